This is an optimization exercise on Yosys and OpenROAD, whose aim is small area, not a production implementation.
RTL that was checked went through simulation tests only; none was proved equivalent to the original.
Order is by start time. A run may have started before the one above it ended, and the first run may already hold edits.
Not every run is shown, and edits may drop behaviour that the tests do not exercise.
Only the layout flow was run in runs 2 and 3; the RTL was not checked for function there.
Power and IR drop assume default switching activity.

$ cat config.mk
export PLATFORM = sky130hd
export DESIGN_NAME = alu
export DESIGN_NICKNAME = alu
export VERILOG_FILES = /design/flow/design.v
export SDC_FILE = /design/flow/constraint.sdc
export NUM_CORES = 4
export LEC_CHECK = 0
export CAP_MARGIN = 20
export CORE_MARGIN = 2
export CORE_UTILIZATION = 40
export SLEW_MARGIN = 20
$ cat constraint.sdc
create_clock -name core_clock -period 11.0 [get_ports {i_clk}]
set_input_delay 2.2000 -clock core_clock [delete_from_list [all_inputs] [get_ports {i_clk}]]
set_output_delay 2.2000 -clock core_clock [all_outputs]
set_load 0.01 [all_outputs]
$ cat design.v
module alu #(
    parameter INT_W  = 4,
    parameter FRAC_W = 6,
    parameter INST_W = 4,
    parameter DATA_W = INT_W + FRAC_W
)(
    input                     i_clk,
    input                     i_rst_n,
    input                     i_valid,
    input signed [DATA_W-1:0] i_data_a,
    input signed [DATA_W-1:0] i_data_b,
    input        [INST_W-1:0] i_inst,
    output                    o_valid,
    output       [DATA_W-1:0] o_data
);  
reg [DATA_W-1:0] o_data_w, o_data_r;
reg              o_valid_w, o_valid_r;
assign o_valid = o_valid_r;
assign o_data = o_data_r;
reg [9:0] o_data_t;  
wire signed [10:0] sum_temp;
assign sum_temp = {i_data_a[9],i_data_a} + {i_data_b[9],i_data_b};
wire signed [10:0] sub_temp;
assign sub_temp = {i_data_a[9],i_data_a} - {i_data_b[9],i_data_b};
wire signed [19:0] mult_temp;
wire signed [20:0] mult_rnd;
wire signed [14:0] mult_r;
assign mult_temp = i_data_a * i_data_b;
assign mult_rnd = $signed({mult_temp[19],mult_temp}) + $signed(21'd32);  
assign mult_r = mult_rnd[20:6];
wire signed [20:0] i_data_f;
wire signed [20:0] o_data_f;
wire signed [14:0] mult_f;
assign i_data_f = {{5{o_data_r[9]}},o_data_r,6'b0};
assign o_data_f = i_data_f + $signed({mult_temp[19],mult_temp}) + $signed(21'd32);
assign mult_f = o_data_f[20:6];
wire signed [10:0] tanh_pos;
wire signed [10:0] tanh_neg;
assign tanh_pos = ({i_data_a[9],i_data_a} + $signed(11'd33)) >>> 1;
assign tanh_neg = ({i_data_a[9],i_data_a} - $signed(11'd31)) >>> 1;
always@(*)begin
    o_data_t = 10'd0;
    case(i_inst)
        4'd0:begin  
            if (sum_temp > $signed(11'd511)) o_data_t = 10'b0111_1111_11;
            else if (sum_temp < $signed(-11'sd512)) o_data_t = 10'b1000_0000_00;
            else o_data_t = sum_temp[9:0];
        end
        4'd1:begin  
            if (sub_temp > $signed(11'd511)) o_data_t = 10'b0111_1111_11;
            else if (sub_temp < $signed(-11'sd512)) o_data_t = 10'b1000_0000_00;
            else o_data_t = sub_temp[9:0];
        end
        4'd2:begin  
            if (mult_r > $signed(15'd511)) o_data_t = 10'b0111_1111_11;
            else if (mult_r < $signed(-15'sd512)) o_data_t = 10'b1000_0000_00;
            else o_data_t = mult_r[9:0];
        end
        4'd3:begin  
            if (mult_f > $signed(15'd511)) o_data_t = 10'b0111_1111_11;
            else if (mult_f < $signed(-15'sd512)) o_data_t = 10'b1000_0000_00;
            else o_data_t = mult_f[9:0];
        end
        4'd4:begin  
            if(!i_data_a[9])begin
                if(i_data_a >= 10'b0001_1000_00) o_data_t = 10'b0001_0000_00;
                else if(i_data_a >= 10'b0000_1000_00) o_data_t = tanh_pos[9:0];
                else o_data_t = i_data_a;
            end
            else begin
                if(i_data_a >= 10'b1111_100000) o_data_t = i_data_a;
                else if(i_data_a >= 10'b1110_1000_00) o_data_t = tanh_neg[9:0];
                else o_data_t = 10'b1111_0000_00;
            end
        end
        4'd5:begin  
            o_data_t = i_data_a | (~i_data_b);
        end
        4'd6:begin  
            casez(i_data_a)
            10'b1???_????_??: o_data_t = 10'd0;
            10'b01??_????_??: o_data_t = 10'd1;
            10'b001?_????_??: o_data_t = 10'd2;
            10'b0001_????_??: o_data_t = 10'd3;
            10'b0000_1???_??: o_data_t = 10'd4;
            10'b0000_01??_??: o_data_t = 10'd5;
            10'b0000_001?_??: o_data_t = 10'd6;
            10'b0000_0001_??: o_data_t = 10'd7;
            10'b0000_0000_1?: o_data_t = 10'd8;
            10'b0000_0000_01: o_data_t = 10'd9;
            10'd0: o_data_t = 10'd10;
            endcase
        end
        4'd7:begin  
            casez(i_data_a)
            10'd0: o_data_t = 10'd0;
            10'b????_????_?1: o_data_t = 10'd0;
            10'b????_????_10: o_data_t = 10'd1;
            10'b????_???1_00: o_data_t = 10'd2;
            10'b????_??10_00: o_data_t = 10'd3;
            10'b????_?100_00: o_data_t = 10'd4;
            10'b????_1000_00: o_data_t = 10'd5;
            10'b???1_0000_00: o_data_t = 10'd6;
            10'b??10_0000_00: o_data_t = 10'd7;
            10'b?100_0000_00: o_data_t = 10'd8;
            10'b1000_0000_00: o_data_t = 10'd9;
            endcase
        end
        4'd8:begin  
            o_data_t = i_data_a[9] + i_data_a[8] +i_data_a[7] +i_data_a[6] +i_data_a[5] +i_data_a[4] +i_data_a[3] +i_data_a[2] +i_data_a[1] +i_data_a[0];
        end
        4'd9:begin  
            if(i_data_b == 10'd0) o_data_t = i_data_a;
            else if(i_data_b == 10'd1) o_data_t = {i_data_a[8:0],i_data_a[9]};
            else if(i_data_b == 10'd2) o_data_t = {i_data_a[7:0],i_data_a[9:8]};
            else if(i_data_b == 10'd3) o_data_t = {i_data_a[6:0],i_data_a[9:7]};
            else if(i_data_b == 10'd4) o_data_t = {i_data_a[5:0],i_data_a[9:6]};
            else if(i_data_b == 10'd5) o_data_t = {i_data_a[4:0],i_data_a[9:5]};
            else if(i_data_b == 10'd6) o_data_t = {i_data_a[3:0],i_data_a[9:4]};
            else if(i_data_b == 10'd7) o_data_t = {i_data_a[2:0],i_data_a[9:3]};
            else if(i_data_b == 10'd8) o_data_t = {i_data_a[1:0],i_data_a[9:2]};
            else   o_data_t = {i_data_a[0],i_data_a[9:1]};
        end
    endcase
end
always@(*) begin
    o_data_w = o_data_t;
    o_valid_w = (i_valid == 1'b1)? 1'b1:1'b0;
end
always@(posedge i_clk or negedge i_rst_n) begin
    if (!i_rst_n) begin
        o_data_r <= 'b0;
        o_valid_r <= 'b0;
    end 
    else begin
        if (i_valid) o_data_r <= o_data_w;
        o_valid_r <= o_valid_w;
    end
end
endmodule
$ cat run.sh
#!/bin/bash
# synth_recipe.tcl (not shown) runs the flow's synth.tcl, then flattens the netlist and writes it again
# the make line also repeats each setting of config.mk as NAME=value (left out here)
make -C /OpenROAD-flow-scripts/flow DESIGN_CONFIG=/design/flow/config.mk WORK_HOME=/design/flow/orfs CLKGATE_MAP_FILE= SYNTH_SCRIPT=/design/flow/synth_recipe.tcl finish
==> flow_metrics.tcl, run 1 <==
set metrics [dict create \
    initial_core_util_pct 40.80 \
    max-cap-violations 0 \
    die_area_sq_um 23470 \
    viasPerCell 6.127 \
    critPathRequiredTime_ns 11.07 \
    crit_path_start_kind "input pin" \
    status "finished clean" \
    htreeDepth 1 \
    cts_root_buf "clkbuf_16" \
    cp-end-kind "flop" \
    whs_endpoint "o_data_r[1]" \
    synth_flop_cell "dfrtp_1" \
    synth_edf_count 0 \
    drc 0 \
    rr_worst_depth 10 \
    synth.distinct_cells 92 \
    grt_pass1_wl_um 50680 \
    wl_per_cell_um 21.73 \
    grt_antenna_before_repair 0 \
    cts_sinks 11 \
    portBuffers 37 \
    hold_viol 0 \
    grt_max_degree 28 \
    firstDrtPassIters 8 \
    cts_tree "built" \
    grt_use_total_pct 27.18 \
    rows 54 \
    final_cell_mix "156 x inv_1, 114 x nand2_1, 109 x nor2_1, 99 x fa_1, 97 x ha_1" \
    syn_area_per_cell_sq_um 7.591 \
    hold_path_class "reg -> reg" \
    postSynthRegisterBits 11 \
    setup_viol 0 \
    nNetsFinal 1428 \
    tns_ns 0 \
    die_height_um 153.2 \
    core_area_sq_um 21820 \
    drv_slew 0 \
    worst_slack_ns 0.6160 \
    fin_util_pct 45.03 \
    grt_pass1_vias 8886 \
    synthesis.nets 1396 \
    drt_iter0_markers 790 \
    cp_max_fo 9 \
    diodes 0 \
    hold_depth 2 \
    cts_resized 0 \
    period_needed_ns 10.38 \
    postRouteWirelength_um 32250 \
    syn2layout_area_growth_pct 10.36 \
    insertion_delay_ns 0.24 \
    io_pins 38 \
    async_reset_ff_share_pct 100.0 \
    placed_area_sq_um 9748 \
    cp.arrival_ns 10.46 \
    r2r-end "o_data_r[8]" \
    ys_warn_count 1 \
    gp_congestion 0.9828 \
    drive_above_1_share_pct 6.478 \
    dp_hpwl_um 26550 \
    clk_pin_slew_ns 0.04 \
    final_common_cell "inv_1" \
    hold_buffers 0 \
    tightest_slew_ns 1.058 \
    rr_startpoint "o_data_r[0]" \
    fmax_ghz 0.09630 \
    vias 9092 \
    post-route-cell-area_sq_um 9827 \
    relSlewSlack_pct 28.91 \
    rsz0062_at_grt "no" \
    ant_nets 0 \
    cts_made_buffers 3 \
    r2r_slack_ns 7.31 \
    period_share_pct 94.40 \
    grt_overflow 0 \
    post_cts_buffers 0 \
    die_x_um 153.2 \
    ys_seq_area_share_pct 3.091 \
    netlist_area_sq_um 8905 \
    synthCells 1173 \
    skew_ns 0.009253 \
    crit_type "in -> reg" \
    place_ws_ns 0.4567 \
    min_from "o_data_r[1]" \
    clock_path_buffers 2 \
]
flip-flops by register name (all words and copies together) (netlist names):
signal     count
o_data_r      10
o_valid_r      1
final cells by class:
cell class                      instances  area [sq um]
Fill cell                            2203         12000
Clock buffer                            4         78.83
Tap cell                              280         350.3
Timing Repair Buffer                   81         713.2
Sequential cell                        11         275.3
Inverter                              166         623.1
Multi-Input combinational cell        942          7786
how the worst max path moves through the flow:
stage,depth (start not counted),slack (ns),endpoint,startpoint
after floorplan,30,1.42,o_data_r[3],i_data_a[0]
after global placement,28,0.55,o_data_r[3],i_data_b[3]
after detailed placement,28,0.46,o_data_r[3],i_data_b[3]
after CTS,28,0.70,o_data_r[3],i_data_b[3]
after global routing,30,0.13,o_data_r[8],i_data_a[3]
final,28,0.62,o_data_r[8],i_data_b[3]
logic make-up (layout without fill, tap and decap cells):
family	Yosys count	after routing	share of synthesized area, %
compound gates	308	308	24.35
xor+xnor	47	47	4.876
fa+ha+maj	196	196	35.89
buf+inv	220	251	9.583
flops	11	11	3.091
mux	17	17	1.911
simple gates	374	374	20.30
synth_stat cells (17+ instances only):
| cell type | count | area (sq um) |
|---|---|---|
| clkbuf_1 | 40 | 150.1 |
| nand3_1 | 23 | 115.1 |
| a211oi_1 | 21 | 157.7 |
| nor3_1 | 32 | 160.2 |
| xnor2_1 | 27 | 236.5 |
| nor2_1 | 109 | 409.1 |
| o22ai_1 | 19 | 118.9 |
| o21ai_0 | 54 | 270.3 |
| nand2_1 | 114 | 427.9 |
| a21oi_1 | 66 | 330.3 |
| ha_1 | 97 | 1214 |
| fa_1 | 99 | 1982 |
| mux2i_1 | 17 | 170.2 |
| xor2_1 | 17 | 148.9 |
| inv_1 | 156 | 585.6 |
through the flow:
step	hold WS [ns]	cells
floorplan	0.5745	1173
global placement	0.5908	1480
detailed placement	0.5880	1480
CTS	0.5954	1484
global route	0.6218	1484
finish	0.5956	1484
worst max-delay path, cell delays in order:
cell and delay [ns]:
clkdlybuf4s50_1 0.74, ha_1 0.31, inv_1 0.13, fa_1 0.53
fa_1 0.52, inv_1 0.04, ha_1 0.31, fa_1 0.55
inv_1 0.06, fa_1 0.53, inv_1 0.07, ha_1 0.39
and4_4 0.22, and2_4 0.16, a211o_4 0.38, or4_1 0.41
nand3_1 0.23, ha_1 0.38, inv_1 0.21, o2bb2ai_1 0.21
o211ai_1 0.13, o21ai_0 0.21, xor2_1 0.24, nand4_1 0.28
a21boi_1 0.40, nand2_1 0.15, o31ai_1 0.29, o2111ai_1 0.15
routing by layer:
| metal | share of wire [%] | vias up | wire [um] | track usage [%] |
|---|---|---|---|---|
| met4 | 3.8 | 0 | 1225 | 9.436 |
| met3 | 7.7 | 78 | 2481 | 2.694 |
| li1 | - | 4180 | - | - |
| met2 | 45 | 429 | 14640 | 43.43 |
| met1 | 43 | 4405 | 13900 | 38.40 |
| met5 | 0 | - | 0 | 0 |
Power of run 1 is not shown: the default activity estimate is doubtful for this run.
==> inputs of run 2 (changes only) <==
==> design.v (replaced) <==
module alu (
    input             i_clk,
    input             i_rst_n,
    input             i_valid,
    input      [9:0]  i_data_a,
    input      [9:0]  i_data_b,
    input      [3:0]  i_inst,
    output            o_valid,
    output     [9:0]  o_data
);
reg [9:0] o_data_r;
reg       o_valid_r;
assign o_valid = o_valid_r;
assign o_data  = o_data_r;
wire [9:0] a = i_data_a;
wire [9:0] b = i_data_b;
wire t_hi = ~a[9] & (a[8] | a[7] | (a[6] & a[5]));      
wire t_pm = ~a[9] & ~t_hi & (a[6] | a[5]);              
wire t_lo =  a[9] & ~(a[8] & a[7] & (a[6] | a[5]));     
wire t_nm =  a[9] & ~t_lo & ~(a[6] & a[5]);             
wire arith = i_valid ? (i_inst <= 4'd4) : 1'b1;
reg  [9:0] bm;
reg  [9:0] x;
reg        cin;
always @(*) begin
    bm = 10'd0; x = 10'd0; cin = 1'b0;
    if (!i_valid) x = o_data_r;        
    else case (i_inst)
        4'd0: begin bm = 10'd64; x = b; end
        4'd1: begin bm = 10'd64; x = ~b; cin = 1'b1; end
        4'd2: begin bm = b; end
        4'd3: begin bm = b; x = o_data_r; end
        4'd4: begin
            if (t_hi)      x = 10'd64;
            else if (t_lo) x = 10'h3c0;           
            else if (t_pm) begin bm = 10'd32; x = 10'd16; end
            else if (t_nm) begin bm = 10'd32; x = 10'h3f0; end    
            else bm = 10'd64;
        end
        default: ;
    endcase
end
wire c1;
wire s2;
wire c3;
wire c4;
wire s5;
wire c6;
wire s7;
wire c8;
wire c9;
wire s10;
wire c11;
wire s12;
wire c13;
wire s14;
wire c15;
wire c16;
wire s17;
wire c18;
wire s19;
wire c20;
wire s21;
wire c22;
wire s23;
wire c24;
wire c25;
wire s26;
wire c27;
wire s28;
wire c29;
wire s30;
wire c31;
wire s32;
wire c33;
wire s34;
wire c35;
wire s36;
wire c37;
wire c38;
wire s39;
wire s40;
wire c41;
wire s42;
wire c43;
wire s44;
wire c45;
wire s46;
wire c47;
wire s48;
wire c49;
wire s50;
wire c51;
wire s52;
wire c53;
wire c54;
wire s55;
wire s56;
wire c57;
wire s58;
wire c59;
wire s60;
wire c61;
wire s62;
wire c63;
wire s64;
wire c65;
wire s66;
wire c67;
wire s68;
wire c69;
wire s70;
wire c71;
wire c72;
wire s73;
wire s74;
wire c75;
wire s76;
wire c77;
wire s78;
wire c79;
wire s80;
wire c81;
wire s82;
wire c83;
wire s84;
wire c85;
wire s86;
wire c87;
wire s88;
wire c89;
wire s90;
wire c91;
wire c92;
wire s93;
wire s94;
wire c95;
wire s96;
wire c97;
wire s98;
wire c99;
wire s100;
wire c101;
wire s102;
wire c103;
wire s104;
wire c105;
wire s106;
wire c107;
wire s108;
wire c109;
wire s110;
wire c111;
wire s112;
wire c113;
wire s114;
wire c115;
wire s116;
wire c117;
wire s118;
wire c119;
wire s120;
wire c121;
wire s122;
wire c123;
wire s124;
wire c125;
wire s126;
wire c127;
wire s128;
wire c129;
wire s130;
wire c131;
wire s132;
wire c133;
wire s134;
wire c135;
wire s136;
wire c137;
wire s138;
wire c139;
wire s140;
wire c141;
wire s142;
wire c143;
wire s144;
wire c145;
wire s146;
wire c147;
wire s148;
wire c149;
wire s150;
wire c151;
wire s152;
wire c153;
wire s154;
wire c155;
wire s156;
wire c157;
wire s158;
wire c159;
wire s160;
wire c161;
wire s162;
wire c163;
wire s164;
wire c165;
wire s166;
wire c167;
wire s168;
wire c169;
wire s170;
wire c171;
wire s172;
wire c173;
wire s174;
wire c175;
wire s176;
wire c177;
wire s178;
wire c179;
wire s180;
wire c181;
wire s182;
wire c183;
wire c184;
wire s185;
wire s186;
wire c187;
wire s188;
wire c189;
wire s190;
wire c191;
wire s192;
wire c193;
wire c194;
wire s195;
wire s196;
wire c197;
wire s198;
wire c199;
wire s200;
wire c201;
wire c202;
wire s203;
wire s204;
wire c205;
wire s206;
wire c207;
wire c208;
wire s209;
wire s210;
wire c211;
wire s212;
wire c213;
assign c1 = (a[0] & bm[1]) & (a[1] & bm[0]);
assign s2 = (a[0] & bm[2]) ^ (a[1] & bm[1]) ^ (a[2] & bm[0]);
assign c3 = ((a[0] & bm[2]) & (a[1] & bm[1])) | ((a[0] & bm[2]) & (a[2] & bm[0])) | ((a[1] & bm[1]) & (a[2] & bm[0]));
assign c4 = c1 & s2;
assign s5 = (a[0] & bm[3]) ^ (a[1] & bm[2]) ^ (a[2] & bm[1]);
assign c6 = ((a[0] & bm[3]) & (a[1] & bm[2])) | ((a[0] & bm[3]) & (a[2] & bm[1])) | ((a[1] & bm[2]) & (a[2] & bm[1]));
assign s7 = (a[3] & bm[0]) ^ c3 ^ s5;
assign c8 = ((a[3] & bm[0]) & c3) | ((a[3] & bm[0]) & s5) | (c3 & s5);
assign c9 = c4 & s7;
assign s10 = (a[0] & bm[4]) ^ (a[1] & bm[3]) ^ (a[2] & bm[2]);
assign c11 = ((a[0] & bm[4]) & (a[1] & bm[3])) | ((a[0] & bm[4]) & (a[2] & bm[2])) | ((a[1] & bm[3]) & (a[2] & bm[2]));
assign s12 = (a[3] & bm[1]) ^ (a[4] & bm[0]) ^ c6;
assign c13 = ((a[3] & bm[1]) & (a[4] & bm[0])) | ((a[3] & bm[1]) & c6) | ((a[4] & bm[0]) & c6);
assign s14 = s10 ^ c8 ^ s12;
assign c15 = (s10 & c8) | (s10 & s12) | (c8 & s12);
assign c16 = c9 & s14;
assign s17 = 1'b1 ^ (a[0] & bm[5]) ^ (a[1] & bm[4]);
assign c18 = (1'b1 & (a[0] & bm[5])) | (1'b1 & (a[1] & bm[4])) | ((a[0] & bm[5]) & (a[1] & bm[4]));
assign s19 = (a[2] & bm[3]) ^ (a[3] & bm[2]) ^ (a[4] & bm[1]);
assign c20 = ((a[2] & bm[3]) & (a[3] & bm[2])) | ((a[2] & bm[3]) & (a[4] & bm[1])) | ((a[3] & bm[2]) & (a[4] & bm[1]));
assign s21 = (a[5] & bm[0]) ^ c11 ^ s17;
assign c22 = ((a[5] & bm[0]) & c11) | ((a[5] & bm[0]) & s17) | (c11 & s17);
assign s23 = s19 ^ c13 ^ s21;
assign c24 = (s19 & c13) | (s19 & s21) | (c13 & s21);
assign c25 = (c15 & s23) | (c15 & c16) | (s23 & c16);
assign s26 = (a[0] & bm[6]) ^ (a[1] & bm[5]) ^ (a[2] & bm[4]);
assign c27 = ((a[0] & bm[6]) & (a[1] & bm[5])) | ((a[0] & bm[6]) & (a[2] & bm[4])) | ((a[1] & bm[5]) & (a[2] & bm[4]));
assign s28 = (a[3] & bm[3]) ^ (a[4] & bm[2]) ^ (a[5] & bm[1]);
assign c29 = ((a[3] & bm[3]) & (a[4] & bm[2])) | ((a[3] & bm[3]) & (a[5] & bm[1])) | ((a[4] & bm[2]) & (a[5] & bm[1]));
assign s30 = (a[6] & bm[0]) ^ x[0] ^ cin;
assign c31 = ((a[6] & bm[0]) & x[0]) | ((a[6] & bm[0]) & cin) | (x[0] & cin);
assign s32 = c18 ^ c20 ^ s26;
assign c33 = (c18 & c20) | (c18 & s26) | (c20 & s26);
assign s34 = s28 ^ s30 ^ c22;
assign c35 = (s28 & s30) | (s28 & c22) | (s30 & c22);
assign s36 = s32 ^ c24 ^ s34;
assign c37 = (s32 & c24) | (s32 & s34) | (c24 & s34);
assign c38 = s36 & c25;
assign s39 = s36 ^ c25;
assign s40 = (a[0] & bm[7]) ^ (a[1] & bm[6]) ^ (a[2] & bm[5]);
assign c41 = ((a[0] & bm[7]) & (a[1] & bm[6])) | ((a[0] & bm[7]) & (a[2] & bm[5])) | ((a[1] & bm[6]) & (a[2] & bm[5]));
assign s42 = (a[3] & bm[4]) ^ (a[4] & bm[3]) ^ (a[5] & bm[2]);
assign c43 = ((a[3] & bm[4]) & (a[4] & bm[3])) | ((a[3] & bm[4]) & (a[5] & bm[2])) | ((a[4] & bm[3]) & (a[5] & bm[2]));
assign s44 = (a[6] & bm[1]) ^ (a[7] & bm[0]) ^ x[1];
assign c45 = ((a[6] & bm[1]) & (a[7] & bm[0])) | ((a[6] & bm[1]) & x[1]) | ((a[7] & bm[0]) & x[1]);
assign s46 = c27 ^ c29 ^ c31;
assign c47 = (c27 & c29) | (c27 & c31) | (c29 & c31);
assign s48 = s40 ^ s42 ^ s44;
assign c49 = (s40 & s42) | (s40 & s44) | (s42 & s44);
assign s50 = c33 ^ s46 ^ s48;
assign c51 = (c33 & s46) | (c33 & s48) | (s46 & s48);
assign s52 = c35 ^ s50 ^ c37;
assign c53 = (c35 & s50) | (c35 & c37) | (s50 & c37);
assign c54 = s52 & c38;
assign s55 = s52 ^ c38;
assign s56 = (a[0] & bm[8]) ^ (a[1] & bm[7]) ^ (a[2] & bm[6]);
assign c57 = ((a[0] & bm[8]) & (a[1] & bm[7])) | ((a[0] & bm[8]) & (a[2] & bm[6])) | ((a[1] & bm[7]) & (a[2] & bm[6]));
assign s58 = (a[3] & bm[5]) ^ (a[4] & bm[4]) ^ (a[5] & bm[3]);
assign c59 = ((a[3] & bm[5]) & (a[4] & bm[4])) | ((a[3] & bm[5]) & (a[5] & bm[3])) | ((a[4] & bm[4]) & (a[5] & bm[3]));
assign s60 = (a[6] & bm[2]) ^ (a[7] & bm[1]) ^ (a[8] & bm[0]);
assign c61 = ((a[6] & bm[2]) & (a[7] & bm[1])) | ((a[6] & bm[2]) & (a[8] & bm[0])) | ((a[7] & bm[1]) & (a[8] & bm[0]));
assign s62 = x[2] ^ c41 ^ c43;
assign c63 = (x[2] & c41) | (x[2] & c43) | (c41 & c43);
assign s64 = c45 ^ s56 ^ s58;
assign c65 = (c45 & s56) | (c45 & s58) | (s56 & s58);
assign s66 = s60 ^ c47 ^ c49;
assign c67 = (s60 & c47) | (s60 & c49) | (c47 & c49);
assign s68 = s62 ^ s64 ^ c51;
assign c69 = (s62 & s64) | (s62 & c51) | (s64 & c51);
assign s70 = s66 ^ s68 ^ c53;
assign c71 = (s66 & s68) | (s66 & c53) | (s68 & c53);
assign c72 = s70 & c54;
assign s73 = s70 ^ c54;
assign s74 = ~(a[0] & bm[9]) ^ (a[1] & bm[8]) ^ (a[2] & bm[7]);
assign c75 = (~(a[0] & bm[9]) & (a[1] & bm[8])) | (~(a[0] & bm[9]) & (a[2] & bm[7])) | ((a[1] & bm[8]) & (a[2] & bm[7]));
assign s76 = (a[3] & bm[6]) ^ (a[4] & bm[5]) ^ (a[5] & bm[4]);
assign c77 = ((a[3] & bm[6]) & (a[4] & bm[5])) | ((a[3] & bm[6]) & (a[5] & bm[4])) | ((a[4] & bm[5]) & (a[5] & bm[4]));
assign s78 = (a[6] & bm[3]) ^ (a[7] & bm[2]) ^ (a[8] & bm[1]);
assign c79 = ((a[6] & bm[3]) & (a[7] & bm[2])) | ((a[6] & bm[3]) & (a[8] & bm[1])) | ((a[7] & bm[2]) & (a[8] & bm[1]));
assign s80 = ~(a[9] & bm[0]) ^ x[3] ^ c57;
assign c81 = (~(a[9] & bm[0]) & x[3]) | (~(a[9] & bm[0]) & c57) | (x[3] & c57);
assign s82 = c59 ^ c61 ^ s74;
assign c83 = (c59 & c61) | (c59 & s74) | (c61 & s74);
assign s84 = s76 ^ s78 ^ c63;
assign c85 = (s76 & s78) | (s76 & c63) | (s78 & c63);
assign s86 = c65 ^ s80 ^ s82;
assign c87 = (c65 & s80) | (c65 & s82) | (s80 & s82);
assign s88 = c67 ^ s84 ^ s86;
assign c89 = (c67 & s84) | (c67 & s86) | (s84 & s86);
assign s90 = c69 ^ s88 ^ c71;
assign c91 = (c69 & s88) | (c69 & c71) | (s88 & c71);
assign c92 = s90 & c72;
assign s93 = s90 ^ c72;
assign s94 = 1'b1 ^ ~(a[1] & bm[9]) ^ (a[2] & bm[8]);
assign c95 = (1'b1 & ~(a[1] & bm[9])) | (1'b1 & (a[2] & bm[8])) | (~(a[1] & bm[9]) & (a[2] & bm[8]));
assign s96 = (a[3] & bm[7]) ^ (a[4] & bm[6]) ^ (a[5] & bm[5]);
assign c97 = ((a[3] & bm[7]) & (a[4] & bm[6])) | ((a[3] & bm[7]) & (a[5] & bm[5])) | ((a[4] & bm[6]) & (a[5] & bm[5]));
assign s98 = (a[6] & bm[4]) ^ (a[7] & bm[3]) ^ (a[8] & bm[2]);
assign c99 = ((a[6] & bm[4]) & (a[7] & bm[3])) | ((a[6] & bm[4]) & (a[8] & bm[2])) | ((a[7] & bm[3]) & (a[8] & bm[2]));
assign s100 = ~(a[9] & bm[1]) ^ x[4] ^ c75;
assign c101 = (~(a[9] & bm[1]) & x[4]) | (~(a[9] & bm[1]) & c75) | (x[4] & c75);
assign s102 = c77 ^ c79 ^ s94;
assign c103 = (c77 & c79) | (c77 & s94) | (c79 & s94);
assign s104 = s96 ^ s98 ^ c81;
assign c105 = (s96 & s98) | (s96 & c81) | (s98 & c81);
assign s106 = c83 ^ s100 ^ s102;
assign c107 = (c83 & s100) | (c83 & s102) | (s100 & s102);
assign s108 = c85 ^ s104 ^ c87;
assign c109 = (c85 & s104) | (c85 & c87) | (s104 & c87);
assign s110 = s106 ^ c89 ^ s108;
assign c111 = (s106 & c89) | (s106 & s108) | (c89 & s108);
assign s112 = s110 ^ c91 ^ c92;
assign c113 = (s110 & c91) | (s110 & c92) | (c91 & c92);
assign s114 = ~(a[2] & bm[9]) ^ (a[3] & bm[8]) ^ (a[4] & bm[7]);
assign c115 = (~(a[2] & bm[9]) & (a[3] & bm[8])) | (~(a[2] & bm[9]) & (a[4] & bm[7])) | ((a[3] & bm[8]) & (a[4] & bm[7]));
assign s116 = (a[5] & bm[6]) ^ (a[6] & bm[5]) ^ (a[7] & bm[4]);
assign c117 = ((a[5] & bm[6]) & (a[6] & bm[5])) | ((a[5] & bm[6]) & (a[7] & bm[4])) | ((a[6] & bm[5]) & (a[7] & bm[4]));
assign s118 = (a[8] & bm[3]) ^ ~(a[9] & bm[2]) ^ x[5];
assign c119 = ((a[8] & bm[3]) & ~(a[9] & bm[2])) | ((a[8] & bm[3]) & x[5]) | (~(a[9] & bm[2]) & x[5]);
assign s120 = c95 ^ c97 ^ c99;
assign c121 = (c95 & c97) | (c95 & c99) | (c97 & c99);
assign s122 = s114 ^ s116 ^ s118;
assign c123 = (s114 & s116) | (s114 & s118) | (s116 & s118);
assign s124 = c101 ^ c103 ^ s120;
assign c125 = (c101 & c103) | (c101 & s120) | (c103 & s120);
assign s126 = s122 ^ c105 ^ c107;
assign c127 = (s122 & c105) | (s122 & c107) | (c105 & c107);
assign s128 = s124 ^ c109 ^ s126;
assign c129 = (s124 & c109) | (s124 & s126) | (c109 & s126);
assign s130 = c111 ^ s128 ^ c113;
assign c131 = (c111 & s128) | (c111 & c113) | (s128 & c113);
assign s132 = ~(a[3] & bm[9]) ^ (a[4] & bm[8]) ^ (a[5] & bm[7]);
assign c133 = (~(a[3] & bm[9]) & (a[4] & bm[8])) | (~(a[3] & bm[9]) & (a[5] & bm[7])) | ((a[4] & bm[8]) & (a[5] & bm[7]));
assign s134 = (a[6] & bm[6]) ^ (a[7] & bm[5]) ^ (a[8] & bm[4]);
assign c135 = ((a[6] & bm[6]) & (a[7] & bm[5])) | ((a[6] & bm[6]) & (a[8] & bm[4])) | ((a[7] & bm[5]) & (a[8] & bm[4]));
assign s136 = ~(a[9] & bm[3]) ^ x[6] ^ c115;
assign c137 = (~(a[9] & bm[3]) & x[6]) | (~(a[9] & bm[3]) & c115) | (x[6] & c115);
assign s138 = c117 ^ c119 ^ s132;
assign c139 = (c117 & c119) | (c117 & s132) | (c119 & s132);
assign s140 = s134 ^ c121 ^ c123;
assign c141 = (s134 & c121) | (s134 & c123) | (c121 & c123);
assign s142 = s136 ^ s138 ^ c125;
assign c143 = (s136 & s138) | (s136 & c125) | (s138 & c125);
assign s144 = s140 ^ c127 ^ s142;
assign c145 = (s140 & c127) | (s140 & s142) | (c127 & s142);
assign s146 = c129 ^ s144 ^ c131;
assign c147 = (c129 & s144) | (c129 & c131) | (s144 & c131);
assign s148 = ~(a[4] & bm[9]) ^ (a[5] & bm[8]) ^ (a[6] & bm[7]);
assign c149 = (~(a[4] & bm[9]) & (a[5] & bm[8])) | (~(a[4] & bm[9]) & (a[6] & bm[7])) | ((a[5] & bm[8]) & (a[6] & bm[7]));
assign s150 = (a[7] & bm[6]) ^ (a[8] & bm[5]) ^ ~(a[9] & bm[4]);
assign c151 = ((a[7] & bm[6]) & (a[8] & bm[5])) | ((a[7] & bm[6]) & ~(a[9] & bm[4])) | ((a[8] & bm[5]) & ~(a[9] & bm[4]));
assign s152 = x[7] ^ c133 ^ c135;
assign c153 = (x[7] & c133) | (x[7] & c135) | (c133 & c135);
assign s154 = s148 ^ s150 ^ c137;
assign c155 = (s148 & s150) | (s148 & c137) | (s150 & c137);
assign s156 = c139 ^ s152 ^ c141;
assign c157 = (c139 & s152) | (c139 & c141) | (s152 & c141);
assign s158 = s154 ^ c143 ^ s156;
assign c159 = (s154 & c143) | (s154 & s156) | (c143 & s156);
assign s160 = c145 ^ s158 ^ c147;
assign c161 = (c145 & s158) | (c145 & c147) | (s158 & c147);
assign s162 = ~(a[5] & bm[9]) ^ (a[6] & bm[8]) ^ (a[7] & bm[7]);
assign c163 = (~(a[5] & bm[9]) & (a[6] & bm[8])) | (~(a[5] & bm[9]) & (a[7] & bm[7])) | ((a[6] & bm[8]) & (a[7] & bm[7]));
assign s164 = (a[8] & bm[6]) ^ ~(a[9] & bm[5]) ^ x[8];
assign c165 = ((a[8] & bm[6]) & ~(a[9] & bm[5])) | ((a[8] & bm[6]) & x[8]) | (~(a[9] & bm[5]) & x[8]);
assign s166 = c149 ^ c151 ^ s162;
assign c167 = (c149 & c151) | (c149 & s162) | (c151 & s162);
assign s168 = s164 ^ c153 ^ s166;
assign c169 = (s164 & c153) | (s164 & s166) | (c153 & s166);
assign s170 = c155 ^ s168 ^ c157;
assign c171 = (c155 & s168) | (c155 & c157) | (s168 & c157);
assign s172 = c159 ^ s170 ^ c161;
assign c173 = (c159 & s170) | (c159 & c161) | (s170 & c161);
assign s174 = 1'b1 ^ ~(a[6] & bm[9]) ^ (a[7] & bm[8]);
assign c175 = (1'b1 & ~(a[6] & bm[9])) | (1'b1 & (a[7] & bm[8])) | (~(a[6] & bm[9]) & (a[7] & bm[8]));
assign s176 = (a[8] & bm[7]) ^ ~(a[9] & bm[6]) ^ ~x[9];
assign c177 = ((a[8] & bm[7]) & ~(a[9] & bm[6])) | ((a[8] & bm[7]) & ~x[9]) | (~(a[9] & bm[6]) & ~x[9]);
assign s178 = c163 ^ c165 ^ s174;
assign c179 = (c163 & c165) | (c163 & s174) | (c165 & s174);
assign s180 = s176 ^ c167 ^ s178;
assign c181 = (s176 & c167) | (s176 & s178) | (c167 & s178);
assign s182 = c169 ^ s180 ^ c171;
assign c183 = (c169 & s180) | (c169 & c171) | (s180 & c171);
assign c184 = s182 & c173;
assign s185 = s182 ^ c173;
assign s186 = 1'b1 ^ ~(a[7] & bm[9]) ^ (a[8] & bm[8]);
assign c187 = (1'b1 & ~(a[7] & bm[9])) | (1'b1 & (a[8] & bm[8])) | (~(a[7] & bm[9]) & (a[8] & bm[8]));
assign s188 = ~(a[9] & bm[7]) ^ c175 ^ c177;
assign c189 = (~(a[9] & bm[7]) & c175) | (~(a[9] & bm[7]) & c177) | (c175 & c177);
assign s190 = s186 ^ c179 ^ s188;
assign c191 = (s186 & c179) | (s186 & s188) | (c179 & s188);
assign s192 = c181 ^ s190 ^ c183;
assign c193 = (c181 & s190) | (c181 & c183) | (s190 & c183);
assign c194 = s192 & c184;
assign s195 = s192 ^ c184;
assign s196 = 1'b1 ^ ~(a[8] & bm[9]) ^ ~(a[9] & bm[8]);
assign c197 = (1'b1 & ~(a[8] & bm[9])) | (1'b1 & ~(a[9] & bm[8])) | (~(a[8] & bm[9]) & ~(a[9] & bm[8]));
assign s198 = c187 ^ s196 ^ c189;
assign c199 = (c187 & s196) | (c187 & c189) | (s196 & c189);
assign s200 = c191 ^ s198 ^ c193;
assign c201 = (c191 & s198) | (c191 & c193) | (s198 & c193);
assign c202 = s200 & c194;
assign s203 = s200 ^ c194;
assign s204 = 1'b1 ^ (a[9] & bm[9]) ^ c197;
assign c205 = (1'b1 & (a[9] & bm[9])) | (1'b1 & c197) | ((a[9] & bm[9]) & c197);
assign s206 = s204 ^ c199 ^ c201;
assign c207 = (s204 & c199) | (s204 & c201) | (c199 & c201);
assign c208 = s206 & c202;
assign s209 = s206 ^ c202;
assign s210 = 1'b1 ^ 1'b1 ^ c205;
assign c211 = (1'b1 & 1'b1) | (1'b1 & c205) | (1'b1 & c205);
assign s212 = s210 ^ c207 ^ c208;
assign c213 = (s210 & c207) | (s210 & c208) | (c207 & c208);
wire [19:6] sum = {s212, s209, s203, s195, s185, s172, s160, s146, s130, s112, s93, s73, s55, s39};
wire ovf = ~((sum[19:15] == 5'b00000) | (sum[19:15] == 5'b11111));
wire [9:0] ares = ovf ? {sum[19], {9{~sum[19]}}} : sum[15:6];
reg [3:0] clz, ctz;
integer k;
always @(*) begin
    clz = 4'd10;
    for (k = 0; k < 10; k = k + 1) if (a[k]) clz = 4'd9 - k;
    ctz = 4'd0;
    for (k = 9; k >= 0; k = k - 1) if (a[k]) ctz = k;
end
wire [3:0] pop = a[0] + a[1] + a[2] + a[3] + a[4] + a[5] + a[6] + a[7] + a[8] + a[9];
wire [3:0] sh = (b > 10'd8) ? 4'd9 : b[3:0];
wire [19:0] dbl = {a, a} << sh;
wire [9:0] rot = dbl[19:10];
reg [9:0] res;
always @(*) begin
    if (arith) res = ares;
    else case (i_inst)
        4'd5: res = a | ~b;
        4'd6: res = {6'd0, clz};
        4'd7: res = {6'd0, ctz};
        4'd8: res = {6'd0, pop};
        4'd9: res = rot;
        default: res = 10'd0;
    endcase
end
always @(posedge i_clk or negedge i_rst_n) begin
    if (!i_rst_n) begin
        o_data_r  <= 10'd0;
        o_valid_r <= 1'b0;
    end else begin
        o_data_r  <= res;
        o_valid_r <= i_valid;
    end
end
endmodule
--- a/config.mk
+++ b/config.mk
@@ -5,6 +5,7 @@
 export SDC_FILE = /design/flow/constraint.sdc
 export NUM_CORES = 4
 export LEC_CHECK = 0
+export ABC_AREA = 1
 export CAP_MARGIN = 20
 export CORE_MARGIN = 2
 export CORE_UTILIZATION = 40
==> run 2 against run 1 <==
  * Critical endpoint is now o_data_r[5]
  * Synthesized cell count decreased by 40%
  * Global-route usage decreased by 2.3 points
  * Highest routed layer unchanged
  * Critical path type unchanged
  * Count of clock-buffer cells in the layout unchanged
==> flow_metrics.tcl, run 2 <==
set metrics [dict create \
    status "finished clean" \
    post-route-cell-area_sq_um 5758 \
    min_from "o_data_r[1]" \
    drc 0 \
    power.share.switching_pct 52.18 \
    die_area_sq_um 13370 \
    crit_top_cell "fa_1" \
    fmax_ghz 0.09553 \
    cts_made_buffers 3 \
    ys_warn_count 1 \
    internal_power_mw 0.3499 \
    die_x_um 115.6 \
    cp-end-kind "flop" \
    whs_endpoint "o_data_r[2]" \
    hold_depth 11 \
    grt_use_total_pct 24.92 \
    cts_root_buf "clkbuf_16" \
    synthesis.nets 838 \
    synth_common_cells "165 x nand2_1, 134 x inv_1, 94 x fa_1, 88 x nor2_1, 44 x nand3_1" \
    synth_top_area_cell "fa_1" \
    vias 4870 \
    relSlewSlack_pct 62.89 \
    largest_reg_flops 10 \
    final_cell_mix "165 x nand2_1, 133 x inv_1, 94 x fa_1, 84 x nor2_1, 44 x nand3_1" \
    crit_type "in -> reg" \
    drt_iter0_markers 385 \
    top_regs "o_data_r (10), o_valid_r (1)" \
    die_height_um 115.6 \
    leakagePower_nw 2.804 \
    pwr-share-comb_pct 79.9 \
    grt_max_degree 14 \
    finalPower_mw 0.7316 \
    synth_flop_cell "dfrtp_1" \
    yosysMostFrequentCell "nand2_1" \
    multi_input_area_sq_um 4081 \
    rr_worst_depth 31 \
    rr_startpoint "o_data_r[0]" \
    gp_congestion 0.9619 \
    crit_path_start_kind "input pin" \
    hold_path_class "reg -> reg" \
    grt_pass1_wl_um 25630 \
    fin_util_pct 47.54 \
    grt_pass1_vias 4939 \
    vdd_drop_max_v 0.0001162 \
    cts_tree "built" \
    insertion_delay_ns 0.24 \
    syn2layout_area_growth_pct 15.54 \
    synthCells 699 \
    grt_antenna_before_repair 0 \
    n_fill_cell 1275 \
    period_share_pct 95.16 \
    dp_hpwl_um 13490 \
    core_area_sq_um 12110 \
    viasPerCell 5.317 \
    period_needed_ns 10.47 \
    nNetsFinal 888 \
    synth.distinct_cells 42 \
    diodes 0 \
    final_common_cell "nand2_1" \
    hold_viol 0 \
    power_density_nw_per_um2 127.1 \
    pwr-share-clk_pct 9.4 \
    portBuffers 37 \
    ys_seq_area_share_pct 5.523 \
    max-cap-violations 0 \
    slowest_stage "fa_1" \
    rsz0062_at_grt "no" \
    htreeDepth 1 \
    drive_above_1_share_pct 9.492 \
    r2r_slack_ns 3.55 \
    yosysTopAreaCellShare_pct 37.76 \
    wl_per_cell_um 17.63 \
    initial_core_util_pct 41.15 \
    cp_max_fo 9 \
    slowest_delay_ns 0.57 \
    ant_nets 0 \
    synth_edf_count 0 \
    skew_ns 0.0007274 \
    placed_area_sq_um 5654 \
    netlist_area_sq_um 4984 \
    drv_slew 0 \
    r2r-end "o_data_r[5]" \
    clock_path_buffers 2 \
    p_switching_mw 0.3817 \
    postRouteWirelength_um 16150 \
    grt_overflow 0 \
    postSynthRegisterBits 11 \
    seqCellArea_sq_um 275.3 \
    clk_pin_slew_ns 0.04 \
    async_reset_ff_share_pct 100.0 \
    critPathRequiredTime_ns 11.13 \
    firstDrtPassIters 5 \
    cp.arrival_ns 10.60 \
    cts_sinks 11 \
    syn_area_per_cell_sq_um 7.130 \
    io_pins 38 \
    synth_area_leaders "fa_1 38%, nand2_1 12%, inv_1 10%, nor2_1 6.6%, dfrtp_1 5.5%" \
    rows 40 \
    power_frac_seq_pct 10.7 \
    setup_viol 0 \
    top_register "o_data_r" \
    tightest_slew_ns 0.5560 \
]
run 2: layout make-up:
type | count | share of cell area (%)
Multi-Input combinational cell | 526 | 70.88
Timing Repair Buffer | 64 | 9.996
Inverter | 143 | 9.322
Sequential cell | 11 | 4.781
Tap cell | 168 | 3.651
Clock buffer | 4 | 1.369
run 2: how the worst max path moves through the flow:
| stage | startpoint | endpoint | slack [ns] | depth (start not counted) |
|---|---|---|---|---|
| after floorplan | i_valid | o_data_r[4] | 1.27 | 35 |
| after global placement | i_inst[3] | o_data_r[8] | 0.19 | 36 |
| after detailed placement | i_inst[3] | o_data_r[8] | -0.06 | 36 |
| after CTS | i_inst[3] | o_data_r[5] | 0.23 | 36 |
| after global routing | i_data_a[5] | o_data_r[8] | 0.01 | 39 |
| final | i_inst[1] | o_data_r[5] | 0.53 | 36 |
run 2: logic make-up (layout without fill, tap and decap cells):
logic type,after synthesis,in the layout,synth area share (%)
xor+xnor,3,3,0.6780
flops,11,11,5.523
fa+ha+maj,112,112,42.28
compound gates,70,70,8.034
mux,1,1,0.2009
buf+inv,162,211,12.88
simple gates,340,340,30.40
run 2: power groups by stage:
stage	logic [mW]	clock network [mW]	registers, mW
2_1_floorplan	0.344	0	0.0765
3_3_place_gp	0.557	0	0.0778
3_5_place_dp	0.567	0	0.0775
4_1_cts	0.578	0.0682	0.0777
5_1_grt	0.656	0.0703	0.0793
6_report	0.584	0.0691	0.0781
run 2: worst max-delay path, delay by kind of cell:
| family | cells | cell delay (ns) |
|---|---|---|
| xor+xnor | 2 | 0.34 |
| fa+ha+maj | 16 | 5.47 |
| compound gates | 3 | 0.37 |
| buf+inv | 6 | 0.92 |
| simple gates | 9 | 1.26 |
run 2: timing repair:
item	4_1_cts	5_1_grt
setup buffers	0	1
endpoints found under the hold margin	0	0
endpoints found under the setup margin	0	9
hold buffers	0	0
gates resized for setup	0	7
run 2: per-stage QoR:
step	TNS (ns)	std cells	hold WS (ns)	setup WS, ns
after floorplan	0	699	1.527	1.274
after global placement	0	911	1.822	0.1908
after detailed placement	-0.2562	911	1.825	-0.05673
after CTS	0	915	1.890	0.2270
after global routing	0	916	2.029	0.01278
final	0	916	1.918	0.5325
run 2: layer usage:
layer / part of all wire, % / vias to the layer above / GRT usage, %
met5: 0 / - / 0
met4: 2.3 / 0 / 6.111
met3: 8.1 / 31 / 3.504
met2: 46 / 207 / 39.73
met1: 44 / 2402 / 36.11
li1: - / 2230 / -
==> inputs of run 3 (changes only) <==
--- a/design.v
+++ b/design.v
@@ -326,14 +326,14 @@
 assign c71 = (s66 & s68) | (s66 & c53) | (s68 & c53);
 assign c72 = s70 & c54;
 assign s73 = s70 ^ c54;
-assign s74 = ~(a[0] & bm[9]) ^ (a[1] & bm[8]) ^ (a[2] & bm[7]);
-assign c75 = (~(a[0] & bm[9]) & (a[1] & bm[8])) | (~(a[0] & bm[9]) & (a[2] & bm[7])) | ((a[1] & bm[8]) & (a[2] & bm[7]));
+assign s74 = (~(a[0] & bm[9])) ^ (a[1] & bm[8]) ^ (a[2] & bm[7]);
+assign c75 = ((~(a[0] & bm[9])) & (a[1] & bm[8])) | ((~(a[0] & bm[9])) & (a[2] & bm[7])) | ((a[1] & bm[8]) & (a[2] & bm[7]));
 assign s76 = (a[3] & bm[6]) ^ (a[4] & bm[5]) ^ (a[5] & bm[4]);
 assign c77 = ((a[3] & bm[6]) & (a[4] & bm[5])) | ((a[3] & bm[6]) & (a[5] & bm[4])) | ((a[4] & bm[5]) & (a[5] & bm[4]));
 assign s78 = (a[6] & bm[3]) ^ (a[7] & bm[2]) ^ (a[8] & bm[1]);
 assign c79 = ((a[6] & bm[3]) & (a[7] & bm[2])) | ((a[6] & bm[3]) & (a[8] & bm[1])) | ((a[7] & bm[2]) & (a[8] & bm[1]));
-assign s80 = ~(a[9] & bm[0]) ^ x[3] ^ c57;
-assign c81 = (~(a[9] & bm[0]) & x[3]) | (~(a[9] & bm[0]) & c57) | (x[3] & c57);
+assign s80 = (~(a[9] & bm[0])) ^ x[3] ^ c57;
+assign c81 = ((~(a[9] & bm[0])) & x[3]) | ((~(a[9] & bm[0])) & c57) | (x[3] & c57);
 assign s82 = c59 ^ c61 ^ s74;
 assign c83 = (c59 & c61) | (c59 & s74) | (c61 & s74);
 assign s84 = s76 ^ s78 ^ c63;
@@ -346,14 +346,14 @@
 assign c91 = (c69 & s88) | (c69 & c71) | (s88 & c71);
 assign c92 = s90 & c72;
 assign s93 = s90 ^ c72;
-assign s94 = 1'b1 ^ ~(a[1] & bm[9]) ^ (a[2] & bm[8]);
-assign c95 = (1'b1 & ~(a[1] & bm[9])) | (1'b1 & (a[2] & bm[8])) | (~(a[1] & bm[9]) & (a[2] & bm[8]));
+assign s94 = 1'b1 ^ (~(a[1] & bm[9])) ^ (a[2] & bm[8]);
+assign c95 = (1'b1 & (~(a[1] & bm[9]))) | (1'b1 & (a[2] & bm[8])) | ((~(a[1] & bm[9])) & (a[2] & bm[8]));
 assign s96 = (a[3] & bm[7]) ^ (a[4] & bm[6]) ^ (a[5] & bm[5]);
 assign c97 = ((a[3] & bm[7]) & (a[4] & bm[6])) | ((a[3] & bm[7]) & (a[5] & bm[5])) | ((a[4] & bm[6]) & (a[5] & bm[5]));
 assign s98 = (a[6] & bm[4]) ^ (a[7] & bm[3]) ^ (a[8] & bm[2]);
 assign c99 = ((a[6] & bm[4]) & (a[7] & bm[3])) | ((a[6] & bm[4]) & (a[8] & bm[2])) | ((a[7] & bm[3]) & (a[8] & bm[2]));
-assign s100 = ~(a[9] & bm[1]) ^ x[4] ^ c75;
-assign c101 = (~(a[9] & bm[1]) & x[4]) | (~(a[9] & bm[1]) & c75) | (x[4] & c75);
+assign s100 = (~(a[9] & bm[1])) ^ x[4] ^ c75;
+assign c101 = ((~(a[9] & bm[1])) & x[4]) | ((~(a[9] & bm[1])) & c75) | (x[4] & c75);
 assign s102 = c77 ^ c79 ^ s94;
 assign c103 = (c77 & c79) | (c77 & s94) | (c79 & s94);
 assign s104 = s96 ^ s98 ^ c81;
@@ -366,12 +366,12 @@
 assign c111 = (s106 & c89) | (s106 & s108) | (c89 & s108);
 assign s112 = s110 ^ c91 ^ c92;
 assign c113 = (s110 & c91) | (s110 & c92) | (c91 & c92);
-assign s114 = ~(a[2] & bm[9]) ^ (a[3] & bm[8]) ^ (a[4] & bm[7]);
-assign c115 = (~(a[2] & bm[9]) & (a[3] & bm[8])) | (~(a[2] & bm[9]) & (a[4] & bm[7])) | ((a[3] & bm[8]) & (a[4] & bm[7]));
+assign s114 = (~(a[2] & bm[9])) ^ (a[3] & bm[8]) ^ (a[4] & bm[7]);
+assign c115 = ((~(a[2] & bm[9])) & (a[3] & bm[8])) | ((~(a[2] & bm[9])) & (a[4] & bm[7])) | ((a[3] & bm[8]) & (a[4] & bm[7]));
 assign s116 = (a[5] & bm[6]) ^ (a[6] & bm[5]) ^ (a[7] & bm[4]);
 assign c117 = ((a[5] & bm[6]) & (a[6] & bm[5])) | ((a[5] & bm[6]) & (a[7] & bm[4])) | ((a[6] & bm[5]) & (a[7] & bm[4]));
-assign s118 = (a[8] & bm[3]) ^ ~(a[9] & bm[2]) ^ x[5];
-assign c119 = ((a[8] & bm[3]) & ~(a[9] & bm[2])) | ((a[8] & bm[3]) & x[5]) | (~(a[9] & bm[2]) & x[5]);
+assign s118 = (a[8] & bm[3]) ^ (~(a[9] & bm[2])) ^ x[5];
+assign c119 = ((a[8] & bm[3]) & (~(a[9] & bm[2]))) | ((a[8] & bm[3]) & x[5]) | ((~(a[9] & bm[2])) & x[5]);
 assign s120 = c95 ^ c97 ^ c99;
 assign c121 = (c95 & c97) | (c95 & c99) | (c97 & c99);
 assign s122 = s114 ^ s116 ^ s118;
@@ -384,12 +384,12 @@
 assign c129 = (s124 & c109) | (s124 & s126) | (c109 & s126);
 assign s130 = c111 ^ s128 ^ c113;
 assign c131 = (c111 & s128) | (c111 & c113) | (s128 & c113);
-assign s132 = ~(a[3] & bm[9]) ^ (a[4] & bm[8]) ^ (a[5] & bm[7]);
-assign c133 = (~(a[3] & bm[9]) & (a[4] & bm[8])) | (~(a[3] & bm[9]) & (a[5] & bm[7])) | ((a[4] & bm[8]) & (a[5] & bm[7]));
+assign s132 = (~(a[3] & bm[9])) ^ (a[4] & bm[8]) ^ (a[5] & bm[7]);
+assign c133 = ((~(a[3] & bm[9])) & (a[4] & bm[8])) | ((~(a[3] & bm[9])) & (a[5] & bm[7])) | ((a[4] & bm[8]) & (a[5] & bm[7]));
 assign s134 = (a[6] & bm[6]) ^ (a[7] & bm[5]) ^ (a[8] & bm[4]);
 assign c135 = ((a[6] & bm[6]) & (a[7] & bm[5])) | ((a[6] & bm[6]) & (a[8] & bm[4])) | ((a[7] & bm[5]) & (a[8] & bm[4]));
-assign s136 = ~(a[9] & bm[3]) ^ x[6] ^ c115;
-assign c137 = (~(a[9] & bm[3]) & x[6]) | (~(a[9] & bm[3]) & c115) | (x[6] & c115);
+assign s136 = (~(a[9] & bm[3])) ^ x[6] ^ c115;
+assign c137 = ((~(a[9] & bm[3])) & x[6]) | ((~(a[9] & bm[3])) & c115) | (x[6] & c115);
 assign s138 = c117 ^ c119 ^ s132;
 assign c139 = (c117 & c119) | (c117 & s132) | (c119 & s132);
 assign s140 = s134 ^ c121 ^ c123;
@@ -400,10 +400,10 @@
 assign c145 = (s140 & c127) | (s140 & s142) | (c127 & s142);
 assign s146 = c129 ^ s144 ^ c131;
 assign c147 = (c129 & s144) | (c129 & c131) | (s144 & c131);
-assign s148 = ~(a[4] & bm[9]) ^ (a[5] & bm[8]) ^ (a[6] & bm[7]);
-assign c149 = (~(a[4] & bm[9]) & (a[5] & bm[8])) | (~(a[4] & bm[9]) & (a[6] & bm[7])) | ((a[5] & bm[8]) & (a[6] & bm[7]));
-assign s150 = (a[7] & bm[6]) ^ (a[8] & bm[5]) ^ ~(a[9] & bm[4]);
-assign c151 = ((a[7] & bm[6]) & (a[8] & bm[5])) | ((a[7] & bm[6]) & ~(a[9] & bm[4])) | ((a[8] & bm[5]) & ~(a[9] & bm[4]));
+assign s148 = (~(a[4] & bm[9])) ^ (a[5] & bm[8]) ^ (a[6] & bm[7]);
+assign c149 = ((~(a[4] & bm[9])) & (a[5] & bm[8])) | ((~(a[4] & bm[9])) & (a[6] & bm[7])) | ((a[5] & bm[8]) & (a[6] & bm[7]));
+assign s150 = (a[7] & bm[6]) ^ (a[8] & bm[5]) ^ (~(a[9] & bm[4]));
+assign c151 = ((a[7] & bm[6]) & (a[8] & bm[5])) | ((a[7] & bm[6]) & (~(a[9] & bm[4]))) | ((a[8] & bm[5]) & (~(a[9] & bm[4])));
 assign s152 = x[7] ^ c133 ^ c135;
 assign c153 = (x[7] & c133) | (x[7] & c135) | (c133 & c135);
 assign s154 = s148 ^ s150 ^ c137;
@@ -414,10 +414,10 @@
 assign c159 = (s154 & c143) | (s154 & s156) | (c143 & s156);
 assign s160 = c145 ^ s158 ^ c147;
 assign c161 = (c145 & s158) | (c145 & c147) | (s158 & c147);
-assign s162 = ~(a[5] & bm[9]) ^ (a[6] & bm[8]) ^ (a[7] & bm[7]);
-assign c163 = (~(a[5] & bm[9]) & (a[6] & bm[8])) | (~(a[5] & bm[9]) & (a[7] & bm[7])) | ((a[6] & bm[8]) & (a[7] & bm[7]));
-assign s164 = (a[8] & bm[6]) ^ ~(a[9] & bm[5]) ^ x[8];
-assign c165 = ((a[8] & bm[6]) & ~(a[9] & bm[5])) | ((a[8] & bm[6]) & x[8]) | (~(a[9] & bm[5]) & x[8]);
+assign s162 = (~(a[5] & bm[9])) ^ (a[6] & bm[8]) ^ (a[7] & bm[7]);
+assign c163 = ((~(a[5] & bm[9])) & (a[6] & bm[8])) | ((~(a[5] & bm[9])) & (a[7] & bm[7])) | ((a[6] & bm[8]) & (a[7] & bm[7]));
+assign s164 = (a[8] & bm[6]) ^ (~(a[9] & bm[5])) ^ x[8];
+assign c165 = ((a[8] & bm[6]) & (~(a[9] & bm[5]))) | ((a[8] & bm[6]) & x[8]) | ((~(a[9] & bm[5])) & x[8]);
 assign s166 = c149 ^ c151 ^ s162;
 assign c167 = (c149 & c151) | (c149 & s162) | (c151 & s162);
 assign s168 = s164 ^ c153 ^ s166;
@@ -426,10 +426,10 @@
 assign c171 = (c155 & s168) | (c155 & c157) | (s168 & c157);
 assign s172 = c159 ^ s170 ^ c161;
 assign c173 = (c159 & s170) | (c159 & c161) | (s170 & c161);
-assign s174 = 1'b1 ^ ~(a[6] & bm[9]) ^ (a[7] & bm[8]);
-assign c175 = (1'b1 & ~(a[6] & bm[9])) | (1'b1 & (a[7] & bm[8])) | (~(a[6] & bm[9]) & (a[7] & bm[8]));
-assign s176 = (a[8] & bm[7]) ^ ~(a[9] & bm[6]) ^ ~x[9];
-assign c177 = ((a[8] & bm[7]) & ~(a[9] & bm[6])) | ((a[8] & bm[7]) & ~x[9]) | (~(a[9] & bm[6]) & ~x[9]);
+assign s174 = 1'b1 ^ (~(a[6] & bm[9])) ^ (a[7] & bm[8]);
+assign c175 = (1'b1 & (~(a[6] & bm[9]))) | (1'b1 & (a[7] & bm[8])) | ((~(a[6] & bm[9])) & (a[7] & bm[8]));
+assign s176 = (a[8] & bm[7]) ^ (~(a[9] & bm[6])) ^ (~x[9]);
+assign c177 = ((a[8] & bm[7]) & (~(a[9] & bm[6]))) | ((a[8] & bm[7]) & (~x[9])) | ((~(a[9] & bm[6])) & (~x[9]));
 assign s178 = c163 ^ c165 ^ s174;
 assign c179 = (c163 & c165) | (c163 & s174) | (c165 & s174);
 assign s180 = s176 ^ c167 ^ s178;
@@ -438,18 +438,18 @@
 assign c183 = (c169 & s180) | (c169 & c171) | (s180 & c171);
 assign c184 = s182 & c173;
 assign s185 = s182 ^ c173;
-assign s186 = 1'b1 ^ ~(a[7] & bm[9]) ^ (a[8] & bm[8]);
-assign c187 = (1'b1 & ~(a[7] & bm[9])) | (1'b1 & (a[8] & bm[8])) | (~(a[7] & bm[9]) & (a[8] & bm[8]));
-assign s188 = ~(a[9] & bm[7]) ^ c175 ^ c177;
-assign c189 = (~(a[9] & bm[7]) & c175) | (~(a[9] & bm[7]) & c177) | (c175 & c177);
+assign s186 = 1'b1 ^ (~(a[7] & bm[9])) ^ (a[8] & bm[8]);
+assign c187 = (1'b1 & (~(a[7] & bm[9]))) | (1'b1 & (a[8] & bm[8])) | ((~(a[7] & bm[9])) & (a[8] & bm[8]));
+assign s188 = (~(a[9] & bm[7])) ^ c175 ^ c177;
+assign c189 = ((~(a[9] & bm[7])) & c175) | ((~(a[9] & bm[7])) & c177) | (c175 & c177);
 assign s190 = s186 ^ c179 ^ s188;
 assign c191 = (s186 & c179) | (s186 & s188) | (c179 & s188);
 assign s192 = c181 ^ s190 ^ c183;
 assign c193 = (c181 & s190) | (c181 & c183) | (s190 & c183);
 assign c194 = s192 & c184;
 assign s195 = s192 ^ c184;
-assign s196 = 1'b1 ^ ~(a[8] & bm[9]) ^ ~(a[9] & bm[8]);
-assign c197 = (1'b1 & ~(a[8] & bm[9])) | (1'b1 & ~(a[9] & bm[8])) | (~(a[8] & bm[9]) & ~(a[9] & bm[8]));
+assign s196 = 1'b1 ^ (~(a[8] & bm[9])) ^ (~(a[9] & bm[8]));
+assign c197 = (1'b1 & (~(a[8] & bm[9]))) | (1'b1 & (~(a[9] & bm[8]))) | ((~(a[8] & bm[9])) & (~(a[9] & bm[8])));
 assign s198 = c187 ^ s196 ^ c189;
 assign c199 = (c187 & s196) | (c187 & c189) | (s196 & c189);
 assign s200 = c191 ^ s198 ^ c193;
@@ -469,29 +469,31 @@
 wire [19:6] sum = {s212, s209, s203, s195, s185, s172, s160, s146, s130, s112, s93, s73, s55, s39};
 wire ovf = ~((sum[19:15] == 5'b00000) | (sum[19:15] == 5'b11111));
 wire [9:0] ares = ovf ? {sum[19], {9{~sum[19]}}} : sum[15:6];
-reg [3:0] clz, ctz;
-integer k;
-always @(*) begin
-    clz = 4'd10;
-    for (k = 0; k < 10; k = k + 1) if (a[k]) clz = 4'd9 - k;
-    ctz = 4'd0;
-    for (k = 9; k >= 0; k = k - 1) if (a[k]) ctz = k;
-end
-wire [3:0] pop = a[0] + a[1] + a[2] + a[3] + a[4] + a[5] + a[6] + a[7] + a[8] + a[9];
-wire [3:0] sh = (b > 10'd8) ? 4'd9 : b[3:0];
-wire [19:0] dbl = {a, a} << sh;
+wire [9:0] q, p;    
+assign q[9] = a[9];
+assign p[0] = a[0];
+genvar gi;
+generate for (gi = 0; gi < 9; gi = gi + 1) begin : g_or
+    assign q[gi] = q[gi+1] | a[gi];
+    assign p[gi+1] = p[gi] | a[gi+1];
+end endgenerate
+wire sel_clz = (i_inst == 4'd6);
+wire sel_ctz = (i_inst == 4'd7);
+wire sel_pop = (i_inst == 4'd8);
+wire [9:0] cin_bits = ({10{sel_pop}} & a) | ({10{sel_clz}} & ~q) | ({10{sel_ctz & p[9]}} & ~p);
+wire [3:0] pop = cin_bits[0] + cin_bits[1] + cin_bits[2] + cin_bits[3] + cin_bits[4]
+               + cin_bits[5] + cin_bits[6] + cin_bits[7] + cin_bits[8] + cin_bits[9];
+wire sel_rot = (i_inst == 4'd9);
+wire sel_orn = (i_inst == 4'd5);
+wire [9:0] rin = a | ({10{sel_orn}} & ~b);
+wire [3:0] sh = ~sel_rot ? 4'd0 : (b > 10'd8) ? 4'd9 : b[3:0];
+wire [19:0] dbl = {rin, rin} << sh;
 wire [9:0] rot = dbl[19:10];
 reg [9:0] res;
 always @(*) begin
     if (arith) res = ares;
-    else case (i_inst)
-        4'd5: res = a | ~b;
-        4'd6: res = {6'd0, clz};
-        4'd7: res = {6'd0, ctz};
-        4'd8: res = {6'd0, pop};
-        4'd9: res = rot;
-        default: res = 10'd0;
-    endcase
+    else if (sel_rot | sel_orn) res = rot;
+    else res = {6'd0, pop};
 end
 always @(posedge i_clk or negedge i_rst_n) begin
     if (!i_rst_n) begin
--- a/config.mk
+++ b/config.mk
@@ -9,4 +9,5 @@
 export CAP_MARGIN = 20
 export CORE_MARGIN = 2
 export CORE_UTILIZATION = 40
+export GPL_TIMING_DRIVEN = 0
 export SLEW_MARGIN = 20
==> run 3 against run 2 <==
  * Still clean
  * Worst hold slack better by 0.028 ns
  * Maximum frequency is 0.73% lower
  * Combinational power is 13% higher
==> flow_metrics.tcl, run 3 <==
set metrics [dict create \
    power.share.switching_pct 50.62 \
    tns_ns 0 \
    clock_path_buffers 2 \
    pwr-share-comb_pct 81.9 \
    wl_per_cell_um 17.36 \
    post-route-cell-area_sq_um 5684 \
    hold_viol 0 \
    rows 40 \
    cts_made_buffers 3 \
    internal_power_mw 0.3975 \
    min_from "o_data_r[1]" \
    fmax_ghz 0.09483 \
    grt_use_total_pct 23.87 \
    power_frac_seq_pct 10.0 \
    diodes 0 \
    clk_pin_slew_ns 0.04 \
    synth_common_cells "143 x inv_1, 140 x nand2_1, 94 x fa_1, 86 x nor2_1, 66 x nand3_1" \
    grt_pass1_wl_um 24650 \
    crit_top_cell "fa_1" \
    hold_depth 10 \
    critPathRequiredTime_ns 11.11 \
    top_regs "o_data_r (10), o_valid_r (1)" \
    period_needed_ns 10.54 \
    cp.arrival_ns 10.65 \
    die_height_um 114.9 \
    crit_path_start_kind "input pin" \
    n_fill_cell 1250 \
    vdd_drop_max_v 0.0001407 \
    placed_area_sq_um 5433 \
    synthesis.nets 823 \
    hold_buffers 0 \
    r2r-end "o_data_r[4]" \
    crit_type "in -> reg" \
    io_pins 38 \
    syn_area_per_cell_sq_um 7.170 \
    cts_tree "built" \
    period_share_pct 95.86 \
    tightest_slew_ns 0.6788 \
    grt_overflow 0 \
    cp-end-kind "flop" \
    largest_reg_flops 10 \
    grt_pass1_vias 4716 \
    syn2layout_area_growth_pct 15.57 \
    crit_family "adder cells" \
    synth_top_area_cell "fa_1" \
    rr_worst_depth 30 \
    cts_root_buf "clkbuf_16" \
    synth_flop_cell "dfrtp_1" \
    insertion_delay_ns 0.23 \
    whs_endpoint "o_data_r[1]" \
    synth.distinct_cells 43 \
    final_common_cell "inv_1" \
    htreeDepth 1 \
    worst-path-buf-inv 6 \
    core_area_sq_um 12010 \
    synth_edf_count 0 \
    yosysMostFrequentCell "inv_1" \
    netlist_area_sq_um 4918 \
    die_x_um 114.9 \
    synthCells 686 \
    relSlewSlack_pct 54.75 \
    ys_seq_area_share_pct 5.597 \
    dp_hpwl_um 12950 \
    p_switching_mw 0.4075 \
    max-cap-violations 0 \
    viasPerCell 5.419 \
    grt_max_degree 12 \
    leakagePower_nw 2.819 \
    status "finished clean" \
    rr_startpoint "o_data_r[0]" \
    drive_above_1_share_pct 10.50 \
    gp_congestion 0.9470 \
    ys_warn_count 1 \
    initial_core_util_pct 40.95 \
    slowest_delay_ns 0.49 \
    cts_sinks 11 \
    drv_slew 0 \
    nNetsFinal 871 \
    r2r_slack_ns 3.42 \
    ant_nets 0 \
    postRouteWirelength_um 15280 \
    hold_path_class "reg -> reg" \
    die_area_sq_um 13200 \
    postSynthRegisterBits 11 \
    yosysTopAreaCellShare_pct 38.26 \
    power_density_nw_per_um2 141.6 \
    drc 0 \
    grt_antenna_before_repair 0 \
    synth_area_leaders "fa_1 38%, inv_1 11%, nand2_1 11%, nand3_1 6.7%, nor2_1 6.6%" \
    drt_iter0_markers 404 \
    vias 4769 \
    portBuffers 33 \
    pwr-share-clk_pct 8.1 \
    skew_ns 0.003149 \
    async_reset_ff_share_pct 100.0 \
    slowest_stage "fa_1" \
    top_register "o_data_r" \
    firstDrtPassIters 5 \
    setup_viol 0 \
    final_cell_mix "143 x inv_1, 136 x nand2_1, 94 x fa_1, 76 x nor2_1, 66 x nand3_1" \
    cp_max_fo 10 \
]
[run 3: cell count changes after synthesis, sizes merged, moves of 3 or more]
cell    change
nand4      -11
nand2      -25
nand3      +13
clkbuf      -4
nand3b      +3
o211ai      +9
nor2        -9
inv        +13
o21ai       -5
[run 3: power groups by stage]
stage               logic [mW]  clock network, mW  registers (mW)
floorplan                0.341                  0          0.0798
global placement         0.575                  0          0.0798
detailed placement       0.586                  0          0.0796
CTS                      0.641             0.0655          0.0797
global route             0.740             0.0668          0.0825
finish                   0.659             0.0649          0.0807
[run 3: worst reg2reg max path, delay by kind of cell (launching register included)]
family	cells	cell delay, ns
compound gates	4	0.48
simple gates	3	0.30
fa+ha+maj	16	5.37
xor+xnor	2	0.47
flops	1	0.40
buf+inv	5	0.43
[run 3: logic make-up (layout without fill, tap and decap cells)]
group	after synthesis	in the layout	share of synthesized area, %
xor gates and xnor gates	3	3	0.5343
adders and majority gates	110	110	42.33
DFF	11	11	5.596
buffers and inverters	169	216	13.43
AOI/OAI and AO/OA	80	80	10.12
and+or+nand+nor	313	313	27.98
[run 3: how the worst max path moves through the flow]
stage / endpoint / slack (ns) / start / cells after the start
finish: o_data_r[4] / 0.46 / i_inst[3] / 35
global route: o_data_r[4] / -0.01 / i_data_a[5] / 40
CTS: o_data_r[6] / 0.002 / i_data_a[8] / 40
detailed placement: o_data_r[6] / -0.67 / i_data_a[8] / 40
global placement: o_data_r[6] / -0.55 / i_data_a[9] / 38
floorplan: o_data_r[6] / 1.11 / i_data_a[5] / 40
[run 3: final cells by class]
type	count	area [sq um]	share of cell area (%)
multi-input cells	506	4081	71.80
inverters	154	588.1	10.35
plain buffers	14	77.57	1.365
clock buffers	3	75.07	1.321
repair buffers	44	397.9	7.000
clock inverters	1	5.005	0.08805
well taps	147	183.9	3.236
flip-flops and latches	11	275.3	4.843
[run 3: per-stage QoR]
step                      setup slack, ns  power [mW]  hold slack [ns]  instances  util [%]
final                              0.4554      0.8050            1.946        880     47.32
after global routing             -0.01055      0.8895            2.060        880     47.32
after CTS                        0.001843      0.7866            1.933        877     46.45
after detailed placement          -0.6726      0.6654            1.920        866     45.23
after global placement            -0.5531      0.6552            1.860        866     45.23
after floorplan                     1.106      0.4211            1.560        686         -
[run 3: timing repair]
action,in CTS,in global routing
resized for setup,10,36
pin swaps,1,2
setup buffers,7,4
setup endpoints to repair,9,10
[run 3: per-layer routing]
layer	global-route usage, %	up-vias	routed length, um
met5	0	-	0
met4	1.847	0	161
met3	1.950	18	990
met2	40.16	199	7295
met1	35.27	2351	6830
li1	-	2201	-
==> inputs of run 4 (changes only) <==
==> design.v (replaced) <==
module alu (
    input             i_clk,
    input             i_rst_n,
    input             i_valid,
    input      [9:0]  i_data_a,
    input      [9:0]  i_data_b,
    input      [3:0]  i_inst,
    output            o_valid,
    output     [9:0]  o_data
);
reg [9:0] o_data_r;
reg       o_valid_r;
assign o_valid = o_valid_r;
assign o_data  = o_data_r;
wire [9:0] a = i_data_a;
wire [9:0] b = i_data_b;
wire t_hi = ~a[9] & (a[8] | a[7] | (a[6] & a[5]));      
wire t_pm = ~a[9] & ~t_hi & (a[6] | a[5]);              
wire t_lo =  a[9] & ~(a[8] & a[7] & (a[6] | a[5]));     
wire t_nm =  a[9] & ~t_lo & ~(a[6] & a[5]);             
wire arith = i_valid ? (i_inst <= 4'd4) : 1'b1;
reg  [9:0] bm;
reg  [9:0] x;
reg        cin;
always @(*) begin
    bm = 10'd0; x = 10'd0; cin = 1'b0;
    if (!i_valid) x = o_data_r;        
    else case (i_inst)
        4'd0: begin bm = 10'd64; x = b; end
        4'd1: begin bm = 10'd64; x = ~b; cin = 1'b1; end
        4'd2: begin bm = b; end
        4'd3: begin bm = b; x = o_data_r; end
        4'd4: begin
            if (t_hi)      x = 10'd64;
            else if (t_lo) x = 10'h3c0;           
            else if (t_pm) begin bm = 10'd32; x = 10'd16; end
            else if (t_nm) begin bm = 10'd32; x = 10'h3f0; end    
            else bm = 10'd64;
        end
        default: ;
    endcase
end
wire c1;
wire s2;
wire c3;
wire c4;
wire s5;
wire c6;
wire s7;
wire c8;
wire c9;
wire s10;
wire c11;
wire s12;
wire c13;
wire s14;
wire c15;
wire c16;
wire c17;
wire s18;
wire s19;
wire c20;
wire s21;
wire c22;
wire s23;
wire c24;
wire c25;
wire s26;
wire c27;
wire s28;
wire c29;
wire s30;
wire c31;
wire s32;
wire c33;
wire s34;
wire c35;
wire s36;
wire c37;
wire c38;
wire s39;
wire s40;
wire c41;
wire s42;
wire c43;
wire s44;
wire c45;
wire s46;
wire c47;
wire s48;
wire c49;
wire s50;
wire c51;
wire s52;
wire c53;
wire c54;
wire s55;
wire s56;
wire c57;
wire s58;
wire c59;
wire s60;
wire c61;
wire s62;
wire c63;
wire s64;
wire c65;
wire s66;
wire c67;
wire s68;
wire c69;
wire s70;
wire c71;
wire c72;
wire s73;
wire s74;
wire c75;
wire s76;
wire c77;
wire s78;
wire c79;
wire s80;
wire c81;
wire s82;
wire c83;
wire s84;
wire c85;
wire s86;
wire c87;
wire s88;
wire c89;
wire s90;
wire c91;
wire c92;
wire s93;
wire c94;
wire s95;
wire s96;
wire c97;
wire s98;
wire c99;
wire s100;
wire c101;
wire s102;
wire c103;
wire s104;
wire c105;
wire s106;
wire c107;
wire s108;
wire c109;
wire s110;
wire c111;
wire s112;
wire c113;
wire s114;
wire c115;
wire s116;
wire c117;
wire s118;
wire c119;
wire s120;
wire c121;
wire s122;
wire c123;
wire s124;
wire c125;
wire s126;
wire c127;
wire s128;
wire c129;
wire s130;
wire c131;
wire s132;
wire c133;
wire s134;
wire c135;
wire s136;
wire c137;
wire s138;
wire c139;
wire s140;
wire c141;
wire s142;
wire c143;
wire s144;
wire c145;
wire s146;
wire c147;
wire s148;
wire c149;
wire s150;
wire c151;
wire s152;
wire c153;
wire s154;
wire c155;
wire s156;
wire c157;
wire s158;
wire c159;
wire s160;
wire c161;
wire s162;
wire c163;
wire s164;
wire c165;
wire s166;
wire c167;
wire s168;
wire c169;
wire s170;
wire c171;
wire s172;
wire c173;
wire c174;
wire s175;
wire s176;
wire c177;
wire s178;
wire c179;
wire s180;
wire c181;
wire s182;
wire c183;
wire c184;
wire s185;
wire c186;
wire s187;
wire s188;
wire c189;
wire s190;
wire c191;
wire s192;
wire c193;
wire c194;
wire s195;
wire c196;
wire s197;
wire s198;
wire c199;
wire s200;
wire c201;
wire c202;
wire s203;
wire c204;
wire s205;
wire s206;
wire c207;
wire c208;
wire s209;
wire s210;
wire c211;
assign c1 = (~(a[0] & bm[1])) | (~(a[1] & bm[0]));
fa u_s2 (.a((~(a[0] & bm[2]))), .b((~(a[1] & bm[1]))), .c((~(a[2] & bm[0]))), .s(s2), .co(c3));
assign c4 = c1 | s2;
fa u_s5 (.a((~(a[0] & bm[3]))), .b((~(a[1] & bm[2]))), .c((~(a[2] & bm[1]))), .s(s5), .co(c6));
fa u_s7 (.a((~(a[3] & bm[0]))), .b(c3), .c(s5), .s(s7), .co(c8));
assign c9 = c4 | s7;
fa u_s10 (.a((~(a[0] & bm[4]))), .b((~(a[1] & bm[3]))), .c((~(a[2] & bm[2]))), .s(s10), .co(c11));
fa u_s12 (.a((~(a[3] & bm[1]))), .b((~(a[4] & bm[0]))), .c(c6), .s(s12), .co(c13));
fa u_s14 (.a(s10), .b(c8), .c(s12), .s(s14), .co(c15));
assign c16 = c9 | s14;
assign c17 = (~(a[0] & bm[5])) & (~(a[1] & bm[4]));
assign s18 = (~(a[0] & bm[5])) ^ (~(a[1] & bm[4]));
fa u_s19 (.a((~(a[2] & bm[3]))), .b((~(a[3] & bm[2]))), .c((~(a[4] & bm[1]))), .s(s19), .co(c20));
fa u_s21 (.a((~(a[5] & bm[0]))), .b(c11), .c(s18), .s(s21), .co(c22));
fa u_s23 (.a(s19), .b(c13), .c(s21), .s(s23), .co(c24));
assign c25 = (c15 & s23) | (c15 & c16) | (s23 & c16);
fa u_s26 (.a((~(a[0] & bm[6]))), .b((~(a[1] & bm[5]))), .c((~(a[2] & bm[4]))), .s(s26), .co(c27));
fa u_s28 (.a((~(a[3] & bm[3]))), .b((~(a[4] & bm[2]))), .c((~(a[5] & bm[1]))), .s(s28), .co(c29));
fa u_s30 (.a((~(a[6] & bm[0]))), .b((~x[0])), .c((~cin)), .s(s30), .co(c31));
fa u_s32 (.a(c17), .b(c20), .c(s26), .s(s32), .co(c33));
fa u_s34 (.a(s28), .b(s30), .c(c22), .s(s34), .co(c35));
fa u_s36 (.a(s32), .b(c24), .c(s34), .s(s36), .co(c37));
assign c38 = s36 | c25;
assign s39 = ~(s36 ^ c25);
fa u_s40 (.a((~(a[0] & bm[7]))), .b((~(a[1] & bm[6]))), .c((~(a[2] & bm[5]))), .s(s40), .co(c41));
fa u_s42 (.a((~(a[3] & bm[4]))), .b((~(a[4] & bm[3]))), .c((~(a[5] & bm[2]))), .s(s42), .co(c43));
fa u_s44 (.a((~(a[6] & bm[1]))), .b((~(a[7] & bm[0]))), .c((~x[1])), .s(s44), .co(c45));
fa u_s46 (.a(c27), .b(c29), .c(c31), .s(s46), .co(c47));
fa u_s48 (.a(s40), .b(s42), .c(s44), .s(s48), .co(c49));
fa u_s50 (.a(c33), .b(s46), .c(s48), .s(s50), .co(c51));
fa u_s52 (.a(c35), .b(s50), .c(c37), .s(s52), .co(c53));
assign c54 = s52 | c38;
assign s55 = ~(s52 ^ c38);
fa u_s56 (.a((~(a[0] & bm[8]))), .b((~(a[1] & bm[7]))), .c((~(a[2] & bm[6]))), .s(s56), .co(c57));
fa u_s58 (.a((~(a[3] & bm[5]))), .b((~(a[4] & bm[4]))), .c((~(a[5] & bm[3]))), .s(s58), .co(c59));
fa u_s60 (.a((~(a[6] & bm[2]))), .b((~(a[7] & bm[1]))), .c((~(a[8] & bm[0]))), .s(s60), .co(c61));
fa u_s62 (.a((~x[2])), .b(c41), .c(c43), .s(s62), .co(c63));
fa u_s64 (.a(c45), .b(s56), .c(s58), .s(s64), .co(c65));
fa u_s66 (.a(s60), .b(c47), .c(c49), .s(s66), .co(c67));
fa u_s68 (.a(s62), .b(s64), .c(c51), .s(s68), .co(c69));
fa u_s70 (.a(s66), .b(s68), .c(c53), .s(s70), .co(c71));
assign c72 = s70 | c54;
assign s73 = ~(s70 ^ c54);
fa u_s74 (.a((~(~(a[0] & bm[9])))), .b((~(a[1] & bm[8]))), .c((~(a[2] & bm[7]))), .s(s74), .co(c75));
fa u_s76 (.a((~(a[3] & bm[6]))), .b((~(a[4] & bm[5]))), .c((~(a[5] & bm[4]))), .s(s76), .co(c77));
fa u_s78 (.a((~(a[6] & bm[3]))), .b((~(a[7] & bm[2]))), .c((~(a[8] & bm[1]))), .s(s78), .co(c79));
fa u_s80 (.a((~(~(a[9] & bm[0])))), .b((~x[3])), .c(c57), .s(s80), .co(c81));
fa u_s82 (.a(c59), .b(c61), .c(s74), .s(s82), .co(c83));
fa u_s84 (.a(s76), .b(s78), .c(c63), .s(s84), .co(c85));
fa u_s86 (.a(c65), .b(s80), .c(s82), .s(s86), .co(c87));
fa u_s88 (.a(c67), .b(s84), .c(s86), .s(s88), .co(c89));
fa u_s90 (.a(c69), .b(s88), .c(c71), .s(s90), .co(c91));
assign c92 = s90 | c72;
assign s93 = ~(s90 ^ c72);
assign c94 = (~(~(a[1] & bm[9]))) & (~(a[2] & bm[8]));
assign s95 = (~(~(a[1] & bm[9]))) ^ (~(a[2] & bm[8]));
fa u_s96 (.a((~(a[3] & bm[7]))), .b((~(a[4] & bm[6]))), .c((~(a[5] & bm[5]))), .s(s96), .co(c97));
fa u_s98 (.a((~(a[6] & bm[4]))), .b((~(a[7] & bm[3]))), .c((~(a[8] & bm[2]))), .s(s98), .co(c99));
fa u_s100 (.a((~(~(a[9] & bm[1])))), .b((~x[4])), .c(c75), .s(s100), .co(c101));
fa u_s102 (.a(c77), .b(c79), .c(s95), .s(s102), .co(c103));
fa u_s104 (.a(s96), .b(s98), .c(c81), .s(s104), .co(c105));
fa u_s106 (.a(c83), .b(s100), .c(s102), .s(s106), .co(c107));
fa u_s108 (.a(c85), .b(s104), .c(c87), .s(s108), .co(c109));
fa u_s110 (.a(s106), .b(c89), .c(s108), .s(s110), .co(c111));
fa u_s112 (.a(s110), .b(c91), .c(c92), .s(s112), .co(c113));
fa u_s114 (.a((~(~(a[2] & bm[9])))), .b((~(a[3] & bm[8]))), .c((~(a[4] & bm[7]))), .s(s114), .co(c115));
fa u_s116 (.a((~(a[5] & bm[6]))), .b((~(a[6] & bm[5]))), .c((~(a[7] & bm[4]))), .s(s116), .co(c117));
fa u_s118 (.a((~(a[8] & bm[3]))), .b((~(~(a[9] & bm[2])))), .c((~x[5])), .s(s118), .co(c119));
fa u_s120 (.a(c94), .b(c97), .c(c99), .s(s120), .co(c121));
fa u_s122 (.a(s114), .b(s116), .c(s118), .s(s122), .co(c123));
fa u_s124 (.a(c101), .b(c103), .c(s120), .s(s124), .co(c125));
fa u_s126 (.a(s122), .b(c105), .c(c107), .s(s126), .co(c127));
fa u_s128 (.a(s124), .b(c109), .c(s126), .s(s128), .co(c129));
fa u_s130 (.a(c111), .b(s128), .c(c113), .s(s130), .co(c131));
fa u_s132 (.a((~(~(a[3] & bm[9])))), .b((~(a[4] & bm[8]))), .c((~(a[5] & bm[7]))), .s(s132), .co(c133));
fa u_s134 (.a((~(a[6] & bm[6]))), .b((~(a[7] & bm[5]))), .c((~(a[8] & bm[4]))), .s(s134), .co(c135));
fa u_s136 (.a((~(~(a[9] & bm[3])))), .b((~x[6])), .c(c115), .s(s136), .co(c137));
fa u_s138 (.a(c117), .b(c119), .c(s132), .s(s138), .co(c139));
fa u_s140 (.a(s134), .b(c121), .c(c123), .s(s140), .co(c141));
fa u_s142 (.a(s136), .b(s138), .c(c125), .s(s142), .co(c143));
fa u_s144 (.a(s140), .b(c127), .c(s142), .s(s144), .co(c145));
fa u_s146 (.a(c129), .b(s144), .c(c131), .s(s146), .co(c147));
fa u_s148 (.a((~(~(a[4] & bm[9])))), .b((~(a[5] & bm[8]))), .c((~(a[6] & bm[7]))), .s(s148), .co(c149));
fa u_s150 (.a((~(a[7] & bm[6]))), .b((~(a[8] & bm[5]))), .c((~(~(a[9] & bm[4])))), .s(s150), .co(c151));
fa u_s152 (.a((~x[7])), .b(c133), .c(c135), .s(s152), .co(c153));
fa u_s154 (.a(s148), .b(s150), .c(c137), .s(s154), .co(c155));
fa u_s156 (.a(c139), .b(s152), .c(c141), .s(s156), .co(c157));
fa u_s158 (.a(s154), .b(c143), .c(s156), .s(s158), .co(c159));
fa u_s160 (.a(c145), .b(s158), .c(c147), .s(s160), .co(c161));
fa u_s162 (.a((~(~(a[5] & bm[9])))), .b((~(a[6] & bm[8]))), .c((~(a[7] & bm[7]))), .s(s162), .co(c163));
fa u_s164 (.a((~(a[8] & bm[6]))), .b((~(~(a[9] & bm[5])))), .c((~x[8])), .s(s164), .co(c165));
fa u_s166 (.a(c149), .b(c151), .c(s162), .s(s166), .co(c167));
fa u_s168 (.a(s164), .b(c153), .c(s166), .s(s168), .co(c169));
fa u_s170 (.a(c155), .b(s168), .c(c157), .s(s170), .co(c171));
fa u_s172 (.a(c159), .b(s170), .c(c161), .s(s172), .co(c173));
assign c174 = (~(~(a[6] & bm[9]))) & (~(a[7] & bm[8]));
assign s175 = (~(~(a[6] & bm[9]))) ^ (~(a[7] & bm[8]));
fa u_s176 (.a((~(a[8] & bm[7]))), .b((~(~(a[9] & bm[6])))), .c((~(~x[9]))), .s(s176), .co(c177));
fa u_s178 (.a(c163), .b(c165), .c(s175), .s(s178), .co(c179));
fa u_s180 (.a(s176), .b(c167), .c(s178), .s(s180), .co(c181));
fa u_s182 (.a(c169), .b(s180), .c(c171), .s(s182), .co(c183));
assign c184 = s182 | c173;
assign s185 = ~(s182 ^ c173);
assign c186 = (~(~(a[7] & bm[9]))) & (~(a[8] & bm[8]));
assign s187 = (~(~(a[7] & bm[9]))) ^ (~(a[8] & bm[8]));
fa u_s188 (.a((~(~(a[9] & bm[7])))), .b(c174), .c(c177), .s(s188), .co(c189));
fa u_s190 (.a(s187), .b(c179), .c(s188), .s(s190), .co(c191));
fa u_s192 (.a(c181), .b(s190), .c(c183), .s(s192), .co(c193));
assign c194 = s192 | c184;
assign s195 = ~(s192 ^ c184);
assign c196 = (~(~(a[8] & bm[9]))) & (~(~(a[9] & bm[8])));
assign s197 = (~(~(a[8] & bm[9]))) ^ (~(~(a[9] & bm[8])));
fa u_s198 (.a(c186), .b(s197), .c(c189), .s(s198), .co(c199));
fa u_s200 (.a(c191), .b(s198), .c(c193), .s(s200), .co(c201));
assign c202 = s200 | c194;
assign s203 = ~(s200 ^ c194);
assign c204 = (~(a[9] & bm[9])) & c196;
assign s205 = (~(a[9] & bm[9])) ^ c196;
fa u_s206 (.a(s205), .b(c199), .c(c201), .s(s206), .co(c207));
assign c208 = s206 | c202;
assign s209 = ~(s206 ^ c202);
fa u_s210 (.a(c204), .b(c207), .c(c208), .s(s210), .co(c211));
wire [19:6] sum = {~s210, ~s209, ~s203, ~s195, ~s185, ~s172, ~s160, ~s146, ~s130, ~s112, ~s93, ~s73, ~s55, ~s39};
wire ovf = ~((sum[19:15] == 5'b00000) | (sum[19:15] == 5'b11111));
wire [9:0] ares = ovf ? {sum[19], {9{~sum[19]}}} : sum[15:6];
wire [9:0] q, p;    
assign q[9] = a[9];
assign p[0] = a[0];
genvar gi;
generate for (gi = 0; gi < 9; gi = gi + 1) begin : g_or
    assign q[gi] = q[gi+1] | a[gi];
    assign p[gi+1] = p[gi] | a[gi+1];
end endgenerate
wire sel_clz = (i_inst == 4'd6);
wire sel_ctz = (i_inst == 4'd7);
wire sel_pop = (i_inst == 4'd8);
wire [9:0] cin_bits = ({10{sel_pop}} & a) | ({10{sel_clz}} & ~q) | ({10{sel_ctz & p[9]}} & ~p);
wire [3:0] pop = cin_bits[0] + cin_bits[1] + cin_bits[2] + cin_bits[3] + cin_bits[4]
               + cin_bits[5] + cin_bits[6] + cin_bits[7] + cin_bits[8] + cin_bits[9];
wire sel_rot = (i_inst == 4'd9);
wire sel_orn = (i_inst == 4'd5);
wire [9:0] rin = a | ({10{sel_orn}} & ~b);
wire [3:0] sh = ~sel_rot ? 4'd0 : (b > 10'd8) ? 4'd9 : b[3:0];
wire [19:0] dbl = {rin, rin} << sh;
wire [9:0] rot = dbl[19:10];
reg [9:0] res;
always @(*) begin
    if (arith) res = ares;
    else if (sel_rot | sel_orn) res = rot;
    else res = {6'd0, pop};
end
always @(posedge i_clk or negedge i_rst_n) begin
    if (!i_rst_n) begin
        o_data_r  <= 10'd0;
        o_valid_r <= 1'b0;
    end else begin
        o_data_r  <= res;
        o_valid_r <= i_valid;
    end
end
endmodule
module fa (input a, input b, input c, output s, output co);
assign s  = a ^ b ^ c;
assign co = (a & b) | (a & c) | (b & c);
endmodule
--- a/config.mk
+++ b/config.mk
@@ -9,5 +9,8 @@
 export CAP_MARGIN = 20
 export CORE_MARGIN = 2
 export CORE_UTILIZATION = 40
+export CTS_BUF_LIST = sky130_fd_sc_hd__clkbuf_2
 export GPL_TIMING_DRIVEN = 0
 export SLEW_MARGIN = 20
+export SYNTH_HIERARCHICAL = 1
+export SYNTH_MINIMUM_KEEP_SIZE = 0
==> run 4 against run 3 <==
  * Combinational power decreased by 24%
  * Power decreased by 25%
  * Cell count decreased by 7.3%
  * Sequential share of layout area is 0.21 points higher
  * Cell area down 4.1%
  * Register-to-register slack improved by 0.05 ns
  * Largest cell class unchanged
  * Sequential power decreased by 1%
==> flow_metrics.tcl, run 4 <==
set metrics [dict create \
    die_height_um 112.9 \
    grt_pass1_vias 4661 \
    io_pins 38 \
    power_density_nw_per_um2 110.6 \
    rows 39 \
    cts_sinks 11 \
    clock_path_buffers 2 \
    ys_seq_area_share_pct 5.803 \
    hold_viol 0 \
    viasPerCell 5.559 \
    drc 0 \
    die_x_um 112.9 \
    synth_top_area_cell "fa_1" \
    postSynthRegisterBits 11 \
    skew_ns 0.003508 \
    grt.busiest_layer "met2" \
    placed_area_sq_um 5273 \
    slowest_stage "clkdlybuf4s50_1" \
    relSlewSlack_pct 47.96 \
    insertion_delay_ns 0.26 \
    tightest_slew_ns 0.7705 \
    max-cap-violations 0 \
    grt_use_met2_pct 39.64 \
    cp-end-kind "flop" \
    drv_slew 0 \
    worst_slack_ns 0.3047 \
    cts_made_buffers 3 \
    holdWs_ns 1.684 \
    firstDrtPassIters 16 \
    htreeDepth 1 \
    nNetsFinal 812 \
    hold_buffers 0 \
    dp_hpwl_um 12840 \
    vdd_drop_max_v 0.0001106 \
    yosysTopAreaCellShare_pct 40.09 \
    crit_top_cell "fa_1" \
    crit_type "in -> reg" \
    drt_iter0_markers 446 \
    crit_path_start_kind "input pin" \
    synth_common_cells "179 x nand2_1, 95 x fa_1, 71 x inv_1, 68 x nand3_1, 42 x nor2_1" \
    syn2layout_area_growth_pct 14.96 \
    syn_area_per_cell_sq_um 7.577 \
    post-route-cell-area_sq_um 5453 \
    status "finished clean" \
    portBuffers 35 \
    yosysMostFrequentCell "nand2_1" \
    final_common_cell "nand2_1" \
    slowest_delay_ns 0.51 \
    grt_antenna_before_repair 0 \
    final_cell_mix "177 x nand2_1, 93 x fa_1, 68 x nand3_1, 67 x inv_1, 39 x nor2_1" \
    gp_congestion 0.9702 \
    fmax_ghz 0.09350 \
    place_ws_ns -0.4437 \
    top_regs "o_data_r (10), o_valid_r (1)" \
    netlist_area_sq_um 4743 \
    use_met3_pct 2.999 \
    cp_max_fo 8 \
    setup_viol 0 \
    diodes 0 \
    n_fill_cell 1172 \
    synth_flop_cell "dfrtp_1" \
    synthCells 626 \
    wl_per_cell_um 18.47 \
    drive_above_1_share_pct 11.29 \
    grt_pass1_wl_um 24410 \
    synth_edf_count 0 \
    core_area_sq_um 11520 \
    initial_core_util_pct 41.19 \
    async_reset_ff_share_pct 100.0 \
    grt_use_total_pct 24.44 \
    synth.distinct_cells 42 \
    cts_tree "built" \
    period_needed_ns 10.70 \
    ant_nets 0 \
    period_share_pct 97.23 \
    top_register "o_data_r" \
    clk_pin_slew_ns 0.10 \
    grt_overflow 0 \
    grt_max_degree 12 \
    postRouteWirelength_um 15080 \
    largest_reg_flops 10 \
    leakagePower_nw 2.060 \
    critPathRequiredTime_ns 11.19 \
    met1_usage_pct 35.79 \
    synthesis.nets 764 \
    cts_root_buf "clkbuf_2" \
    hold_path_class "reg -> reg" \
    die_area_sq_um 12750 \
    cp.arrival_ns 10.89 \
    ys_warn_count 7 \
    synth_area_leaders "fa_1 40%, nand2_1 14%, nand3_1 7.2%, dfrtp_1 5.8%, inv_1 5.6%" \
    vias 4536 \
]
==> run 4: changes by cell type in the layout (fill, tap and decap cells not counted), moves of 6 or more <==
cell / previous run / this run
clkdlybuf4s50_1: 27 / 33
a21oi_1: 11 / 25
nand3_2: 0 / 6
nand2_1: 136 / 177
inv_1: 143 / 67
inv_2: 6 / 12
o21ai_0: 37 / 22
nor2_1: 76 / 39
==> run 4: kinds of logic (layout without fill, tap and decap cells) <==
kind of cell	Yosys count	in the layout	synth area share, %
simple gates	322	322	30.78
xor+xnor	1	1	0.1847
fa+ha+maj	111	111	44.32
buf+inv	105	152	9.549
compound gates	76	76	9.365
flops	11	11	5.803
==> run 4: per-module statistics from Yosys (local to each module, per instance) <==
module  copies in the design  area, sq um
alu                        1         2962
fa                        89        20.02
==> run 4: final cells by class <==
| cell class | count | area (sq um) | area share, % |
|---|---|---|---|
| multi-input combinational | 510 | 4104 | 75.26 |
| clock buffer | 4 | 20.02 | 0.3671 |
| inverter | 84 | 326.6 | 5.989 |
| timing repair buffer | 43 | 415.4 | 7.618 |
| sequential | 11 | 275.3 | 5.048 |
| buffer | 21 | 132.6 | 2.432 |
| tap | 143 | 178.9 | 3.281 |
==> run 4: worst paths after layout <==
kind / from / to / slack, ns / depth (start not counted)
setup reg to reg: o_data_r[1] / o_data_r[6] / 3.47 / 31
min in group asynchronous: i_rst_n / o_valid_r / 2.24 / 1
setup / recovery: i_data_a[8] / o_data_r[6] / 0.30 / 41
hold / removal: o_data_r[9] / o_data_r[9] / 1.68 / 10
max in group asynchronous: i_rst_n / o_data_r[3] / 8.44 / 1
hold reg to reg: o_data_r[9] / o_data_r[9] / 1.68 / 10
==> run 4: what timing repair did <==
item	in CTS	in global routing
hold endpoints to repair	0	0
setup buffers	0	8
pin swaps	0	3
endpoints found under the setup margin	6	9
gates cloned	0	0
gates resized for setup	3	24
==> run 4: routing by layer <==
metal | routed length, um | vias to the layer above
met1 | 6664 | 2230
met4 | 295 | 0
li1 | - | 2093
met3 | 1008 | 26
met5 | 0 | -
met2 | 7107 | 187
==> run 4: power breakdown <==
group	internal, mW	switching (mW)	total [mW]	leakage, nW
sequential	0.0590	0.0207	0.0798	0.136
combinational	0.204	0.296	0.500	1.91
clock	0.00965	0.0134	0.0231	0.0166
==> run 4: through the flow <==
step / utilization, % / cells / power [mW] / setup TNS [ns]
after global routing: 47.35 / 816 / 0.6801 / -0.007305
after CTS: 46.11 / 808 / 0.5925 / 0
after detailed placement: 45.78 / 804 / 0.5626 / -3.426
after floorplan: - / 626 / 0.3718 / 0
after global placement: 45.78 / 804 / 0.5583 / -2.501
final: 47.35 / 816 / 0.6033 / 0
==> run 4: worst max-delay path: cells and delay by family <==
kind / cells / cell delay, ns
AOI/OAI and AO/OA: 4 / 0.41
adders and majority gates: 18 / 5.87
buffers and inverters: 12 / 1.54
and+or+nand+nor: 7 / 0.83
==> inputs of run 5 (changes only) <==
==> flow/run.sh (new file) <==
#!/bin/bash
# Standard layout; keeps the full log of each step.
set -e
bash standard.sh > standard.log 2>&1
==> standard.sh (new file) <==
#!/bin/bash
# synth_recipe.tcl (not shown) runs the flow's synth.tcl, then flattens the netlist and writes it again
# the make line also repeats each setting of config.mk as NAME=value (left out here)
make -C /OpenROAD-flow-scripts/flow DESIGN_CONFIG=/design/flow/config.mk WORK_HOME=/design/flow/orfs CLKGATE_MAP_FILE= SYNTH_SCRIPT=/design/flow/synth_recipe.tcl "${@:-finish}"
removed: run.sh
==> run 5 against run 4 <==
  * Still clean on timing, DRC and antenna
  * Global-route usage unchanged
  * Clock skew is the same
  * Register-to-register slack about the same
  * Synthesized area is the same
  * Cell count did not move
  * Sequential power is essentially flat
  * Cell area unchanged
  * Count of clock-buffer cells in the layout stayed put
  * Clock power about the same
  * Die area did not move
  * Routed wire length stayed put
  * Critical path type unchanged
  * Highest routed layer unchanged
==> flow_metrics.tcl, run 5 <==
set metrics [dict create \
    core_area_sq_um 11520 \
    crit_path_start_kind "input pin" \
    initial_core_util_pct 41.19 \
    viasPerCell 5.559 \
    ys_warn_count 7 \
    synthesis.nets 764 \
    clock_path_buffers 2 \
    period_needed_ns 10.70 \
    multi_input_area_sq_um 4104 \
    dp_hpwl_um 12840 \
    syn2layout_area_growth_pct 14.96 \
    cts_tree "built" \
    hold_viol 0 \
    min_from "o_data_r[9]" \
    final_common_cell "nand2_1" \
    nNetsFinal 812 \
    cp_max_fo 8 \
    wl_per_cell_um 18.47 \
    leakagePower_nw 2.060 \
    largest_reg_flops 10 \
    crit_start "i_data_a[8]" \
    power_density_nw_per_um2 110.6 \
    cts_root_buf "clkbuf_2" \
    cp-end-kind "flop" \
    tns_ns 0 \
    netlist_area_sq_um 4743 \
    vdd_drop_max_v 0.0001106 \
    rr_startpoint "o_data_r[1]" \
    postRouteWirelength_um 15080 \
    portBuffers 35 \
    top_register "o_data_r" \
    yosysTopAreaCellShare_pct 40.09 \
    synth_common_cells "179 x nand2_1, 95 x fa_1, 71 x inv_1, 68 x nand3_1, 42 x nor2_1" \
    period_share_pct 97.23 \
    synth_flop_cell "dfrtp_1" \
    drc 0 \
    grt_use_total_pct 24.44 \
    grt_max_degree 12 \
    vias 4536 \
    synth_area_leaders "fa_1 40%, nand2_1 14%, nand3_1 7.2%, dfrtp_1 5.8%, inv_1 5.6%" \
    crit_type "in -> reg" \
    cts_made_buffers 3 \
    hold_depth 10 \
    grt_pass1_wl_um 24410 \
    synth.distinct_cells 42 \
    setup_viol 0 \
    rr_worst_depth 31 \
    grt_pass1_vias 4661 \
    placed_cells_incl_taps 804 \
    r2r-end "o_data_r[6]" \
    seqCellArea_sq_um 275.3 \
    rows 39 \
    htreeDepth 1 \
    ys_seq_area_share_pct 5.803 \
    tightest_slew_ns 0.7705 \
    slowest_delay_ns 0.51 \
    max-cap-violations 0 \
    yosysMostFrequentCell "nand2_1" \
    r2r_slack_ns 3.47 \
    critPathRequiredTime_ns 11.19 \
    skew_ns 0.003508 \
    diodes 0 \
    drt_iter0_markers 446 \
    drive_above_1_share_pct 11.29 \
    synth_edf_count 0 \
    firstDrtPassIters 16 \
    grt_overflow 0 \
    top_regs "o_data_r (10), o_valid_r (1)" \
    finalPower_mw 0.6033 \
    die_x_um 112.9 \
    holdWs_ns 1.684 \
    finalNonFillerCells 816 \
    die_height_um 112.9 \
    cp.arrival_ns 10.89 \
    status "finished clean" \
    synth_top_area_cell "fa_1" \
    die_area_sq_um 12750 \
    clk_pin_slew_ns 0.10 \
    fin_util_pct 47.35 \
    crit_top_cell "fa_1" \
    relSlewSlack_pct 47.96 \
    syn_area_per_cell_sq_um 7.577 \
    async_reset_ff_share_pct 100.0 \
    final_cell_mix "177 x nand2_1, 93 x fa_1, 68 x nand3_1, 67 x inv_1, 39 x nor2_1" \
    hold_path_class "reg -> reg" \
    n_fill_cell 1172 \
    ant_nets 0 \
    drv_slew 0 \
    fmax_ghz 0.09350 \
    synthCells 626 \
    slowest_stage "clkdlybuf4s50_1" \
    grt_antenna_before_repair 0 \
    gp_congestion 0.9702 \
    postSynthRegisterBits 11 \
    io_pins 38 \
    cts_sinks 11 \
    whs_endpoint "o_data_r[9]" \
    insertion_delay_ns 0.26 \
]
-- run 5: cell counts in the layout (fill, tap and decap cells not counted) --
Identical to the previous run, type by type.
-- run 5: power breakdown --
group / switching, mW / internal [mW] / total, mW
clock: 0.0134 / 0.00965 / 0.0231
combinational: 0.296 / 0.204 / 0.500
sequential: 0.0207 / 0.0590 / 0.0798
-- run 5: stage by stage --
stage / area (sq um) / setup slack, ns
floorplan: 4743 / 1.065
global placement: 5273 / -0.3370
global route: 5453 / -0.007305
CTS: 5310 / 0.03014
finish: 5453 / 0.3047
detailed placement: 5273 / -0.4437
-- run 5: layer usage --
metal | vias up | share of wire [%] | track usage [%] | wire [um]
li1 | 2093 | - | - | -
met1 | 2230 | 44 | 35.79 | 6664
met2 | 187 | 47 | 39.64 | 7107
met3 | 26 | 6.7 | 2.999 | 1008
met4 | 0 | 2.0 | 4.634 | 295
met5 | - | 0 | 0 | 0
-- run 5: final cells by class --
cell class | count | share of cell area, %
Inverter | 84 | 5.989
Timing Repair Buffer | 43 | 7.618
Tap cell | 143 | 3.281
Buffer | 21 | 2.432
Sequential cell | 11 | 5.048
Clock buffer | 4 | 0.3671
Multi-Input combinational cell | 510 | 75.26
-- run 5: timing repair --
action,in CTS,in global routing
endpoints found under the setup margin,6,9
hold buffers,0,0
resized for setup,3,24
pin swaps,0,3
setup buffers,0,8
-- run 5: how the worst max path moves through the flow --
stage,to,slack (ns),depth (start not counted)
final,o_data_r[6],0.30,41
after global routing,o_data_r[4],-0.007,40
after CTS,o_data_r[1],0.03,38
after floorplan,o_data_r[2],1.06,35
after global placement,o_data_r[2],-0.34,36
after detailed placement,o_data_r[1],-0.44,36
-- run 5: kinds of logic after synthesis --
| family | Yosys count | share of synthesized area [%] |
|---|---|---|
| AND/OR/NAND/NOR | 322 | 30.78 |
| XOR/XNOR | 1 | 0.1847 |
| AO/OA/AOI/OAI | 76 | 9.365 |
| flip-flops | 11 | 5.803 |
| adder cells (fa/ha/maj) | 111 | 44.32 |
| buffers and inverters | 105 | 9.549 |
-- run 5: worst max-delay path: cells and delay by family --
family                   cells  cell delay [ns]
AO/OA/AOI/OAI                4             0.41
adder cells (fa/ha/maj)     18             5.87
buffers and inverters       12             1.54
AND/OR/NAND/NOR              7             0.83
-- run 5: per-module statistics from Yosys, one instance, submodules excluded --
module / cell area [sq um] / copies in the design / cells
fa: 20.02 / 89 / 1
alu: 2962 / 1 / 537

separate check: timing with driven ports:
No port has a modelled driver above. Below, the same layouts with a new extraction and two added sets of constraints. Step 1 sets driving cells, clkbuf_16 on the clock port and buf_2 on the other inputs (assumed; they add their load-dependent delay and slew). Step 2 also shifts input and output timing later by t, the mid clock arrival at the registers, as if the neighbouring blocks saw the same clock. Three values: ideal, step 1, step 2; two values: the first two.
| run | t, ns | setup slack, ns | worst hold slack (ns) | worst setup path at the end | slew at the worst register clock pin (ns) |
|---|---|---|---|---|---|
| run 1 | 0.265 | 0.616 / 0.618 / 0.354 | 0.596 / 0.596 / 0.596 | input to register | 0.05 / 0.05 |
| run 2 | 0.269 | 0.533 / 0.533 / 0.264 | 1.918 / 1.918 / 1.918 | input to register | 0.04 / 0.04 |
| run 3 | 0.259 | 0.455 / 0.457 / 0.199 | 1.946 / 1.946 / 1.946 | input to register | 0.04 / 0.04 |
| run 4 | 0.278 | 0.305 / 0.294 / 0.016 | 1.684 / 1.684 / 1.684 | input to register | 0.10 / 0.10 |
| run 5 | 0.278 | 0.305 / 0.294 / 0.016 | 1.684 / 1.684 / 1.684 | input to register | 0.10 / 0.10 |
After both steps setup and hold are still met in every run listed.
